This is an optimization exercise on Yosys and OpenROAD, whose aim is small area, not a production implementation. In this exercise RTL edits were held to simulation tests only and were not proved equivalent to the original. Runs are listed by start time; runs that overlapped did not see each other's results, and the first one shown may already differ from the original design. Some runs may be left out. An edit can pass the tests and still lose a function that they never use. The clock input has no modelled driver; a real chip could not lean on it and would need a root buffer or a full tree.

## config.mk

```make
export PLATFORM = sky130hd
export DESIGN_NAME = top
export DESIGN_NICKNAME = top
export VERILOG_FILES = /design/flow/design.v
export SDC_FILE = /design/flow/constraint.sdc
export NUM_CORES = 4
export LEC_CHECK = 0
export CAP_MARGIN = 20
export CORE_MARGIN = 2
export CORE_UTILIZATION = 40
export SLEW_MARGIN = 20
```

## constraint.sdc

```tcl
create_clock -name core_clock -period 5.0 [get_ports {clk}]
set_input_delay 1.0000 -clock core_clock [delete_from_list [all_inputs] [get_ports {clk}]]
set_output_delay 1.0000 -clock core_clock [all_outputs]
set_load 0.01 [all_outputs]
```

## design.v

```verilog
module fade #(
    parameter INC_DEC_INTERVAL = 10000,    
    parameter INC_DEC_MAX = 200,          
    parameter PWM_INTERVAL = 600,     
    parameter INC_DEC_VAL = PWM_INTERVAL / INC_DEC_MAX,
    parameter INITIAL_PWM = 1200
)(
    input  logic clk, 
    input  logic rst,
    output logic [$clog2(PWM_INTERVAL) - 1:0] pwm_value
);
    localparam PWM_INC = 1'b0;
    localparam PWM_DEC = 1'b1;
    logic current_state;
    logic next_state;
    logic [$clog2(INC_DEC_INTERVAL) - 1:0] count;
    logic [$clog2(INC_DEC_MAX) - 1:0] inc_dec_count;
    logic time_to_inc_dec;
    logic time_to_transition;
    always_ff @(posedge clk) begin
        if (rst)
            current_state <= PWM_INC;
        else
            current_state <= next_state;
    end
    always_comb begin
        case (current_state)
            PWM_INC: next_state = (pwm_value >= PWM_INTERVAL - INC_DEC_VAL) ? PWM_DEC : PWM_INC;
            PWM_DEC: next_state = (pwm_value <= 0) ? PWM_INC : PWM_DEC;
            default: next_state = PWM_INC;
        endcase
    end
    always_ff @(posedge clk) begin
        if (rst) begin
            count <= 0;
            time_to_inc_dec <= 1'b0;
        end else if (count == INC_DEC_INTERVAL - 1) begin
            count <= 0;
            time_to_inc_dec <= 1'b1;
        end else begin
            count <= count + 1;
            time_to_inc_dec <= 1'b0;
        end
    end
    always_ff @(posedge clk) begin
        if (rst) begin
            pwm_value <= INITIAL_PWM;
        end else if (time_to_inc_dec) begin
            case (current_state)
                PWM_INC: pwm_value <= (pwm_value + INC_DEC_VAL >= PWM_INTERVAL) ? PWM_INTERVAL : pwm_value + INC_DEC_VAL;
                PWM_DEC: pwm_value <= (pwm_value <= INC_DEC_VAL) ? 0 : pwm_value - INC_DEC_VAL;
            endcase
        end
    end
    always_ff @(posedge clk) begin
        if (rst) begin
            inc_dec_count <= 0;
            time_to_transition <= 1'b0;
        end else if (time_to_inc_dec) begin
            if (inc_dec_count == INC_DEC_MAX - 1) begin
                inc_dec_count <= 0;
                time_to_transition <= 1'b1;
            end else begin
                inc_dec_count <= inc_dec_count + 1;
                time_to_transition <= 1'b0;
            end
        end
    end
endmodule
module pwm #(
    parameter PWM_INTERVAL = 12000
)(
    input logic clk, 
    input logic rst,
    input logic [$clog2(PWM_INTERVAL) - 1:0] pwm_value, 
    output logic pwm_out
);
    logic [$clog2(PWM_INTERVAL) - 1:0] pwm_count;
    always_ff @(posedge clk) begin
        if (rst)
            pwm_count <= 0;
        else if (pwm_count == PWM_INTERVAL - 1)
            pwm_count <= 0;
        else
            pwm_count <= pwm_count + 1;
    end
    assign pwm_out = (pwm_count < pwm_value) ? 1'b1 : 1'b0;
endmodule
module top #(   
    parameter PWM_INTERVAL = 600  
)(
    input  logic clk, 
    input  logic rst,
    output logic RGB_R,
    output logic RGB_G,
    output logic RGB_B
);
    logic [$clog2(PWM_INTERVAL) - 1:0] red_value;
    logic [$clog2(PWM_INTERVAL) - 1:0] green_value;
    logic [$clog2(PWM_INTERVAL) - 1:0] blue_value;
    logic red_pwm;
    logic green_pwm;
    logic blue_pwm;
    fade #(
        .PWM_INTERVAL   (PWM_INTERVAL),
        .INITIAL_PWM    (600)
    ) fade_red (
        .clk            (clk), 
        .rst            (rst),
        .pwm_value      (red_value)
    );
    fade #(
        .PWM_INTERVAL   (PWM_INTERVAL),
        .INITIAL_PWM    (600 / 3)
    ) fade_green (
        .clk            (clk), 
        .rst            (rst),
        .pwm_value      (green_value)
    );
    fade #(
        .PWM_INTERVAL   (PWM_INTERVAL),
        .INITIAL_PWM    (600  / 6)
    ) fade_blue (
        .clk            (clk), 
        .rst            (rst),
        .pwm_value      (blue_value)
    );
    pwm #(
        .PWM_INTERVAL (PWM_INTERVAL)
    ) pwm_red (
        .clk        (clk), 
        .rst        (rst),
        .pwm_value  (red_value), 
        .pwm_out    (red_pwm)
    );
    pwm #(
        .PWM_INTERVAL (PWM_INTERVAL)
    ) pwm_green (
        .clk        (clk), 
        .rst        (rst),
        .pwm_value  (green_value), 
        .pwm_out    (green_pwm)
    );
    pwm #(
        .PWM_INTERVAL (PWM_INTERVAL)
    ) pwm_blue (
        .clk        (clk), 
        .rst        (rst),
        .pwm_value  (blue_value), 
        .pwm_out    (blue_pwm)
    );
    assign RGB_R = ~red_pwm;
    assign RGB_G = ~green_pwm;
    assign RGB_B = ~blue_pwm;
endmodule
```

## run.sh

```bash
#!/bin/bash
# synth_recipe.tcl (not shown) runs the flow's synth.tcl, then flattens the netlist and writes it again
# the make line also repeats each setting of config.mk as NAME=value (left out here)
make -C /OpenROAD-flow-scripts/flow DESIGN_CONFIG=/design/flow/config.mk WORK_HOME=/design/flow/orfs CLKGATE_MAP_FILE= SYNTH_SCRIPT=/design/flow/synth_recipe.tcl finish
```

==> notes.md, run 1 <==
GRT
In the global route stage, overall resource usage came out at 17.5%. Entering global routing, the biggest net connects 38 pins. The wire length of the first global-routing pass is 26.4 mm. The aggregate global routing overflow is 0. The number of antenna violations at the first check in global routing came to 0. The number of global-route vias before repair is 5423.

Yosys
Of all cell types, the one taking the most synthesized area is sky130_fd_sc_hd__dfxtp_1. Counting flops with an async set or reset pin after synthesis yields a share of 0%. The number of library cell types mapped by synthesis is 76. The post-synth design cell area is 6870 um^2. The mean instance size in the synthesized netlist is 7.91 um^2. The number of nets in the synthesized netlist is 916.

The main flop type after synthesis is sky130_fd_sc_hd__dfxtp_1. The number of enable-type register cells in the synthesized netlist is 0. The area share of the largest cell type after synthesis is 31.5%. Ranked by instance count, the synthesized netlist is headed by 118 x sky130_fd_sc_hd__nor2_1, 108 x sky130_fd_sc_hd__dfxtp_1, 56 x sky130_fd_sc_hd__nand2_1.

The register bit count reported by yosys is 108. The proportion of synthesized chip area in sequential cells is 31.5%. The number of warnings printed during yosys synthesis is 4.

In the post-synthesis netlist, the biggest area contributors are sky130_fd_sc_hd__dfxtp_1 31%, sky130_fd_sc_hd__ha_1 8.2%, sky130_fd_sc_hd__nor2_1 6.4%, sky130_fd_sc_hd__xor2_1 5.0%, sky130_fd_sc_hd__nand3_1 3.2%. By instance count, the leading cell after synthesis is sky130_fd_sc_hd__nor2_1. After technology mapping, the gate count stands at 869.

Critical path
The maximum single-stage delay on the critical path is 0.71 ns. The timing endpoint of the critical path is RGB_R. The total buffers and inverters traversed by the critical path is 2. The data required time of the worst path is 4.00 ns. The worst register-to-register path has a setup slack of 1.96 ns.

The worst path arrival time is 2.77 ns. Walking the worst path, the cells encountered are inv_1 > ha_1 > a21o_1 > a211o_1 > a21oi_1 > o31ai_1 > clkdlybuf4s50_1. The critical path is of the reg -> out type. The worst-case reg-to-reg path depth is 8.

The worst register-to-register path ends at fade_green.pwm_value[4]. The maximum fanout along the worst path is 19. The kind of start point of the critical path is a flip-flop. The slowest stage of the critical path is the sky130_fd_sc_hd__dfxtp_1 cell. The startpoint identified for the worst register-to-register timing path is fade_green.pwm_value[1].

The kind of cell with the highest combined delay on the critical path is flip-flops. The origin of the worst setup path is fade_red.pwm_value[2]. In this run the number of cells on the critical path is 7. The worst setup path is captured at an output port.

Layout
The share of post-route cells with drive strength above 1 is 3.93%. For this run, the post-layout net count is 882. The multi-input gate area in the final layout is 4330 um^2. The combined flip-flop and latch cell area is 2160 um^2. The layout filler cell count is 1680. Relative to the synthesized area, the layout overhead comes to 6.06%. The repair_antennas step left the layout with diodes totalling 0. At the end of the flow the core is filled with cells to 43.6%.

Timing
The final number of hold-violating endpoints came to 0. The fmax is 265 MHz. The number of pins with negative max-slew slack in the final report was 0.

In the post-route analysis, the smallest setup slack over all paths is 1.23 ns. The routed design could run at a clock period as short as 3.77 ns. For the final database, setup skew stands at 0.00891 ns. Setup repair after global routing left no endpoint under its margin. In this run the tightest slew margin relative to its limit is 47.0%.

The ratio of final minimum period to clock period is 75.4%. The worst hold margin is 0.450 ns. The actual transition at the worst max-transition pin is 0.787 ns. Setup violations remaining at the end of the flow were counted as 0.

The setup TNS after final layout is 0 ns.

Clock tree
The clock tree root buffer cell is sky130_fd_sc_hd__clkbuf_16. The post-CTS resize count is 0. In this run, CTS created clock tree buffers numbering 9. The buffer depth of the longest clock path is 2. For this design, the CTS-stage hold fixing added 0 buffers.

The total number of clock tree sinks is 108. TritonCTS built the clock tree. The post-CTS setup buffer count is 0. The number of H-tree branching levels is 3.

Clock latency on the worst-skew pair, taken at its later pin, is 0.36 ns. The post-CTS clock slew at the launch and capture registers of the worst setup and hold paths is 0.08 ns.

Drt
The total via count after detailed routing is 6028. Using the TritonRoute via totals, the vias-per-cell ratio works out to 5.69. The routed wire length per instance is 14.5 um. The post-route DRC violation count is 0.

The post-route antenna net violation count is 0. The total wire length is 15.3 mm. In this run, the number of DRC markers left after iteration 0 of detailed routing was 466. The first-pass iteration count of the detailed router is 5.

Floorplanning
Once the floorplan was initialized, standard cells occupied 41.2% of the core. The die is 135 um tall. The area of the die is 18200 um^2. The placeable core region is 16700 um^2.

5 I/O pins were placed. Measured along the x axis, the die boundary spans 135 um. Row generation in the floorplan step produced 47 rows.

Placed design
Summed over all nets, the half-perimeter wirelength after detailed placement is 10.6 mm. The count of buffers from port buffering is 4. The global placer's final weighted congestion is 0.842. OpenSTA, run right after detailed placement, puts the worst setup slack at 1.65 ns.

Worst hold path
The worst min-delay path category is reg -> reg. The start point of the worst hold path is fade_green.count[0].

Job
The count of max-cap constraint violations is 0.

Status
The run finished with no timing, DRC or antenna violations.
==> state kept, by name, indices dropped and copies added (netlist names), 10 cells and up <==
name                  flops
pwm_blue.pwm_count       10
fade_red.count           14
fade_blue.pwm_value      10
fade_green.pwm_value     10
fade_green.count         14
pwm_green.pwm_count      10
fade_blue.count          14
pwm_red.pwm_count        10
fade_red.pwm_value       10
==> area by class of cell <==
class / instances / area share [%]
Multi-Input combinational cell: 666 / 59.4
Sequential cell: 108 / 29.7
Tap cell: 220 / 3.78
Clock buffer: 9 / 3.09
Inverter: 44 / 2.27
Clock inverter: 7 / 1.08
Timing Repair Buffer: 6 / 0.687
==> metrics by stage <==
step	area, um^2	cells
3_3_place_gp	6990	1044
3_5_place_dp	6990	1044
6_report	7290	1060
4_1_cts	7290	1060
2_1_floorplan	6870	869
5_1_grt	7290	1060
==> layer usage <==
metal | up-vias | part of all wire, % | GRT usage (%)
li1 | 3096 | - | -
met1 | 2729 | 49 | 23.9
met2 | 168 | 44 | 26.8
met3 | 35 | 4.9 | 4.47
met4 | 0 | 2.3 | 6.31
met5 | - | 0 | 0
==> logic make-up after synthesis <==
group	synth area share (%)
multiplexers	0.437
AO/OA/AOI/OAI	19.8
AND/OR/NAND/NOR	26.5
buffers and inverters	5.50
adder cells (fa/ha/maj)	8.19
XOR/XNOR	8.16
flip-flops	31.5
==> worst min-delay path by stage <==
stage | end | slack (ns) | depth (start not counted)
after global routing | fade_green.count[0] | 0.48 | 1
after floorplan | fade_green.count[0] | 0.41 | 1
after detailed placement | fade_green.count[0] | 0.44 | 1
after CTS | fade_green.count[0] | 0.45 | 1
final | fade_green.count[0] | 0.45 | 1
after global placement | fade_green.count[0] | 0.43 | 1
==> placed cells by master, fill, tap and decap left out, drive strengths merged, types with 4 or more instances in the layout <==
| cell | synthesis | final |
|---|---|---|
| a211oi | 9 | 9 |
| a21o | 8 | 8 |
| a21oi | 35 | 35 |
| a221oi | 4 | 4 |
| a22oi | 4 | 4 |
| a311oi | 9 | 9 |
| a31oi | 11 | 11 |
| and2 | 4 | 4 |
| and3 | 23 | 23 |
| clkbuf | 42 | 10 |
| dfxtp | 108 | 108 |
| ha | 45 | 45 |
| inv | 44 | 48 |
| nand2 | 56 | 56 |
| nand2b | 8 | 8 |
| nand3 | 44 | 44 |
| nand4 | 20 | 20 |
| nor2 | 118 | 118 |
| nor2b | 10 | 10 |
| nor3 | 31 | 31 |
| nor4 | 9 | 9 |
| nor4b | 4 | 4 |
| o2111a | 6 | 6 |
| o2111ai | 5 | 5 |
| o211ai | 9 | 9 |
| o21a | 5 | 5 |
| o21ai | 37 | 37 |
| o311ai | 4 | 4 |
| o31ai | 12 | 12 |
| o41ai | 4 | 4 |
| or2 | 5 | 5 |
| or3 | 7 | 7 |
| or4 | 7 | 7 |
| xnor2 | 25 | 25 |
| xor2 | 39 | 39 |
Power of run 1 is not shown: the default activity estimate is doubtful for this run.
==> run 2: changes to the inputs <==
==> design.v (replaced) <==
module fade #(
    parameter logic [7:0] T0 = 8'd0,    
    parameter logic [1:0] R  = 2'd0     
)(
    input  logic       clk,
    input  logic       rst,
    input  logic       step,
    input  logic [7:0] q,
    input  logic [1:0] s,
    output logic       out
);
    logic [7:0] t;
    logic       dir;
    logic       f;
    wire [1:0] r = f ? R : 2'd0;
    wire t_zero = (t == 8'd0);
    always_ff @(posedge clk) begin
        if (rst) begin
            t   <= T0;
            dir <= 1'b0;
            f   <= (R != 2'd0);
        end else begin
            if (step) begin
                if (!dir)
                    t <= t + 8'd1;
                else if (t_zero)
                    f <= 1'b0;
                else
                    t <= t - 8'd1;
            end
            if (!dir)
                dir <= (t >= 8'd199);
            else
                dir <= !(t_zero && r == 2'd0);
        end
    end
    wire lt = (s < r);
    wire [8:0] d = {1'b0, q} - {1'b0, t} - {8'd0, lt};
    assign out = ~d[8];
endmodule
module top #(
    parameter PWM_INTERVAL = 600
)(
    input  logic clk,
    input  logic rst,
    output logic RGB_R,
    output logic RGB_G,
    output logic RGB_B
);
    logic [1:0] s;
    logic [7:0] q;
    logic [5:0] b;
    wire s_wrap = (s == 2'd2);
    wire q_wrap = (q == 8'd199);
    wire e200 = (s == 2'd0 && q == 8'd0) || (s == 2'd2 && q == 8'd66) || (s == 2'd1 && q == 8'd133);
    wire step = e200 && (b == 6'd0);
    always_ff @(posedge clk) begin
        if (rst) begin
            s <= 2'd0;
            q <= 8'd0;
            b <= 6'd0;
        end else begin
            s <= s_wrap ? 2'd0 : s + 2'd1;
            if (s_wrap)
                q <= q_wrap ? 8'd0 : q + 8'd1;
            if (e200)
                b <= (b == 6'd49) ? 6'd0 : b + 6'd1;
        end
    end
    fade #(.T0(8'd199), .R(2'd0)) fade_red   (.clk(clk), .rst(rst), .step(step), .q(q), .s(s), .out(RGB_R));
    fade #(.T0(8'd65),  .R(2'd2)) fade_green (.clk(clk), .rst(rst), .step(step), .q(q), .s(s), .out(RGB_G));
    fade #(.T0(8'd32),  .R(2'd1)) fade_blue  (.clk(clk), .rst(rst), .step(step), .q(q), .s(s), .out(RGB_B));
endmodule
==> run 2 against run 1 <==
Die area down 46%. Register-to-register slack gained 0.33 ns. Critical path depth rose by 4. Sequential cell count is 63 lower. Global-route usage decreased by 1.9 points. Routed wire length is 52% lower. Clock-buffer cell count fell by 2. Worst hold slack about the same. Sequential share of layout area down 6.4 points. Critical path type unchanged. Highest routed layer unchanged.
==> notes.md, run 2 <==
Timing
The final critical delay including setup and external delays came to 4.02 ns (was 3.77 ns). The fmax is 249 MHz (was 265 MHz). The count of endpoints failing setup in the final report was 0 (unchanged). The actual transition at the worst max-transition pin is 0.816 ns (was 0.787 ns). The setup TNS after final layout came to 0 ns (unchanged).

Unrepaired setup endpoints after global routing: false (unchanged). The max-slew headroom at the worst pin was 45.4% (was 47.0%). The final number of hold-violating endpoints came to 0 (unchanged). The setup clock skew after layout is 0.00724 ns (was 0.00891 ns). The number of pins with negative max-slew slack in the final report was 0 (unchanged). The ratio of final minimum period to clock period is 80.3% (was 75.4%).

Placed design
The global placer's final weighted congestion is 0.809 (was 0.842). The count of buffers from port buffering is 4 (unchanged). The post-DP HPWL is 5.60 mm (was 10.6 mm).

Clock tree
The cts-stage hold buffer count is 0 (unchanged). The clock tree from TritonCTS is built (unchanged). The clock tree root buffer cell is sky130_fd_sc_hd__clkbuf_8 (was sky130_fd_sc_hd__clkbuf_16). The post-CTS setup buffer count was 0 (unchanged). The number of H-tree branching levels is 2 (was 3). The post-CTS resize count is 0 (unchanged). The post-CTS clock slew at the launch and capture registers of the worst setup and hold paths came to 0.09 ns (was 0.08 ns). The total number of clock tree sinks is 45 (was 108). The number of buffers inserted during clock tree synthesis was 5 (was 9). The buffer depth of the longest clock path is 2 (unchanged). The clock latency on the worst-skew pair is 0.29 ns (was 0.36 ns).

Floorplanning
The site row count is 34 (was 47). The die height came to 99.3 um (was 135 um). The die width is 99.3 um (was 135 um). The starting density of the core is 41.5% (was 41.2%). The placeable core region is 8760 um^2 (was 16700 um^2).

The I/O pin count is 5 (unchanged). The area of the die is 9870 um^2 (was 18200 um^2).

Yosys
The post-synth design cell area is 3630 um^2 (was 6870 um^2). Most frequent cells after synthesis: 66 x sky130_fd_sc_hd__ha_1, 61 x sky130_fd_sc_hd__inv_1, 45 x sky130_fd_sc_hd__dfxtp_1 (was 118 x sky130_fd_sc_hd__nor2_1, 108 x sky130_fd_sc_hd__dfxtp_1, 56 x sky130_fd_sc_hd__nand2_1). The share of synthesized registers carrying an async set or reset is 0% (unchanged).

The area share of the largest cell type after synthesis is 24.8% (was 31.5%). The cell type with the highest aggregate area in the netlist is sky130_fd_sc_hd__dfxtp_1 (unchanged). The number of enable-type register cells in the synthesized netlist is 0 (unchanged). The proportion of synthesized chip area in sequential cells is 24.8% (was 31.5%). The number of warnings printed during yosys synthesis is 4 (unchanged). The most instantiated library cell after synthesis is sky130_fd_sc_hd__ha_1 (was sky130_fd_sc_hd__nor2_1). The number of library cell types mapped by synthesis came to 53 (was 76). The main flop type after synthesis is sky130_fd_sc_hd__dfxtp_1 (unchanged). Largest cells by area after synthesis: sky130_fd_sc_hd__dfxtp_1 25%, sky130_fd_sc_hd__ha_1 23%, sky130_fd_sc_hd__inv_1 6.3%, sky130_fd_sc_hd__xnor2_1 3.9%, sky130_fd_sc_hd__nor2_1 3.7% (was sky130_fd_sc_hd__dfxtp_1 31%, sky130_fd_sc_hd__ha_1 8.2%, sky130_fd_sc_hd__nor2_1 6.4%, sky130_fd_sc_hd__xor2_1 5.0%, sky130_fd_sc_hd__nand3_1 3.2%). The number of nets in the synthesized netlist was 517 (was 916). The mean instance size in the synthesized netlist was 8.15 um^2 (was 7.91 um^2). The register bit count reported by yosys is 45 (was 108). The number of instances in the synthesized netlist is 446 (was 869).

Layout
Top library cells by usage in the layout, fill and taps aside: 66 x sky130_fd_sc_hd__ha_1, 61 x sky130_fd_sc_hd__inv_1, 45 x sky130_fd_sc_hd__dfxtp_1 (was 118 x sky130_fd_sc_hd__nor2_1, 108 x sky130_fd_sc_hd__dfxtp_1, 56 x sky130_fd_sc_hd__nand2_1). The share of post-route cells with drive strength above 1 is 3.34% (was 3.93%). The number of nets at the end of the flow is 519 (was 882). The most common library cell in the layout ignoring fill and taps is sky130_fd_sc_hd__ha_1 (was sky130_fd_sc_hd__nor2_1). The number of antenna cells inserted came to 0 (unchanged). The synthesis-to-finish area growth is 6.71% (was 6.06%).

GRT
The maximum number of pins on one net before global-route repair is 21 (was 38). The met1 capacity usage during global routing came to 21.2% (was 23.9%). The number of antenna violations at the first check in global routing is 0 (unchanged). The number of global-route vias before repair is 2769 (was 5423). The aggregate global routing overflow was 0 (unchanged). The routing usage on met3 was 2.25% (was 4.47%).

The global-route layer with the greatest usage is met2 (unchanged). The total global-route track usage was 15.6% (was 17.5%). The met2 track utilization from global routing was 26.7% (was 26.8%).

The wire length of the first global-routing pass is 12.8 mm (was 26.4 mm).

Drt
The post-route DRC violation count is 0 (unchanged). The total wire length is 7.29 mm (was 15.3 mm). The total via count after detailed routing is 2963 (was 6028). The average via count per standard cell is 5.32 (was 5.69). The post-route antenna net violation count came to 0 (unchanged). The routed wire length per instance is 13.1 um (was 14.5 um). The first-pass iteration count of the detailed router came to 4 (was 5). The number of DRC markers in iteration 0 is 68 (was 466).

Critical path
The kind of start point of the critical path is a flip-flop (unchanged). The worst path arrival time was 3.02 ns (was 2.77 ns). The maximum fanout along the worst path is 7 (was 19). The kind of capture point of the worst setup path is an output port (unchanged). The kind of critical path is reg -> out (unchanged). The data required time of the worst path is 4.00 ns (about the same).

Job
The count of max-cap constraint violations is 0 (unchanged).

Worst hold path
The worst min-delay path category is reg -> reg (unchanged).

Status
Outcome: timing/DRC/antenna clean (unchanged).
-- run 2: changes by cell type after synthesis, moves of 10 or more --
cell	previous run	this run
sky130_fd_sc_hd__clkbuf_1	42	5
sky130_fd_sc_hd__ha_1	45	66
sky130_fd_sc_hd__nand4_1	20	7
sky130_fd_sc_hd__xor2_1	39	6
sky130_fd_sc_hd__dfxtp_1	108	45
sky130_fd_sc_hd__nand2_1	56	32
sky130_fd_sc_hd__o21ai_0	36	15
sky130_fd_sc_hd__nor2_1	118	36
sky130_fd_sc_hd__nand3_1	44	11
sky130_fd_sc_hd__nor3_1	31	14
sky130_fd_sc_hd__and3_1	23	3
sky130_fd_sc_hd__inv_1	43	61
sky130_fd_sc_hd__o31ai_1	11	1
sky130_fd_sc_hd__a21oi_1	35	23
-- run 2: area by class of cell --
cell class              instances  area (um^2)
fillers                       851         4880
multi-input cells             329         2460
flip-flops and latches         45          901
inverters                      61          229
well taps                     108          135
clock buffers                   7         96.3
repair buffers                  6         55.1
clock inverters                 1         5.00
-- run 2: cells by family after synthesis --
family,synth area share (%)
and+or+nand+nor,19.8
AOI/OAI and AO/OA,15.9
buffers and inverters,7.61
adders and majority gates,24.4
DFF,24.8
xor gates and xnor gates,5.30
muxes,2.24
-- run 2: metrics by stage --
step           hold slack, ns  std cells  cell area [um^2]  setup WS [ns]  util, %
2_1_floorplan           0.419        446              3630           1.98        -
3_3_place_gp            0.430        549              3780           1.36     43.1
3_5_place_dp            0.441        549              3780           1.34     43.1
4_1_cts                 0.448        557              3880          0.986     44.3
5_1_grt                 0.488        557              3880          0.768     44.3
6_report                0.449        557              3880          0.985     44.3
-- run 2: worst paths after layout --
| kind | from | end | depth (start not counted) | slack [ns] |
|---|---|---|---|---|
| worst max-delay path | fade_blue.t[0] | RGB_B | 11 | 0.98 |
| worst min-delay path | s[0] | s[0] | 1 | 0.45 |
| worst max register to register | s[0] | fade_red.t[1] | 7 | 2.29 |
| worst min register to register | s[0] | s[0] | 1 | 0.45 |
-- run 2: routing by layer --
| metal | share of wire (%) | up-vias |
|---|---|---|
| li1 | - | 1556 |
| met1 | 51 | 1376 |
| met2 | 46 | 25 |
| met3 | 1.8 | 6 |
| met4 | 0.89 | 0 |
| met5 | 0 | - |
-- run 2: critical path: stages (launching register included) --
cell                              delay, ns
sky130_fd_sc_hd__dfxtp_1               0.46
sky130_fd_sc_hd__inv_1                 0.12
sky130_fd_sc_hd__ha_1                  0.30
sky130_fd_sc_hd__a21o_1                0.18
sky130_fd_sc_hd__ha_1                  0.27
sky130_fd_sc_hd__nand2_1               0.07
sky130_fd_sc_hd__nand3b_1              0.08
sky130_fd_sc_hd__a211oi_1              0.24
sky130_fd_sc_hd__o21bai_1              0.11
sky130_fd_sc_hd__a31oi_1               0.22
sky130_fd_sc_hd__xnor2_1               0.14
sky130_fd_sc_hd__clkdlybuf4s50_1       0.54
Power of run 2 is not shown: the default activity estimate is doubtful for this run.
==> run 3: changes to the inputs <==
==> design.v (replaced) <==
module top #(
    parameter PWM_INTERVAL = 600
)(
    input  logic clk,
    input  logic rst,
    output logic RGB_R,
    output logic RGB_G,
    output logic RGB_B
);
    logic [1:0] s;
    logic [7:0] q;
    logic [5:0] b;
    wire s_wrap = (s == 2'd2);
    wire q_wrap = (q == 8'd199);
    wire e200 = (s == 2'd0 && q == 8'd0) || (s == 2'd2 && q == 8'd66) || (s == 2'd1 && q == 8'd133);
    wire step = e200 && (b == 6'd0);
    always_ff @(posedge clk) begin
        if (rst) begin
            s <= 2'd0;
            q <= 8'd0;
            b <= 6'd0;
        end else begin
            s <= s_wrap ? 2'd0 : s + 2'd1;
            if (s_wrap)
                q <= q_wrap ? 8'd0 : q + 8'd1;
            if (e200)
                b <= (b == 6'd49) ? 6'd0 : b + 6'd1;
        end
    end
    logic [8:0] u;
    logic gT, bT;    
    always_ff @(posedge clk) begin
        if (rst) begin
            u <= 9'd197;
            gT <= 1'b1;
            bT <= 1'b1;
        end else if (step) begin
            u <= (u == 9'd397) ? 9'd0 : u + 9'd1;
            if (u == 9'd132) gT <= 1'b0;
            if (u == 9'd165) bT <= 1'b0;
        end
    end
    wire        [10:0] D = 11'd512 + {3'b0, q} - {2'b0, u};    
    wire        [9:0]  S = {2'b0, q} + {1'b0, u};
    function automatic logic chan(input logic [8:0] u, input logic [10:0] D,
                                  input logic [9:0] S, input logic [8:0] c, input logic lt);
        if (u >= c)
            chan = (D >= 11'd512 + {10'd0, lt} - {2'b0, c}) || (S >= 10'd398 + c + lt);
        else
            chan = (S >= c + lt);
    endfunction
    wire red0 = (u == 9'd198) && bT;
    assign RGB_R = !red0 && chan(u, D, S, 9'd0, 1'b0);
    assign RGB_G = gT ? chan(u, D, S, 9'd132, s < 2'd2) : chan(u, D, S, 9'd133, 1'b0);
    assign RGB_B = bT ? chan(u, D, S, 9'd165, s < 2'd1) : chan(u, D, S, 9'd166, 1'b0);
endmodule
==> run 3 against run 2 <==
Still clean on timing, DRC and antenna. Setup slack worse by 0.85 ns. Via count down 2.2%. Sequential cell count down 18. Final cell count down 10%. Clock-buffer cell count down 4.
==> notes.md, run 3 <==
Status
Outcome: timing/DRC/antenna clean (unchanged).

Drt
The routed wire length per instance came to 16.5 um (was 13.1 um). The number of DRC markers in iteration 0 is 235 (was 68). The average via count per standard cell was 5.81 (was 5.32). The post-route antenna net violation count is 0 (unchanged). The total via count after detailed routing was 2898 (was 2963). The first-pass iteration count of the detailed router is 5 (was 4). The post-route DRC violation count is 0 (unchanged). The total wire length is 8.26 mm (was 7.29 mm).

Yosys
The number of nets in the synthesized netlist was 434 (was 517). Most frequent cells after synthesis: 42 x sky130_fd_sc_hd__nor2_1, 37 x sky130_fd_sc_hd__ha_1, 27 x sky130_fd_sc_hd__dfxtp_1 (was 66 x sky130_fd_sc_hd__ha_1, 61 x sky130_fd_sc_hd__inv_1, 45 x sky130_fd_sc_hd__dfxtp_1). The main flop type after synthesis was sky130_fd_sc_hd__dfxtp_1 (unchanged). The mean instance size in the synthesized netlist is 7.67 um^2 (was 8.15 um^2). The number of warnings printed during yosys synthesis is 1 (was 4). The number of library cell types mapped by synthesis is 65 (was 53). The cell type with the highest aggregate area in the netlist is sky130_fd_sc_hd__dfxtp_1 (unchanged).

The register bit count reported by yosys was 27 (was 45). The post-synth design cell area is 3020 um^2 (was 3630 um^2). The share of synthesized registers carrying an async set or reset was 0% (unchanged).

Largest cells by area after synthesis: sky130_fd_sc_hd__dfxtp_1 18%, sky130_fd_sc_hd__ha_1 15%, sky130_fd_sc_hd__nor2_1 5.2%, sky130_fd_sc_hd__xnor2_1 4.6%, sky130_fd_sc_hd__o21ai_0 3.5% (was sky130_fd_sc_hd__dfxtp_1 25%, sky130_fd_sc_hd__ha_1 23%, sky130_fd_sc_hd__inv_1 6.3%, sky130_fd_sc_hd__xnor2_1 3.9%, sky130_fd_sc_hd__nor2_1 3.7%). The number of enable-type register cells in the synthesized netlist was 0 (unchanged). The proportion of synthesized chip area in sequential cells was 17.9% (was 24.8%). The area share of the largest cell type after synthesis is 17.9% (was 24.8%).

The most instantiated library cell after synthesis is sky130_fd_sc_hd__nor2_1 (was sky130_fd_sc_hd__ha_1). The number of instances in the synthesized netlist came to 393 (was 446).

Clock tree
The clock latency on the worst-skew pair was 0.29 ns (about the same). The buffer depth of the longest clock path came to 2 (unchanged). The number of buffers inserted during clock tree synthesis is 3 (was 5).

The number of H-tree branching levels is 1 (was 2). The cts-stage hold buffer count is 0 (unchanged). The total number of clock tree sinks is 27 (was 45). The clock tree root buffer cell is sky130_fd_sc_hd__clkbuf_8 (unchanged). The post-CTS clock slew at the launch and capture registers of the worst setup and hold paths was 0.11 ns (was 0.09 ns). The clock tree from TritonCTS is built (unchanged).

Layout
Top library cells by usage in the layout, fill and taps aside: 42 x sky130_fd_sc_hd__nor2_1, 36 x sky130_fd_sc_hd__ha_1, 25 x sky130_fd_sc_hd__inv_1 (was 66 x sky130_fd_sc_hd__ha_1, 61 x sky130_fd_sc_hd__inv_1, 45 x sky130_fd_sc_hd__dfxtp_1). The post-route non-filler standard cell count came to 499 (was 557). The register with the most flip-flops in the layout has 9 of them.

The layout filler cell count came to 755 (was 851). The register with the most flip-flops is u. The share of post-route cells with drive strength above 1 was 10.0% (was 3.34%). The combined flip-flop and latch cell area is 544 um^2 (was 901 um^2).

The synthesis-to-finish area growth was 11.1% (was 6.71%). The largest registers in the layout are u: 9 flops, q: 8 flops, b: 6 flops. The most common library cell in the layout ignoring fill and taps is sky130_fd_sc_hd__nor2_1 (was sky130_fd_sc_hd__ha_1). The number of nets at the end of the flow is 442 (was 519). The number of antenna cells inserted is 0 (unchanged). The multi-input gate area in the final layout is 2380 um^2 (was 2460 um^2).

GRT
The number of global-route vias before repair was 2609 (was 2769). The maximum number of pins on one net before global-route repair is 19 (was 21). The total global-route track usage came to 19.8% (was 15.6%). The aggregate global routing overflow came to 0 (unchanged). The wire length of the first global-routing pass came to 13.3 mm (was 12.8 mm). The number of antenna violations at the first check in global routing came to 0 (unchanged).

Floorplanning
The I/O pin count came to 5 (unchanged). The area of the die is 8250 um^2 (was 9870 um^2). The starting density of the core is 41.4% (was 41.5%).

The site row count came to 31 (was 34). The die height came to 90.8 um (was 99.3 um). The placeable core region is 7290 um^2 (was 8760 um^2). The die width is 90.8 um (was 99.3 um).

Critical path
The kind of critical path is reg -> out (unchanged). The kind of start point of the critical path is a flip-flop (unchanged). The critical-path cell with the highest stage delay is sky130_fd_sc_hd__clkdlybuf4s50_1 (unchanged). The data required time of the worst path is 4.00 ns (about the same). The worst path arrival time came to 3.86 ns (was 3.02 ns).

The worst-case reg-to-reg path depth is 10 (was 7). The maximum fanout along the worst path is 6 (was 7). The terminus of the critical flop-to-flop path is u[7] (was fade_red.t[1]). The origin of the worst setup path is q[0] (was fade_blue.t[0]). The maximum single-stage delay on the critical path is 0.48 ns (was 0.54 ns). The kind of capture point of the worst setup path is an output port (unchanged).

CP Cell Sequence: buf_4 > ha_1 > fa_1 > nand2b_1 > a21oi_2 > a31oi_4 > mux2_2 > a21o_1 > o21ai_1 > or4b_1 > a32o_1 > clkdlybuf4s50_1 (was inv_1 > ha_1 > a21o_1 > ha_1 > nand2_1 > nand3b_1 > a211oi_1 > o21bai_1 > a31oi_1 > xnor2_1 > clkdlybuf4s50_1). The worst setup slack for register-to-register paths is 2.37 ns (was 2.29 ns). The startpoint of the worst register-to-register path is s[0] (unchanged).

Timing
The final critical delay including setup and external delays is 4.86 ns (was 4.02 ns). The count of endpoints failing setup in the final report was 0 (unchanged). The setup clock skew after layout is 0.0105 ns (was 0.00724 ns). The final number of hold-violating endpoints is 0 (unchanged). The setup TNS after final layout is 0 ns (unchanged). The post-route worst setup slack was 0.139 ns (was 0.985 ns). The ratio of final minimum period to clock period is 97.2% (was 80.3%). The fmax is 206 MHz (was 249 MHz). The max-slew headroom at the worst pin is 52.7% (was 45.4%).

The actual transition at the worst max-transition pin was 0.709 ns (was 0.816 ns). The number of pins with negative max-slew slack in the final report is 0 (unchanged).

Placed design
The count of placed standard cells including taps is 495 (was 549). The count of buffers from port buffering came to 4 (unchanged). The post-place setup slack came to 0.237 ns (was 1.34 ns). The global placer's final weighted congestion came to 0.893 (was 0.809). The post-DP HPWL is 6.44 mm (was 5.60 mm).

Job
The count of max-cap constraint violations came to 0 (unchanged).

Worst hold path
The start point of the worst hold path is s[0] (unchanged). The worst min-delay path category was reg -> reg (unchanged). The endpoint with the worst hold slack is s[0] (unchanged).

The instance count along the most critical hold path came to 1 (unchanged).
-- run 3: cell types whose count changed after synthesis, sizes merged, moves of 6 or more --
| cell | change |
|---|---|
| dfxtp | -18 |
| o21ai | +6 |
| nand2 | -9 |
| nand2b | +9 |
| inv | -35 |
| ha | -29 |
| nand4 | +8 |
| clkbuf | +7 |
| a211o | -6 |
-- run 3: logic make-up after synthesis --
logic type / share of synthesized area, %
simple gates: 27.9
compound gates: 23.1
mux: 1.37
fa+ha+maj: 16.7
buf+inv: 5.52
xor+xnor: 7.55
flops: 17.9
-- run 3: critical path, delay by kind of cell, from the launching register on --
kind            cells  cell delay, ns
mux                 1            0.39
fa+ha+maj           2            0.65
buf+inv             2            0.63
compound gates      5            0.97
simple gates        2            0.59
flops               1            0.33
-- run 3: what timing repair did --
action                                  in CTS  in global routing
pin swaps                                    0                  1
resized for setup                            5                 15
buffers inserted                             0                  0
endpoints found under the setup margin       1                  2
-- run 3: worst max-delay path by stage --
stage,slack [ns],to,cells after the start
after global placement,0.27,RGB_G,11
after CTS,0.04,RGB_G,11
after detailed placement,0.24,RGB_G,11
after floorplan,0.97,RGB_G,12
final,0.14,RGB_B,12
after global routing,-0.08,RGB_G,13
-- run 3: metrics by stage --
| step | hold WS, ns | util (%) | cell area, um^2 |
|---|---|---|---|
| after floorplan | 0.419 | - | 3020 |
| after global placement | 0.441 | 44.2 | 3220 |
| after detailed placement | 0.451 | 44.2 | 3220 |
| after CTS | 0.467 | 45.2 | 3290 |
| after global routing | 0.507 | 46.0 | 3350 |
| final | 0.467 | 46.0 | 3350 |
-- run 3: cell type report --
cell class,count,share of cell area (%)
clock inverter,1,0.261
sequential,27,16.2
timing repair buffer,19,4.56
clock buffer,3,1.23
multi-input combinational,324,71.1
inverter,26,2.91
tap,99,3.70
-- run 3: metal layers --
| metal | track usage, % | wire length, um | vias to the layer above |
|---|---|---|---|
| li1 | - | - | 1445 |
| met1 | 29.8 | 4160 | 1354 |
| met2 | 29.2 | 3560 | 84 |
| met3 | 2.25 | 345 | 15 |
| met4 | 5.93 | 191 | 0 |
| met5 | 0 | 0 | - |
Power of run 3 is not shown: the default activity estimate is doubtful for this run.
==> run 4: changes to the inputs <==
==> flow/run.sh (new file) <==
#!/bin/bash
bash standard.sh > standard.log 2>&1
==> standard.sh (new file) <==
#!/bin/bash
# synth_recipe.tcl (not shown) runs the flow's synth.tcl, then flattens the netlist and writes it again
# the make line also repeats each setting of config.mk as NAME=value (left out here)
make -C /OpenROAD-flow-scripts/flow DESIGN_CONFIG=/design/flow/config.mk WORK_HOME=/design/flow/orfs CLKGATE_MAP_FILE= SYNTH_SCRIPT=/design/flow/synth_recipe.tcl "${@:-finish}"
removed: run.sh
==> run 4 against run 3 <==
Still clean on timing, DRC and antenna. Routed wire length stayed put. Design area stayed put. Setup slack stayed put. Sequential share of layout area stayed put. Synthesized cell count stayed put. Core utilization stayed put. Area after synthesis stayed put. Worst hold slack stayed put. Sequential cell count stayed put. Critical path type unchanged. Largest cell class unchanged. Highest routed layer unchanged.
==> notes.md, run 4 <==
Drt
The post-route antenna net violation count came to 0 (unchanged). The wire length on met3 is 345 um (unchanged). The highest metal layer with signal wires is met4 (unchanged). The total via count after detailed routing is 2898 (unchanged). The average via count per standard cell is 5.81 (unchanged). The number of DRC markers in iteration 0 came to 235 (unchanged). The met1 wire length was 4.16 mm (unchanged). The post-route DRC violation count came to 0 (unchanged). The routed wire length per instance is 16.5 um (unchanged). The wire length on met2 is 3.56 mm (unchanged).

The total wire length is 8.26 mm (unchanged). The first-pass iteration count of the detailed router is 5 (unchanged).

Layout
The number of antenna cells inserted is 0 (unchanged). The number of nets at the end of the flow was 442 (unchanged). The register with the most flip-flops was u (unchanged). Registers with the most flip-flops: u: 9 flops, q: 8 flops, b: 6 flops (unchanged). The most common library cell in the layout ignoring fill and taps was sky130_fd_sc_hd__nor2_1 (unchanged).

The flip-flop count of the largest register after layout was 9 (unchanged). The synthesis-to-finish area growth is 11.1% (unchanged). The layout filler cell count is 755 (unchanged). Top library cells by usage in the layout, fill and taps aside: 42 x sky130_fd_sc_hd__nor2_1, 36 x sky130_fd_sc_hd__ha_1, 25 x sky130_fd_sc_hd__inv_1 (unchanged).

The multi-input gate area in the final layout is 2380 um^2 (unchanged). The combined flip-flop and latch cell area was 544 um^2 (unchanged). The share of post-route cells with drive strength above 1 is 10.0% (unchanged).

Yosys
The number of enable-type register cells in the synthesized netlist is 0 (unchanged). The adder and majority gate portion of the synthesized area came to 16.7% (unchanged). The dominant combinational cell family by area after synthesis is simple AND/OR/NAND/NOR gates (unchanged). The number of nets in the synthesized netlist is 434 (unchanged). The fraction of the mapped netlist area in compound gates is 23.1% (unchanged). The cell type with the highest aggregate area in the netlist is sky130_fd_sc_hd__dfxtp_1 (unchanged). The share of synthesized registers carrying an async set or reset came to 0% (unchanged). The main flop type after synthesis is sky130_fd_sc_hd__dfxtp_1 (unchanged).

The number of warnings printed during yosys synthesis is 1 (unchanged). The number of instances in the synthesized netlist was 393 (unchanged). The area share of and/or/nand/nor cells after synthesis is 27.9% (unchanged). The XOR/XNOR share of the synthesized area is 7.55% (unchanged). The post-synth design cell area is 3020 um^2 (unchanged). The register bit count reported by yosys was 27 (unchanged). The most instantiated library cell after synthesis is sky130_fd_sc_hd__nor2_1 (unchanged).

The mean instance size in the synthesized netlist came to 7.67 um^2 (unchanged). Largest cells by area after synthesis: sky130_fd_sc_hd__dfxtp_1 18%, sky130_fd_sc_hd__ha_1 15%, sky130_fd_sc_hd__nor2_1 5.2%, sky130_fd_sc_hd__xnor2_1 4.6%, sky130_fd_sc_hd__o21ai_0 3.5% (unchanged). Most frequent cells after synthesis: 42 x sky130_fd_sc_hd__nor2_1, 37 x sky130_fd_sc_hd__ha_1, 27 x sky130_fd_sc_hd__dfxtp_1 (unchanged). The proportion of synthesized chip area in sequential cells is 17.9% (unchanged). The area share of the largest cell type after synthesis was 17.9% (unchanged). The number of library cell types mapped by synthesis was 65 (unchanged). The mux share of post-synthesis cell area came to 1.37% (unchanged).

Placed design
The post-DP HPWL is 6.44 mm (unchanged). The global placer's final weighted congestion is 0.893 (unchanged). The count of buffers from port buffering is 4 (unchanged).

Timing
The number of pins with negative max-slew slack in the final report is 0 (unchanged). The fmax came to 206 MHz (unchanged). The worst hold margin is 0.467 ns (unchanged). The final number of hold-violating endpoints is 0 (unchanged). The ratio of final minimum period to clock period was 97.2% (unchanged).

The count of endpoints failing setup in the final report is 0 (unchanged). The max-slew headroom at the worst pin is 52.7% (unchanged). The setup clock skew after layout is 0.0105 ns (unchanged). The actual transition at the worst max-transition pin was 0.709 ns (unchanged). The final critical delay including setup and external delays is 4.86 ns (unchanged). The setup TNS after final layout is 0 ns (unchanged).

Clock tree
The cts-stage hold buffer count is 0 (unchanged). The post-CTS clock slew at the launch and capture registers of the worst setup and hold paths is 0.11 ns (about the same). The number of H-tree branching levels is 1 (unchanged). The buffer depth of the longest clock path is 2 (unchanged). The number of buffers inserted during clock tree synthesis was 3 (unchanged). The post-CTS setup buffer count is 0 (unchanged). The total number of clock tree sinks is 27 (unchanged).

The clock tree root buffer cell is sky130_fd_sc_hd__clkbuf_8 (unchanged). The clock latency on the worst-skew pair is 0.29 ns (about the same). The clock tree from TritonCTS was built (unchanged).

Floorplanning
The die height came to 90.8 um (unchanged). The die width is 90.8 um (unchanged). The placeable core region is 7290 um^2 (unchanged). The area of the die is 8250 um^2 (unchanged). The starting density of the core is 41.4% (unchanged). The site row count is 31 (unchanged). The I/O pin count is 5 (unchanged).

GRT
The total global-route track usage was 19.8% (unchanged). The wire length of the first global-routing pass is 13.3 mm (unchanged). The maximum number of pins on one net before global-route repair is 19 (unchanged).

The aggregate global routing overflow came to 0 (unchanged). The number of antenna violations at the first check in global routing is 0 (unchanged). The number of global-route vias before repair is 2609 (unchanged).

Status
Outcome: timing/DRC/antenna clean (unchanged).

Critical path
The kind of start point of the critical path is a flip-flop (unchanged). The worst path arrival time was 3.86 ns (about the same). The data required time of the worst path was 4.00 ns (about the same). The kind of capture point of the worst setup path is an output port (unchanged). The maximum fanout along the worst path is 6 (unchanged).

The kind of critical path is reg -> out (unchanged).

Worst hold path
The worst min-delay path category is reg -> reg (unchanged).

Job
The count of max-cap constraint violations is 0 (unchanged).
[run 4: logic make-up after synthesis]
family | Yosys count
simple gates | 154
compound gates | 101
buf+inv | 42
fa+ha+maj | 39
flops | 27
xor+xnor | 26
mux | 4
[run 4: area by class of cell]
cell class	instances	area share, %
multi-input combinational	324	71.1
sequential	27	16.2
timing repair buffer	19	4.56
tap	99	3.70
inverter	26	2.91
clock buffer	3	1.23
clock inverter	1	0.261
[run 4: routing by layer]
metal	up-vias	track usage, %
met5	-	0
met4	0	5.93
met3	15	2.25
met2	84	29.2
met1	1354	29.8
li1	1445	-
[run 4: repair_timing]
action / CTS / global route
pin swaps: 0 / 1
endpoints found under the setup margin: 1 / 2
gates cloned: 0 / 0
resized for setup: 5 / 15
[run 4: path summary, 6_finish.rpt]
path                            startpoint    end  slack [ns]  depth (start not counted)
worst max register to register        s[0]   u[7]        2.37                         10
worst min register to register        s[0]   s[0]        0.47                          1
worst max-delay path                  q[0]  RGB_B        0.14                         12
worst min-delay path                  s[0]   s[0]        0.47                          1
[run 4: worst max-delay path: stages, from the launching register on]
cell and delay, ns:
sky130_fd_sc_hd__dfxtp_1 0.33, sky130_fd_sc_hd__buf_4 0.15, sky130_fd_sc_hd__ha_1 0.22, sky130_fd_sc_hd__fa_1 0.43, sky130_fd_sc_hd__nand2b_1 0.14, sky130_fd_sc_hd__a21oi_2 0.11, sky130_fd_sc_hd__a31oi_4 0.24, sky130_fd_sc_hd__mux2_2 0.39
sky130_fd_sc_hd__a21o_1 0.24, sky130_fd_sc_hd__o21ai_1 0.13, sky130_fd_sc_hd__or4b_1 0.45, sky130_fd_sc_hd__a32o_1 0.25, sky130_fd_sc_hd__clkdlybuf4s50_1 0.48
[run 4: stage by stage]
step,util [%],cell area (um^2),setup WS (ns),std cells
2_1_floorplan,-,3020,0.968,393
3_3_place_gp,44.2,3220,0.271,495
3_5_place_dp,44.2,3220,0.237,495
4_1_cts,45.2,3290,0.0370,499
5_1_grt,46.0,3350,-0.0760,499
6_report,46.0,3350,0.139,499
Power of run 4 is not shown: the default activity estimate is doubtful for this run.
==> run 5: changes to the inputs <==
==> flow/run.sh (replaced) <==
#!/bin/bash
# Standard synthesis, then the combinational logic between the standard
# synthesis's registers is re-mapped by ABC for area (registers, their names
# and cells untouched), then the standard layout from that netlist.
set -euo pipefail
HERE=$(pwd)
RES=$HERE/orfs/results/$FLOW_PLATFORM/top/base
YOSYS=$(command -v yosys || echo "$FLOW_HOME/../tools/install/yosys/bin/yosys")

bash standard.sh synth > std_synth.log 2>&1

cp "$RES/1_2_yosys.v" "$HERE/std_1_2_yosys.v"
LIB=$FLOW_HOME/platforms/$FLOW_PLATFORM/lib/sky130_fd_sc_hd__tt_025C_1v80.lib
sed -e "s#@LIB@#$LIB#g" -e "s#@IN@#$HERE/std_1_2_yosys.v#g" -e "s#@OUT@#$HERE/reopt.v#g" \
    -e "s#@ABC@#$HERE/flow/area.abc#g" flow/reopt.ys > reopt_run.ys
"$YOSYS" -l reopt.log -q reopt_run.ys > reopt_stdout.log 2>&1

cp "$HERE/reopt.v" "$RES/1_2_yosys.v"
rm -f "$RES/1_synth.odb" "$RES/1_synth.sdc"
bash standard.sh finish > std_finish.log 2>&1
==> flow/area.abc (new file) <==
strash
&get -n
&deepsyn -T 30
&put
&get -n
&dch -f
&nf -R 1000
&put
==> flow/reopt.ys (new file) <==
read_liberty -ignore_miss_func -overwrite -setattr liberty_cell @LIB@
read_verilog @IN@
hierarchy -top top
setattr -mod -set keep_hierarchy 1 sky130_fd_sc_hd__dfxtp_1
flatten top
opt_clean -purge top
select top
abc -script @ABC@ -liberty @LIB@ -dont_use *lpflow* -dont_use *probe*
setundef -zero
splitnets
opt_clean -purge
hilomap -singleton -hicell sky130_fd_sc_hd__conb_1 HI -locell sky130_fd_sc_hd__conb_1 LO
insbuf -buf sky130_fd_sc_hd__buf_4 A X
opt_clean -purge
tee -o reopt_stat.txt stat -liberty @LIB@
select -clear
delete A:liberty_cell
write_verilog -noattr -nohex -nodec @OUT@
==> run 5 against run 4 <==
Setup slack better by 0.039 ns. Routed wire length decreased by 54%. Register-to-register slack got worse by 0.61 ns. Final cell count is 44% lower. Still clean on timing, DRC and antenna. Design area down 45%. Clock skew decreased by 0.0024 ns. Clock-buffer cell count did not move. Synthesized cell count fell by 44%. Maximum frequency up 0.81%. Critical path depth fell by 1. Global-route usage fell by 2.3 points. Non-clock buffer count fell by 14.
==> notes.md, run 5 <==
Floorplanning
The die height came to 68.5 um (was 90.8 um). The I/O pin count came to 5 (unchanged). The site row count was 23 (was 31).

The die width came to 68.5 um (was 90.8 um). The starting density of the core came to 41.6% (was 41.4%). The placeable core region is 4000 um^2 (was 7290 um^2). The area of the die is 4690 um^2 (was 8250 um^2).

Timing
The fmax came to 207 MHz (was 206 MHz). The number of pins with negative max-slew slack in the final report is 0 (unchanged). The actual transition at the worst max-transition pin came to 0.562 ns (was 0.709 ns). The count of endpoints failing setup in the final report is 0 (unchanged). The ratio of final minimum period to clock period is 96.4% (was 97.2%).

The max-slew headroom at the worst pin was 62.4% (was 52.7%). The post-route worst setup slack is 0.178 ns (was 0.139 ns). The final number of hold-violating endpoints is 0 (unchanged). The final critical delay including setup and external delays is 4.82 ns (was 4.86 ns). The setup clock skew after layout is 0.00804 ns (was 0.0105 ns).

Clock tree
The cts-stage hold buffer count is 0 (unchanged). The clock tree from TritonCTS is built (unchanged). The buffer depth of the longest clock path was 2 (unchanged).

The clock latency on the worst-skew pair came to 0.28 ns (was 0.29 ns). The post-CTS clock slew at the launch and capture registers of the worst setup and hold paths is 0.10 ns (was 0.11 ns). The total number of clock tree sinks was 27 (unchanged).

The number of buffers inserted during clock tree synthesis came to 3 (unchanged). The clock tree root buffer cell is sky130_fd_sc_hd__clkbuf_8 (unchanged). The number of H-tree branching levels is 1 (unchanged).

Drt
The average via count per standard cell is 5.41 (was 5.81). The routed wire length per instance is 13.6 um (was 16.5 um). The total wire length is 3.83 mm (was 8.26 mm). The total via count after detailed routing is 1521 (was 2898). The number of DRC markers in iteration 0 is 90 (was 235). The first-pass iteration count of the detailed router is 4 (was 5). The post-route DRC violation count is 0 (unchanged).

The post-route antenna net violation count came to 0 (unchanged).

Layout
The share of post-route cells with drive strength above 1 is 4.76% (was 10.0%). The number of nets at the end of the flow is 234 (was 442). The post-layout instance area was 1840 um^2 (was 3350 um^2). Top library cells by usage in the layout, fill and taps aside: 32 x sky130_fd_sc_hd__nor2_1, 23 x sky130_fd_sc_hd__dfxtp_1, 22 x sky130_fd_sc_hd__nor3_1 (was 42 x sky130_fd_sc_hd__nor2_1, 36 x sky130_fd_sc_hd__ha_1, 25 x sky130_fd_sc_hd__inv_1). The multi-input gate area in the final layout is 1110 um^2 (was 2380 um^2).

The flip-flop count of the largest register after layout is 9 (unchanged). The combined flip-flop and latch cell area is 548 um^2 (was 544 um^2). The most common library cell in the layout ignoring fill and taps is sky130_fd_sc_hd__nor2_1 (unchanged). The post-route non-filler standard cell count is 281 (was 499). The register with the most flip-flops is u (unchanged). Registers with the most flip-flops: u: 9 flops, q: 8 flops, b: 6 flops (unchanged). The number of antenna cells inserted came to 0 (unchanged). The layout filler cell count was 431 (was 755). The synthesis-to-finish area growth is 10.3% (was 11.1%).

Critical path
The data required time of the worst path is 4.00 ns (about the same). The worst path arrival time is 3.82 ns (was 3.86 ns). The total buffers and inverters traversed by the critical path is 1 (was 2). The origin of the worst setup path is u[2] (was q[0]). The maximum fanout along the worst path is 9 (was 6). The worst setup slack for register-to-register paths is 1.76 ns (was 2.37 ns). The kind of capture point of the worst setup path is an output port (unchanged). The kind of critical path is reg -> out (unchanged). The kind of start point of the critical path is a flip-flop (unchanged).

The worst-case reg-to-reg path depth is 14 (was 10). The timing endpoint of the critical path is RGB_B (unchanged). The number of cells on the critical path came to 11 (was 12). The kind of cell with the highest combined delay on the critical path is adder cells (was compound AO/OA/AOI/OAI gates). The critical-path cell with the highest stage delay is sky130_fd_sc_hd__clkdlybuf4s50_1 (unchanged). The startpoint of the worst register-to-register path was s[1] (was s[0]). The terminus of the critical flop-to-flop path was u[8] (was u[7]). By instance count, the cell type seen most on the critical path is sky130_fd_sc_hd__maj3_1.

CP Cell Sequence: and2_0 > nor2_1 > a21oi_2 > a21oi_1 > maj3_1 > maj3_1 > maj3_1 > maj3_2 > o32ai_1 > nand2_1 > clkdlybuf4s50_1 (was buf_4 > ha_1 > fa_1 > nand2b_1 > a21oi_2 > a31oi_4 > mux2_2 > a21o_1 > o21ai_1 > or4b_1 > a32o_1 > clkdlybuf4s50_1). The maximum single-stage delay on the critical path is 0.48 ns (about the same).

Yosys
The number of instances in the synthesized netlist came to 222 (was 393). The mean instance size in the synthesized netlist is 7.50 um^2 (was 7.67 um^2). The number of warnings printed during yosys synthesis was 1 (unchanged). The number of nets in the synthesized netlist was 224 (was 434). The post-synth design cell area is 1660 um^2 (was 3020 um^2).

Placed design
The post-place setup slack is 0.345 ns (was 0.237 ns). The standard cell area after detailed placement is 1770 um^2 (was 3220 um^2). The post-DP HPWL is 2.90 mm (was 6.44 mm). The count of buffers from port buffering came to 4 (unchanged). The count of placed standard cells including taps is 277 (was 495). The global placer's final weighted congestion is 0.802 (was 0.893).

Job
The count of max-cap constraint violations is 0 (unchanged).

GRT
The total global-route track usage was 17.4% (was 19.8%). The number of antenna violations at the first check in global routing is 0 (unchanged). The wire length of the first global-routing pass is 6.13 mm (was 13.3 mm). The number of global-route vias before repair is 1279 (was 2609). The maximum number of pins on one net before global-route repair is 17 (was 19). The aggregate global routing overflow is 0 (unchanged).

Status
Outcome: timing/DRC/antenna clean (unchanged).

Worst hold path
The worst min-delay path category is reg -> reg (unchanged).
==> run 5: routing by layer <==
layer / GRT usage, % / up-vias / routed length (um)
met1: 24.4 / 670 / 1940
met5: 0 / - / 0
met4: 6.00 / 0 / 55
met3: 1.95 / 5 / 94
li1: - / 825 / -
met2: 27.6 / 21 / 1740
==> run 5: worst min-delay path by stage <==
stage,end,cells after the start,from,slack (ns)
floorplan,gT,2,gT,0.44
global placement,s[0],1,s[0],0.48
detailed placement,s[0],1,s[0],0.48
CTS,s[0],1,s[0],0.50
global route,s[0],1,s[0],0.54
finish,s[0],1,s[0],0.50
==> run 5: stage by stage <==
step	setup TNS, ns	utilization [%]	hold WS [ns]
2_1_floorplan	0	-	0.443
3_3_place_gp	0	44.4	0.484
3_5_place_dp	0	44.4	0.481
4_1_cts	0	45.6	0.498
5_1_grt	-0.0288	45.9	0.541
6_report	0	45.9	0.500
==> run 5: layout make-up <==
cell class              instances  area share [%]
clock buffers                   3            2.25
clock inverters                 1           0.409
inverters                       5            1.02
multi-input cells             190            60.5
flip-flops and latches         27            29.9
well taps                      50            3.41
repair buffers                  5            2.59
==> run 5: repair_timing <==
item	in CTS	in global routing
setup endpoints to repair	0	3
resized for setup	0	7
buffers inserted	0	0
hold endpoints to repair	0	0
Power of run 5 is not shown: the default activity estimate is doubtful for this run.
==> run 6: changes to the inputs <==
==> design.v (replaced) <==
module top #(
    parameter PWM_INTERVAL = 600
)(
    input  logic clk,
    input  logic rst,
    output logic RGB_R,
    output logic RGB_G,
    output logic RGB_B
);
    logic [1:0] s;    
    logic [7:0] q;    
    logic [5:0] b;    
    logic [8:0] u;    
    logic       bT;   
    wire s_wrap = s[1];                                    
    wire q_wrap = q[7] & q[6] & q[2] & q[1] & q[0];        
    wire b_wrap = b[5] & b[4] & b[0];                      
    wire u_wrap = u[8] & u[7] & u[3] & u[2] & u[0];        
    wire e200 = (!s[1] && !s[0] && q == 8'd0) || (s[1] && q == 8'd66) || (s[0] && q == 8'd133);
    wire step = e200 && (b == 6'd0);
    always_ff @(posedge clk) begin
        if (rst) begin
            s  <= 2'd0;
            q  <= 8'd0;
            b  <= 6'd0;
            u  <= 9'd197;
            bT <= 1'b1;
        end else begin
            s <= s_wrap ? 2'd0 : s + 2'd1;
            if (s_wrap)
                q <= q_wrap ? 8'd0 : q + 8'd1;
            if (e200)
                b <= b_wrap ? 6'd0 : b + 6'd1;
            if (step) begin
                u <= u_wrap ? 9'd0 : u + 9'd1;
                if (u == 9'd165) bT <= 1'b0;
            end
        end
    end
    wire gT = bT && !(u >= 9'd133 && u <= 9'd165);
    wire red0 = bT && (u == 9'd198);
    wire [10:0] D = 11'd512 + {3'b0, q} - {2'b0, u};    
    wire [9:0]  S = {2'b0, q} + {1'b0, u};
    function automatic logic chan(input logic [8:0] u, input logic [10:0] D,
                                  input logic [9:0] S, input logic [8:0] c, input logic lt);
        if (u >= c)
            chan = (D >= 11'd512 + {10'd0, lt} - {2'b0, c}) || (S >= 10'd398 + c + lt);
        else
            chan = (S >= c + lt);
    endfunction
    assign RGB_R = !red0 && chan(u, D, S, 9'd0, 1'b0);
    assign RGB_G = gT ? chan(u, D, S, 9'd132, !s[1]) : chan(u, D, S, 9'd133, 1'b0);
    assign RGB_B = bT ? chan(u, D, S, 9'd165, !s[1] && !s[0]) : chan(u, D, S, 9'd166, 1'b0);
endmodule
==> run 6 against run 5 <==
Critical path depth is 2 higher. Sequential share of layout area down 1.3 points. Maximum frequency is 2.8% higher. Die area shrank 2.3%. Still clean on timing, DRC and antenna. Worst hold slack improved by 0.013 ns. Routed wire length decreased by 7.5%. Synthesized cell count did not move.
==> notes.md, run 6 <==
Critical path
The kind of start point of the critical path is a flip-flop (unchanged). The maximum fanout along the worst path is 7 (was 9). The kind of capture point of the worst setup path is an output port (unchanged). The data required time of the worst path is 4.00 ns (about the same). The kind of critical path is reg -> out (unchanged). The worst path arrival time is 3.69 ns (was 3.82 ns). The worst setup slack for register-to-register paths is 1.85 ns (was 1.76 ns).

Placed design
The post-place setup slack is 0.144 ns (was 0.345 ns). The count of buffers from port buffering is 4 (unchanged). The post-DP HPWL came to 2.81 mm (was 2.90 mm). The standard cell area after detailed placement came to 1760 um^2 (was 1770 um^2). The global placer's final weighted congestion is 0.818 (was 0.802).

GRT
The total global-route track usage is 17.7% (was 17.4%). The aggregate global routing overflow came to 0 (unchanged). The number of global-route vias before repair was 1364 (was 1279). The wire length of the first global-routing pass is 6.20 mm (was 6.13 mm). The number of antenna violations at the first check in global routing is 0 (unchanged). The maximum number of pins on one net before global-route repair is 16 (was 17).

Timing
The final number of hold-violating endpoints is 0 (unchanged). The actual transition at the worst max-transition pin is 0.550 ns (was 0.562 ns). The post-route worst setup slack is 0.309 ns (was 0.178 ns). The setup TNS after final layout is 0 ns (unchanged). The setup clock skew after layout is 0.00770 ns (was 0.00804 ns). The max-slew headroom at the worst pin is 63.2% (was 62.4%). The count of endpoints failing setup in the final report came to 0 (unchanged). Setup repair after global routing left no endpoint under its margin.

The number of pins with negative max-slew slack in the final report was 0 (unchanged). The final critical delay including setup and external delays was 4.69 ns (was 4.82 ns). The ratio of final minimum period to clock period is 93.8% (was 96.4%). The fmax is 213 MHz (was 207 MHz).

Layout
The flip-flop count of the largest register after layout is 9 (unchanged). The synthesis-to-finish area growth came to 14.0% (was 10.3%). The most common library cell in the layout ignoring fill and taps is sky130_fd_sc_hd__nor2_1 (unchanged). The post-layout instance area is 1850 um^2 (was 1840 um^2). The number of antenna cells inserted is 0 (unchanged). The share of post-route cells with drive strength above 1 is 5.11% (was 4.76%). The number of nets at the end of the flow is 238 (was 234). The end-of-flow core utilization is 46.9% (was 45.9%). Top library cells by usage in the layout, fill and taps aside: 32 x sky130_fd_sc_hd__nor2_1, 25 x sky130_fd_sc_hd__a21oi_1, 24 x sky130_fd_sc_hd__dfxtp_1 (was 32 x sky130_fd_sc_hd__nor2_1, 23 x sky130_fd_sc_hd__dfxtp_1, 22 x sky130_fd_sc_hd__nor3_1).

The register with the most flip-flops is u (unchanged). Registers with the most flip-flops: u: 9 flops, q: 8 flops, b: 6 flops (unchanged).

Clock tree
The post-CTS setup buffer count came to 0 (unchanged). The number of H-tree branching levels is 1 (unchanged). The number of buffers inserted during clock tree synthesis is 3 (unchanged). The post-CTS clock slew at the launch and capture registers of the worst setup and hold paths came to 0.09 ns (was 0.10 ns). The clock tree from TritonCTS is built (unchanged). The cts-stage hold buffer count came to 0 (unchanged). The total number of clock tree sinks is 26 (was 27). The clock tree root buffer cell was sky130_fd_sc_hd__clkbuf_8 (unchanged). The clock latency on the worst-skew pair was 0.28 ns (about the same). The buffer depth of the longest clock path is 2 (unchanged).

Yosys
The post-synth design cell area is 1620 um^2 (was 1660 um^2). The number of nets in the synthesized netlist came to 224 (unchanged). The mean instance size in the synthesized netlist is 7.31 um^2 (was 7.50 um^2). The number of warnings printed during yosys synthesis came to 1 (unchanged). The number of instances in the synthesized netlist is 222 (unchanged).

Drt
The number of DRC markers in iteration 0 came to 75 (was 90). The total wire length is 3.54 mm (was 3.83 mm). The routed wire length per instance is 12.4 um (was 13.6 um).

The average via count per standard cell was 5.36 (was 5.41). The total via count after detailed routing is 1527 (was 1521). The first-pass iteration count of the detailed router is 4 (unchanged). The post-route antenna net violation count was 0 (unchanged).

The post-route DRC violation count is 0 (unchanged).

Job
The count of max-cap constraint violations is 0 (unchanged).

Floorplanning
The area of the die is 4580 um^2 (was 4690 um^2). The die width was 67.7 um (was 68.5 um). The placeable core region was 3940 um^2 (was 4000 um^2). The die height is 67.7 um (was 68.5 um).

The site row count was 23 (unchanged). The I/O pin count is 5 (unchanged). The starting density of the core was 41.2% (was 41.6%).

Worst hold path
The worst min-delay path category was reg -> reg (unchanged).

Status
Outcome: timing/DRC/antenna clean (unchanged).
## run 6: path summary, 6_finish.rpt
check,from,to,cells past startpoint
max,q[1],RGB_R,13
min,b[2],b[2],2
max reg2reg,s[1],u[7],11
min reg2reg,b[2],b[2],2
## run 6: timing repair
item / CTS / global route
cloned: 0 / 0
pin swaps: 1 / 1
resized for setup: 3 / 5
endpoints found under the setup margin: 3 / 3
## run 6: worst max-delay path, cell delays in order, from the launching register on
cell and delay, ns:
sky130_fd_sc_hd__dfxtp_4 0.39, sky130_fd_sc_hd__xor2_1 0.19, sky130_fd_sc_hd__a21oi_1 0.10, sky130_fd_sc_hd__and2_0 0.19, sky130_fd_sc_hd__a21o_1 0.19, sky130_fd_sc_hd__maj3_1 0.39
sky130_fd_sc_hd__maj3_1 0.40, sky130_fd_sc_hd__maj3_2 0.37, sky130_fd_sc_hd__maj3_1 0.39, sky130_fd_sc_hd__a21oi_1 0.16, sky130_fd_sc_hd__nor3_1 0.10, sky130_fd_sc_hd__nor4_1 0.28
sky130_fd_sc_hd__nor4_1 0.09, sky130_fd_sc_hd__dlymetal6s2s_1 0.18
## run 6: layer usage
metal	GRT usage, %	vias to the layer above	share of wire [%]
li1	-	828	-
met1	25.0	683	53
met2	27.7	11	44
met3	1.50	5	1.7
met4	6.89	0	1.6
met5	0	-	0
## run 6: final cells by class
type / count / area (um^2)
fillers: 410 / 2090
multi-input cells: 188 / 1070
flip-flops and latches: 26 / 528
repair buffers: 9 / 85.1
well taps: 50 / 62.6
clock buffers: 3 / 41.3
clock inverters: 1 / 30.0
inverters: 8 / 30.0
## run 6: stage by stage
step	hold WS, ns	std cells
final	0.513	285
after global routing	0.541	285
after CTS	0.513	285
after detailed placement	0.494	281
after global placement	0.496	281
after floorplan	0.449	222
Power of run 6 is not shown: the default activity estimate is doubtful for this run.
==> run 7: changes to the inputs <==
==> flow/run.sh (replaced) <==
#!/bin/bash
# Standard synthesis, then the combinational logic between the standard
# synthesis's registers is re-mapped by ABC for area (registers, their names
# and cells untouched; several ABC seeds in parallel, the smallest result kept),
# then the standard layout from that netlist, with buf_1 port buffers and a
# clkbuf_8 clock tree.
set -euo pipefail
HERE=$(pwd)
RES=$HERE/orfs/results/$FLOW_PLATFORM/top/base
YOSYS=$(command -v yosys || echo "$FLOW_HOME/../tools/install/yosys/bin/yosys")
LIB=$FLOW_HOME/platforms/$FLOW_PLATFORM/lib/sky130_fd_sc_hd__tt_025C_1v80.lib

bash standard.sh synth > std_synth.log 2>&1
cp "$RES/1_2_yosys.v" "$HERE/std_1_2_yosys.v"

SEEDS="1 2 3 4"
for S in $SEEDS; do
  sed -e "s#@S@#$S#g" -e "s#@T@#${DEEPSYN_T:-60}#g" flow/area.abc > "area_$S.abc"
  sed -e "s#@LIB@#$LIB#g" -e "s#@IN@#$HERE/std_1_2_yosys.v#g" -e "s#@OUT@#$HERE/reopt_$S.v#g" \
      -e "s#@ABC@#$HERE/area_$S.abc#g" -e "s#reopt_stat.txt#reopt_stat_$S.txt#g" flow/reopt.ys > "reopt_$S.ys"
  "$YOSYS" -l "reopt_$S.log" -q "reopt_$S.ys" > "reopt_stdout_$S.log" 2>&1 &
done
wait
BEST=""; BESTA=""
for S in $SEEDS; do
  [ -s "reopt_$S.v" ] || continue
  A=$(awk '/Chip area/ {print $NF}' "reopt_stat_$S.txt")
  if [ -z "$BEST" ] || awk -v a="$A" -v b="$BESTA" 'BEGIN {exit !(a < b)}'; then BEST=$S; BESTA=$A; fi
done
echo "best seed $BEST area $BESTA" > reopt_choice.txt
cp "$HERE/reopt_$BEST.v" "$RES/1_2_yosys.v"
rm -f "$RES/1_synth.odb" "$RES/1_synth.sdc"

export BUFFER_PORTS_ARGS="-buffer_cell sky130_fd_sc_hd__buf_1"
export CTS_ARGS="-sink_clustering_enable -repair_clock_nets -buf_list sky130_fd_sc_hd__clkbuf_8 -root_buf sky130_fd_sc_hd__clkbuf_8 -sink_clustering_size 30 -dont_use_dummy_load"
bash standard.sh finish > std_finish.log 2>&1
==> flow/area.abc (replaced) <==
strash
&get -n
&deepsyn -T @T@ -S @S@
&put
&get -n
&dch -f
&nf -R 1000
&put
==> run 7 against run 6 <==
Sequential cell count did not move. Still clean on timing, DRC and antenna. Synthesized cell count fell by 1.4%. Non-clock buffer count fell by 4. Clock skew fell by 0.0011 ns. Die area fell by 0.15%.
==> notes.md, run 7 <==
Drt
The wire length on met3 is 82 um (was 59 um). The first-pass iteration count of the detailed router is 4 (unchanged). The highest metal layer with signal wires is met4 (unchanged).

The routed wire length per instance is 13.4 um (was 12.4 um). The post-route DRC violation count is 0 (unchanged). The total wire length is 3.71 mm (was 3.54 mm).

The met1 wire length is 1.89 mm (was 1.88 mm). The number of DRC markers in iteration 0 came to 55 (was 75). The wire length on met2 is 1.70 mm (was 1.55 mm). The average via count per standard cell came to 5.49 (was 5.36). The total via count after detailed routing was 1521 (was 1527).

The post-route antenna net violation count was 0 (unchanged).

Floorplanning
The site row count is 23 (unchanged). The die width is 67.6 um (was 67.7 um). The die height came to 67.6 um (was 67.7 um).

The starting density of the core is 41.1% (was 41.2%). The area of the die was 4580 um^2 (about the same). The placeable core region came to 3940 um^2 (unchanged). The I/O pin count is 5 (unchanged).

GRT
The number of global-route vias before repair was 1405 (was 1364). The number of antenna violations at the first check in global routing was 0 (unchanged). The aggregate global routing overflow was 0 (unchanged). The wire length of the first global-routing pass was 6.33 mm (was 6.20 mm). The total global-route track usage is 17.8% (was 17.7%). The maximum number of pins on one net before global-route repair is 15 (was 16).

Layout
The number of nets at the end of the flow is 231 (was 238). The flip-flop count of the largest register after layout is 9 (unchanged). The most common library cell in the layout ignoring fill and taps is sky130_fd_sc_hd__nor2_1 (unchanged). The synthesis-to-finish area growth came to 8.34% (was 14.0%). The end-of-flow core utilization is 44.5% (was 46.9%). The layout filler cell count is 405 (was 410). The register with the most flip-flops is u (unchanged).

The number of antenna cells inserted is 0 (unchanged). The share of post-route cells with drive strength above 1 is 4.85% (was 5.11%). Top library cells by usage in the layout, fill and taps aside: 34 x sky130_fd_sc_hd__nor2_1, 22 x sky130_fd_sc_hd__dfxtp_1, 18 x sky130_fd_sc_hd__nand2_1 (was 32 x sky130_fd_sc_hd__nor2_1, 25 x sky130_fd_sc_hd__a21oi_1, 24 x sky130_fd_sc_hd__dfxtp_1). Registers with the most flip-flops: u: 9 flops, q: 8 flops, b: 6 flops (unchanged).

Timing
The count of endpoints failing setup in the final report is 0 (unchanged). The number of pins with negative max-slew slack in the final report is 0 (unchanged). The ratio of final minimum period to clock period is 94.2% (was 93.8%). The actual transition at the worst max-transition pin was 0.558 ns (was 0.550 ns). The fmax is 212 MHz (was 213 MHz). Unrepaired setup endpoints after global routing: false (unchanged). The setup TNS after final layout is 0 ns (unchanged). The worst hold margin is 0.478 ns (was 0.513 ns).

The final critical delay including setup and external delays is 4.71 ns (was 4.69 ns). The setup clock skew after layout came to 0.00657 ns (was 0.00770 ns). The max-slew headroom at the worst pin is 62.4% (was 63.2%).

The post-route worst setup slack is 0.291 ns (was 0.309 ns). The final number of hold-violating endpoints is 0 (unchanged).

Placed design
The count of buffers from port buffering is 4 (unchanged). The post-place setup slack is 0.289 ns (was 0.144 ns). The global placer's final weighted congestion is 0.815 (was 0.818).

The post-DP HPWL is 2.83 mm (was 2.81 mm).

Clock tree
The number of H-tree branching levels is 1 (unchanged). The clock tree root buffer cell is sky130_fd_sc_hd__clkbuf_8 (unchanged). The total number of clock tree sinks came to 26 (unchanged).

The clock tree from TritonCTS was built (unchanged). The clock latency on the worst-skew pair is 0.27 ns (was 0.28 ns). The post-CTS clock slew at the launch and capture registers of the worst setup and hold paths is 0.09 ns (about the same). The buffer depth of the longest clock path is 2 (unchanged). The number of buffers inserted during clock tree synthesis is 3 (unchanged).

Yosys
The number of instances in the synthesized netlist is 219 (was 222). The number of warnings printed during yosys synthesis is 1 (unchanged). The post-synth design cell area is 1620 um^2 (about the same). The mean instance size in the synthesized netlist came to 7.40 um^2 (was 7.31 um^2). The number of nets in the synthesized netlist is 221 (was 224).

Critical path
CP Cell Sequence: nor2_1 > o21ai_1 > maj3_2 > maj3_1 > maj3_1 > nand2_1 > o21ai_1 > maj3_2 > maj3_2 > nand2_1 > nand2_1 > o21ai_0 > nand4_1 > a31oi_1 > o41ai_1 > buf_1 (was xor2_1 > a21oi_1 > and2_0 > a21o_1 > maj3_1 > maj3_1 > maj3_2 > maj3_1 > a21oi_1 > nor3_1 > nor4_1 > nor4_1 > dlymetal6s2s_1). The kind of critical path is reg -> out (unchanged). The data required time of the worst path is 4.00 ns (about the same). The critical-path cell with the highest stage delay was sky130_fd_sc_hd__maj3_1 (unchanged). The kind of start point of the critical path is a flip-flop (unchanged). The kind of capture point of the worst setup path is an output port (unchanged). The number of cells on the critical path is 16 (was 13). The kind of cell with the highest combined delay on the critical path is adder cells (unchanged). The maximum fanout along the worst path is 8 (was 7). The worst-case reg-to-reg path depth is 11 (unchanged). The maximum single-stage delay on the critical path is 0.40 ns (about the same).

The total buffers and inverters traversed by the critical path is 1 (unchanged). The worst path arrival time is 3.71 ns (was 3.69 ns).

Job
The count of max-cap constraint violations was 0 (unchanged).

Worst hold path
The instance count along the most critical hold path was 1 (was 2). The worst min-delay path category is reg -> reg (unchanged).

Status
Outcome: timing/DRC/antenna clean (unchanged).
run 7: through the flow:
step	instances	area, um^2
2_1_floorplan	219	1620
3_3_place_gp	274	1710
3_5_place_dp	274	1710
4_1_cts	277	1750
5_1_grt	277	1760
6_report	277	1760
run 7: area by class of cell:
cell class                      instances  area [um^2]  area share (%)
Clock buffer                            3         41.3            2.35
Inverter                                6         22.5            1.28
Multi-Input combinational cell        187         1080            61.6
Sequential cell                        26          526            29.9
Tap cell                               50         62.6            3.56
Timing Repair Buffer                    5         22.5            1.28
run 7: worst paths after layout:
check / startpoint / end / slack, ns
min reg2reg: s[0] / s[0] / 0.48
max: u[1] / RGB_B / 0.29
max reg2reg: s[1] / u[7] / 2.21
min: s[0] / s[0] / 0.48
run 7: layer usage:
| metal | track usage [%] | vias up |
|---|---|---|
| li1 | - | 805 |
| met1 | 24.2 | 702 |
| met2 | 29.5 | 10 |
| met3 | 2.50 | 4 |
| met4 | 4.34 | 0 |
| met5 | 0 | - |
run 7: timing repair:
action | CTS | global route
buffers inserted | 0 | 0
hold buffers | 0 | 0
gates resized for setup | 1 | 8
endpoints found under the setup margin | 1 | 1
pin swaps | 0 | 1
Power of run 7 is not shown: the default activity estimate is doubtful for this run.
==> run 8: changes to the inputs <==
--- a/design.v
+++ b/design.v
@@ -14,15 +14,15 @@
     logic       bT;   
     wire s_wrap = s[1];                                    
     wire q_wrap = q[7] & q[6] & q[2] & q[1] & q[0];        
-    wire b_wrap = b[5] & b[4] & b[0];                      
+    wire b_wrap = (b == 6'd26);                            
     wire u_wrap = u[8] & u[7] & u[3] & u[2] & u[0];        
     wire e200 = (!s[1] && !s[0] && q == 8'd0) || (s[1] && q == 8'd66) || (s[0] && q == 8'd133);
-    wire step = e200 && (b == 6'd0);
+    wire step = e200 && (b == 6'd1);
     always_ff @(posedge clk) begin
         if (rst) begin
             s  <= 2'd0;
             q  <= 8'd0;
-            b  <= 6'd0;
+            b  <= 6'd1;
             u  <= 9'd197;
             bT <= 1'b1;
         end else begin
@@ -30,7 +30,7 @@
             if (s_wrap)
                 q <= q_wrap ? 8'd0 : q + 8'd1;
             if (e200)
-                b <= b_wrap ? 6'd0 : b + 6'd1;
+                b <= b_wrap ? 6'd1 : {b[4:0], b[5] ^ b[4]};
             if (step) begin
                 u <= u_wrap ? 9'd0 : u + 9'd1;
                 if (u == 9'd165) bT <= 1'b0;
--- a/flow/run.sh
+++ b/flow/run.sh
@@ -3,7 +3,7 @@
 # synthesis's registers is re-mapped by ABC for area (registers, their names
 # and cells untouched; several ABC seeds in parallel, the smallest result kept),
 # then the standard layout from that netlist, with buf_1 port buffers and a
-# clkbuf_8 clock tree.
+# clock tree of a single clkbuf_16 (flow/post_cts.tcl collapses the CTS tree).
 set -euo pipefail
 HERE=$(pwd)
 RES=$HERE/orfs/results/$FLOW_PLATFORM/top/base
@@ -15,7 +15,7 @@
 
 SEEDS="1 2 3 4"
 for S in $SEEDS; do
-  sed -e "s#@S@#$S#g" -e "s#@T@#${DEEPSYN_T:-60}#g" flow/area.abc > "area_$S.abc"
+  sed -e "s#@S@#$S#g" -e "s#@T@#${DEEPSYN_T:-120}#g" flow/area.abc > "area_$S.abc"
   sed -e "s#@LIB@#$LIB#g" -e "s#@IN@#$HERE/std_1_2_yosys.v#g" -e "s#@OUT@#$HERE/reopt_$S.v#g" \
       -e "s#@ABC@#$HERE/area_$S.abc#g" -e "s#reopt_stat.txt#reopt_stat_$S.txt#g" flow/reopt.ys > "reopt_$S.ys"
   "$YOSYS" -l "reopt_$S.log" -q "reopt_$S.ys" > "reopt_stdout_$S.log" 2>&1 &
@@ -32,5 +32,6 @@
 rm -f "$RES/1_synth.odb" "$RES/1_synth.sdc"
 
 export BUFFER_PORTS_ARGS="-buffer_cell sky130_fd_sc_hd__buf_1"
-export CTS_ARGS="-sink_clustering_enable -repair_clock_nets -buf_list sky130_fd_sc_hd__clkbuf_8 -root_buf sky130_fd_sc_hd__clkbuf_8 -sink_clustering_size 30 -dont_use_dummy_load"
+export CTS_ARGS="-sink_clustering_enable -repair_clock_nets -buf_list sky130_fd_sc_hd__clkbuf_8 -root_buf sky130_fd_sc_hd__clkbuf_16 -sink_clustering_size 30 -dont_use_dummy_load"
+export POST_CTS_TCL=$HERE/flow/post_cts.tcl
 bash standard.sh finish > std_finish.log 2>&1
==> flow/post_cts.tcl (new file) <==
# Collapse the clock tree to a single buffer: every clock sink is moved from the
# leaf buffers' nets onto the root buffer's net, and the leaf buffers removed.
set block [ord::get_db_block]
set clk_net [$block findNet clk]
set roots {}
foreach it [$clk_net getITerms] {
  set inst [$it getInst]
  if { [string match "*clkbuf*" [[$inst getMaster] getName]] } { lappend roots $inst }
}
puts "clock collapse: [llength $roots] root buffer(s) on clk"
if { [llength $roots] == 1 } {
  set root [lindex $roots 0]
  set rootnet [[$root findITerm X] getNet]
  set leaves {}
  foreach it [$rootnet getITerms] {
    if { [$it isOutputSignal] } { continue }
    set inst [$it getInst]
    if { [string match "*clkbuf*" [[$inst getMaster] getName]] } { lappend leaves $inst }
  }
  foreach leaf $leaves {
    set lnet [[$leaf findITerm X] getNet]
    set sinks {}
    foreach it [$lnet getITerms] {
      if { [$it getInst] != $leaf } { lappend sinks $it }
    }
    foreach it $sinks { $it disconnect; $it connect $rootnet }
    [$leaf findITerm A] disconnect
    [$leaf findITerm X] disconnect
    odb::dbInst_destroy $leaf
    odb::dbNet_destroy $lnet
    puts "clock collapse: removed [$leaf getName], moved [llength $sinks] sinks"
  }
  if { [info exists ::env(CLK_ROOT_CELL)] } {
    $root swapMaster [[ord::get_db] findMaster $::env(CLK_ROOT_CELL)]
  }
  estimate_parasitics -placement
  report_clock_skew
  report_check_types -max_slew -max_capacitance -violators
}
==> run 8 against run 7 <==
Still clean. Clock skew up 0.0014 ns. Routed wire length down 6.6%. Critical path depth down 4. Non-clock buffer count down 1. Core utilization up 0.66 points. Final cell count down 6.5%. Die area down 1.7%. Setup slack better by 0.18 ns. Sequential cell count unchanged. Area after synthesis down 1.8%.
==> notes.md, run 8 <==
Status
Outcome: timing/DRC/antenna clean (unchanged).

Timing
The final number of hold-violating endpoints is 0 (unchanged). The setup clock skew after layout is 0.00794 ns (was 0.00657 ns). The max-slew headroom at the worst pin came to 59.6% (was 62.4%). The final critical delay including setup and external delays came to 4.53 ns (was 4.71 ns). The actual transition at the worst max-transition pin is 0.605 ns (was 0.558 ns). Unrepaired setup endpoints after global routing: false (unchanged). The count of endpoints failing setup in the final report is 0 (unchanged). The ratio of final minimum period to clock period is 90.6% (was 94.2%).

The fmax was 221 MHz (was 212 MHz). The number of pins with negative max-slew slack in the final report is 0 (unchanged). The setup TNS after final layout is 0 ns (unchanged).

The post-route worst setup slack is 0.468 ns (was 0.291 ns).

Critical path
The kind of capture point of the worst setup path is an output port (unchanged). The worst setup slack for register-to-register paths was 2.22 ns (was 2.21 ns). The kind of critical path is reg -> out (unchanged). The startpoint of the worst register-to-register path was q[7] (was s[1]). The maximum fanout along the worst path came to 9 (was 8).

The worst path arrival time is 3.53 ns (was 3.71 ns). The data required time of the worst path is 4.00 ns (about the same). The worst-case reg-to-reg path depth is 10 (was 11). The kind of start point of the critical path is a flip-flop (unchanged). The terminus of the critical flop-to-flop path is u[7] (unchanged).

Floorplanning
The site row count is 22 (was 23). The starting density of the core is 42.5% (was 41.1%). The die height is 67.1 um (was 67.6 um). The die width is 67.1 um (was 67.6 um).

The I/O pin count came to 5 (unchanged). The area of the die is 4500 um^2 (was 4580 um^2). The placeable core region came to 3740 um^2 (was 3940 um^2).

GRT
The wire length of the first global-routing pass is 5.95 mm (was 6.33 mm). The number of global-route vias before repair was 1312 (was 1405). The total global-route track usage is 18.8% (was 17.8%). The maximum number of pins on one net before global-route repair is 27 (was 15). The number of antenna violations at the first check in global routing is 0 (unchanged). The aggregate global routing overflow is 0 (unchanged).

Worst hold path
The worst min-delay path category is reg -> reg (unchanged). The start point of the worst hold path is s[0] (unchanged). The endpoint with the worst hold slack is s[0] (unchanged).

The instance count along the most critical hold path is 1 (unchanged).

Yosys
The number of nets in the synthesized netlist is 208 (was 221). The mean instance size in the synthesized netlist is 7.73 um^2 (was 7.40 um^2). The post-synth design cell area is 1590 um^2 (was 1620 um^2). The number of instances in the synthesized netlist was 206 (was 219). The number of warnings printed during yosys synthesis was 1 (unchanged).

Clock tree
The post-CTS clock slew at the launch and capture registers of the worst setup and hold paths is 0.10 ns (was 0.09 ns). The clock latency on the worst-skew pair was 0.16 ns (was 0.27 ns). The total number of clock tree sinks was 26 (unchanged).

Layout
The number of nets at the end of the flow is 215 (was 231). The number of antenna cells inserted is 0 (unchanged). Top library cells by usage in the layout, fill and taps aside: 26 x sky130_fd_sc_hd__dfxtp_1, 25 x sky130_fd_sc_hd__nor2_1, 21 x sky130_fd_sc_hd__a21oi_1 (was 34 x sky130_fd_sc_hd__nor2_1, 22 x sky130_fd_sc_hd__dfxtp_1, 18 x sky130_fd_sc_hd__nand2_1). The end-of-flow core utilization is 45.2% (was 44.5%).

The register with the most flip-flops is u (unchanged). The most common library cell in the layout ignoring fill and taps is sky130_fd_sc_hd__dfxtp_1 (was sky130_fd_sc_hd__nor2_1). The layout filler cell count was 406 (was 405).

The synthesis-to-finish area growth came to 6.29% (was 8.34%). The flip-flop count of the largest register after layout is 9 (unchanged). Registers with the most flip-flops: u: 9 flops, q: 8 flops, b: 6 flops (unchanged). The share of post-route cells with drive strength above 1 is 0.474% (was 4.85%).

Placed design
The global placer's final weighted congestion is 0.810 (was 0.815). The post-place setup slack came to 0.677 ns (was 0.289 ns). The count of buffers from port buffering is 4 (unchanged). The post-DP HPWL is 2.66 mm (was 2.83 mm).

Drt
The post-route antenna net violation count is 0 (unchanged). The average via count per standard cell is 5.77 (was 5.49). The routed wire length per instance is 13.4 um (about the same). The total via count after detailed routing is 1495 (was 1521). The total wire length is 3.47 mm (was 3.71 mm). The post-route DRC violation count is 0 (unchanged). The number of DRC markers in iteration 0 came to 96 (was 55). The first-pass iteration count of the detailed router is 7 (was 4).

Job
The count of max-cap constraint violations is 0 (unchanged).
-- run 8: changes by cell type in the layout (fill, tap and decap cells not counted), moves of 5 or more --
cell / delta
sky130_fd_sc_hd__a21oi_1: +5
sky130_fd_sc_hd__a22o_1: +6
sky130_fd_sc_hd__nand2_1: -5
sky130_fd_sc_hd__nor2_1: -9
-- run 8: worst max path at each step --
stage	end	slack, ns	start	depth (start not counted)
floorplan	RGB_R	0.96	q[0]	11
global placement	RGB_R	0.75	q[0]	12
detailed placement	RGB_R	0.68	q[0]	12
global route	RGB_R	0.20	q[0]	12
finish	RGB_R	0.47	q[0]	12
-- run 8: layer usage --
metal / track usage [%] / vias to the layer above / share of wire [%]
met3: 1.69 / 2 / 3.7
met5: 0 / - / 0
met1: 27.2 / 688 / 49
li1: - / 776 / -
met4: 2.04 / 0 / 0.38
met2: 30.9 / 29 / 47
-- run 8: area by class of cell --
type	instances	area [um^2]	area share [%]
Multi-Input combinational cell	172	1040	61.5
Sequential cell	26	520	30.8
Tap cell	48	60.1	3.55
Inverter	8	30.0	1.78
Clock buffer	1	25.0	1.48
Timing Repair Buffer	4	15.0	0.888
-- run 8: critical path, stage by stage, from the launching register on --
cell                        delay, ns
sky130_fd_sc_hd__dfxtp_1         0.40
sky130_fd_sc_hd__nand2_1         0.13
sky130_fd_sc_hd__a21oi_1         0.10
sky130_fd_sc_hd__maj3_1          0.40
sky130_fd_sc_hd__maj3_1          0.40
sky130_fd_sc_hd__maj3_1          0.39
sky130_fd_sc_hd__a21oi_1         0.22
sky130_fd_sc_hd__nor2_1          0.08
sky130_fd_sc_hd__maj3_1          0.39
sky130_fd_sc_hd__o21a_1          0.20
sky130_fd_sc_hd__a2111oi_0       0.40
sky130_fd_sc_hd__o31ai_1         0.13
sky130_fd_sc_hd__buf_1           0.14
-- run 8: stage by stage --
stage	instance area, um^2	instances	hold slack, ns
floorplan	1590	206	0.426
global placement	1670	258	0.453
detailed placement	1670	258	0.459
global route	1690	259	0.506
finish	1690	259	0.472
Power of run 8 is not shown: the default activity estimate is doubtful for this run.
==> run 9: changes to the inputs <==
--- a/flow/run.sh
+++ b/flow/run.sh
@@ -13,13 +13,17 @@
 bash standard.sh synth > std_synth.log 2>&1
 cp "$RES/1_2_yosys.v" "$HERE/std_1_2_yosys.v"
 
-SEEDS="1 2 3 4"
-for S in $SEEDS; do
+SEEDS="1 2 3 4 5 6 7 8"
+reopt() {
+  local S=$1
   sed -e "s#@S@#$S#g" -e "s#@T@#${DEEPSYN_T:-120}#g" flow/area.abc > "area_$S.abc"
   sed -e "s#@LIB@#$LIB#g" -e "s#@IN@#$HERE/std_1_2_yosys.v#g" -e "s#@OUT@#$HERE/reopt_$S.v#g" \
       -e "s#@ABC@#$HERE/area_$S.abc#g" -e "s#reopt_stat.txt#reopt_stat_$S.txt#g" flow/reopt.ys > "reopt_$S.ys"
-  "$YOSYS" -l "reopt_$S.log" -q "reopt_$S.ys" > "reopt_stdout_$S.log" 2>&1 &
-done
+  "$YOSYS" -l "reopt_$S.log" -q "reopt_$S.ys" > "reopt_stdout_$S.log" 2>&1 || true
+}
+for S in 1 2 3 4; do reopt $S & done
+wait
+for S in 5 6 7 8; do reopt $S & done
 wait
 BEST=""; BESTA=""
 for S in $SEEDS; do
==> run 9 against run 8 <==
Still clean on timing, DRC and antenna. Global-route usage unchanged. Critical path depth unchanged. Setup slack unchanged. Maximum frequency unchanged. Via count unchanged. Area after synthesis unchanged. Final cell count unchanged. Sequential share of layout area unchanged. Routed wire length unchanged. Design area unchanged. First-iteration DRC count unchanged. Largest cell class unchanged.
==> notes.md, run 9 <==
Status
Outcome: timing/DRC/antenna clean (unchanged).

Timing
The actual transition at the worst max-transition pin was 0.605 ns (unchanged). The setup TNS after final layout is 0 ns (unchanged). The setup clock skew after layout came to 0.00794 ns (unchanged). The count of endpoints failing setup in the final report is 0 (unchanged). The ratio of final minimum period to clock period is 90.6% (unchanged). The final critical delay including setup and external delays was 4.53 ns (unchanged).

The final number of hold-violating endpoints is 0 (unchanged). The fmax came to 221 MHz (unchanged). Unrepaired setup endpoints after global routing: false (unchanged). The number of pins with negative max-slew slack in the final report was 0 (unchanged). The max-slew headroom at the worst pin is 59.6% (unchanged). The worst hold margin is 0.472 ns (unchanged).

GRT
The number of global-route vias before repair is 1312 (unchanged). The maximum number of pins on one net before global-route repair is 27 (unchanged). The number of antenna violations at the first check in global routing is 0 (unchanged). The total global-route track usage came to 18.8% (unchanged).

The aggregate global routing overflow is 0 (unchanged). The wire length of the first global-routing pass is 5.95 mm (unchanged).

Layout
Top library cells by usage in the layout, fill and taps aside: 26 x sky130_fd_sc_hd__dfxtp_1, 25 x sky130_fd_sc_hd__nor2_1, 21 x sky130_fd_sc_hd__a21oi_1 (unchanged). The flip-flop count of the largest register after layout was 9 (unchanged). The synthesis-to-finish area growth is 6.29% (unchanged). The most common library cell in the layout ignoring fill and taps is sky130_fd_sc_hd__dfxtp_1 (unchanged).

Registers with the most flip-flops: u: 9 flops, q: 8 flops, b: 6 flops (unchanged). The register with the most flip-flops is u (unchanged). The post-layout instance area is 1690 um^2 (unchanged). The number of nets at the end of the flow is 215 (unchanged). The number of antenna cells inserted is 0 (unchanged). The share of post-route cells with drive strength above 1 is 0.474% (unchanged). The end-of-flow core utilization is 45.2% (unchanged).

Drt
The post-route antenna net violation count is 0 (unchanged). The number of DRC markers in iteration 0 is 96 (unchanged). The total via count after detailed routing is 1495 (unchanged). The first-pass iteration count of the detailed router came to 7 (unchanged). The routed wire length per instance was 13.4 um (unchanged). The post-route DRC violation count is 0 (unchanged). The average via count per standard cell is 5.77 (unchanged). The total wire length is 3.47 mm (unchanged).

Placed design
The post-DP HPWL is 2.66 mm (unchanged). The standard cell area after detailed placement came to 1670 um^2 (unchanged). The global placer's final weighted congestion was 0.810 (unchanged). The count of buffers from port buffering was 4 (unchanged).

Yosys
The number of nets in the synthesized netlist was 208 (unchanged). The mean instance size in the synthesized netlist is 7.73 um^2 (unchanged). The number of warnings printed during yosys synthesis is 1 (unchanged). The number of instances in the synthesized netlist was 206 (unchanged).

The post-synth design cell area is 1590 um^2 (unchanged).

Job
The count of max-cap constraint violations came to 0 (unchanged).

Critical path
The worst path arrival time was 3.53 ns (about the same). The kind of capture point of the worst setup path is an output port (unchanged). The critical-path cell with the highest stage delay is sky130_fd_sc_hd__dfxtp_1 (unchanged). The kind of start point of the critical path was a flip-flop (unchanged). CP Cell Sequence: nand2_1 > a21oi_1 > maj3_1 > maj3_1 > maj3_1 > a21oi_1 > nor2_1 > maj3_1 > o21a_1 > a2111oi_0 > o31ai_1 > buf_1 (unchanged). The maximum fanout along the worst path came to 9 (unchanged).

The total buffers and inverters traversed by the critical path came to 1 (unchanged). The kind of cell with the highest combined delay on the critical path is adder cells (unchanged). The data required time of the worst path is 4.00 ns (about the same). The most repeated library cell on the critical path was sky130_fd_sc_hd__maj3_1 (unchanged). The maximum single-stage delay on the critical path is 0.40 ns (about the same). The kind of critical path is reg -> out (unchanged).

Clock tree
The post-CTS clock slew at the launch and capture registers of the worst setup and hold paths is 0.10 ns (about the same). The total number of clock tree sinks is 26 (unchanged). The clock latency on the worst-skew pair is 0.16 ns (about the same).

Floorplanning
The die height is 67.1 um (unchanged). The placeable core region is 3740 um^2 (unchanged). The area of the die is 4500 um^2 (unchanged). The starting density of the core is 42.5% (unchanged). The die width came to 67.1 um (unchanged). The site row count is 22 (unchanged). The I/O pin count is 5 (unchanged).

Worst hold path
The worst min-delay path category is reg -> reg (unchanged).
-- run 9: cell counts in the layout (fill, tap and decap cells not counted) --
Identical to the previous run, type by type.
-- run 9: final cells by class --
type                       count  area, um^2
tap                           48        60.1
multi-input combinational    172        1040
timing repair buffer           4        15.0
inverter                       8        30.0
clock buffer                   1        25.0
sequential                    26         520
fill                         406        2050
-- run 9: final timing paths --
| kind | from | end | slack, ns | cells after the start |
|---|---|---|---|---|
| setup / recovery | q[0] | RGB_R | 0.47 | 12 |
| hold / removal | s[0] | s[0] | 0.47 | 1 |
| setup reg to reg | q[7] | u[7] | 2.22 | 10 |
| hold reg to reg | s[0] | s[0] | 0.47 | 1 |
-- run 9: per-stage QoR --
step | instances | worst slack (ns)
floorplan | 206 | 0.955
global placement | 258 | 0.752
detailed placement | 258 | 0.677
global route | 259 | 0.202
finish | 259 | 0.468
-- run 9: worst register-to-register path, delay by kind of cell, from the launching register on --
kind | cells | cell delay, ns
AOI/OAI and AO/OA | 3 | 0.35
DFF | 1 | 0.54
and+or+nand+nor | 7 | 1.79
-- run 9: routing by layer --
metal / track usage [%] / wire length [um] / vias to the layer above
li1: - / - / 776
met1: 27.2 / 1690 / 688
met2: 30.9 / 1630 / 29
met3: 1.69 / 127 / 2
met4: 2.04 / 13 / 0
met5: 0 / 0 / -
Power of run 9 is not shown: the default activity estimate is doubtful for this run.
==> run 10: changes to the inputs <==
--- a/design.v
+++ b/design.v
@@ -41,14 +41,12 @@
     wire red0 = bT && (u == 9'd198);
     wire [10:0] D = 11'd512 + {3'b0, q} - {2'b0, u};    
     wire [9:0]  S = {2'b0, q} + {1'b0, u};
-    function automatic logic chan(input logic [8:0] u, input logic [10:0] D,
-                                  input logic [9:0] S, input logic [8:0] c, input logic lt);
-        if (u >= c)
-            chan = (D >= 11'd512 + {10'd0, lt} - {2'b0, c}) || (S >= 10'd398 + c + lt);
-        else
-            chan = (S >= c + lt);
+    function automatic logic chan(input logic [10:0] D, input logic [9:0] S,
+                                  input logic [8:0] c, input logic lt);
+        chan = ((D >= 11'd512 + {10'd0, lt} - {2'b0, c}) && (S >= {1'b0, c} + {9'd0, lt}))
+            || (S >= 10'd398 + {1'b0, c} + {9'd0, lt});
     endfunction
-    assign RGB_R = !red0 && chan(u, D, S, 9'd0, 1'b0);
-    assign RGB_G = gT ? chan(u, D, S, 9'd132, !s[1]) : chan(u, D, S, 9'd133, 1'b0);
-    assign RGB_B = bT ? chan(u, D, S, 9'd165, !s[1] && !s[0]) : chan(u, D, S, 9'd166, 1'b0);
+    assign RGB_R = !red0 && chan(D, S, 9'd0, 1'b0);
+    assign RGB_G = gT ? chan(D, S, 9'd132, !s[1]) : chan(D, S, 9'd133, 1'b0);
+    assign RGB_B = bT ? chan(D, S, 9'd165, !s[1] && !s[0]) : chan(D, S, 9'd166, 1'b0);
 endmodule
--- a/flow/run.sh
+++ b/flow/run.sh
@@ -13,18 +13,18 @@
 bash standard.sh synth > std_synth.log 2>&1
 cp "$RES/1_2_yosys.v" "$HERE/std_1_2_yosys.v"
 
-SEEDS="1 2 3 4 5 6 7 8"
+SEEDS="$(seq 1 16)"
 reopt() {
   local S=$1
-  sed -e "s#@S@#$S#g" -e "s#@T@#${DEEPSYN_T:-120}#g" flow/area.abc > "area_$S.abc"
+  sed -e "s#@S@#$S#g" -e "s#@T@#${DEEPSYN_T:-90}#g" flow/area.abc > "area_$S.abc"
   sed -e "s#@LIB@#$LIB#g" -e "s#@IN@#$HERE/std_1_2_yosys.v#g" -e "s#@OUT@#$HERE/reopt_$S.v#g" \
       -e "s#@ABC@#$HERE/area_$S.abc#g" -e "s#reopt_stat.txt#reopt_stat_$S.txt#g" flow/reopt.ys > "reopt_$S.ys"
   "$YOSYS" -l "reopt_$S.log" -q "reopt_$S.ys" > "reopt_stdout_$S.log" 2>&1 || true
 }
-for S in 1 2 3 4; do reopt $S & done
-wait
-for S in 5 6 7 8; do reopt $S & done
-wait
+for BATCH in "1 2 3 4" "5 6 7 8" "9 10 11 12" "13 14 15 16"; do
+  for S in $BATCH; do reopt $S & done
+  wait
+done
 BEST=""; BESTA=""
 for S in $SEEDS; do
   [ -s "reopt_$S.v" ] || continue
==> run 10 against run 9 <==
Worst hold slack gained 0.016 ns. Sequential share of layout area shrank 0.27 points. Via count grew 1.7%. Area after synthesis grew 0.47%. Final cell count grew 2.3%. Design area grew 0.89%. Synthesized cell count grew 2.9%. Setup slack gained 0.030 ns. First-iteration DRC count shrank 7.3%. Die area grew 0.45%. Clock-buffer cell count is the same. Register-to-register slack gained 0.10 ns. Critical endpoint unchanged. Highest routed layer unchanged.
==> notes.md, run 10 <==
Layout
The register with the most flip-flops was u (unchanged). The post-route non-filler standard cell count came to 265 (was 259). The flip-flop count of the largest register after layout is 9 (unchanged).

The number of nets at the end of the flow came to 221 (was 215). The synthesis-to-finish area growth was 6.73% (was 6.29%). The most common library cell in the layout ignoring fill and taps is sky130_fd_sc_hd__nor2_1 (was sky130_fd_sc_hd__dfxtp_1). The layout filler cell count was 395 (was 406). The share of post-route cells with drive strength above 1 was 0.922% (was 0.474%). Registers with the most flip-flops: u: 9 flops, q: 8 flops, b: 6 flops (unchanged). Top library cells by usage in the layout, fill and taps aside: 30 x sky130_fd_sc_hd__nor2_1, 26 x sky130_fd_sc_hd__dfxtp_1, 19 x sky130_fd_sc_hd__a21oi_1 (was 26 x sky130_fd_sc_hd__dfxtp_1, 25 x sky130_fd_sc_hd__nor2_1, 21 x sky130_fd_sc_hd__a21oi_1). The number of antenna cells inserted came to 0 (unchanged).

Worst hold path
The start point of the worst hold path is s[0] (unchanged). The worst min-delay path category is reg -> reg (unchanged).

Timing
The number of pins with negative max-slew slack in the final report is 0 (unchanged). The ratio of final minimum period to clock period is 90.0% (was 90.6%). The setup clock skew after layout is 0.000896 ns (was 0.00794 ns). The max-slew headroom at the worst pin came to 59.3% (was 59.6%).

The post-route worst setup slack is 0.498 ns (was 0.468 ns). The setup TNS after final layout is 0 ns (unchanged). The final number of hold-violating endpoints is 0 (unchanged). The actual transition at the worst max-transition pin is 0.611 ns (was 0.605 ns). The fmax is 222 MHz (was 221 MHz). The final critical delay including setup and external delays is 4.50 ns (was 4.53 ns). The count of endpoints failing setup in the final report was 0 (unchanged). The worst hold margin is 0.488 ns (was 0.472 ns). Unrepaired setup endpoints after global routing: false (unchanged).

Critical path
The most repeated library cell on the critical path is sky130_fd_sc_hd__o21ai_0 (was sky130_fd_sc_hd__maj3_1). The critical-path cell with the highest stage delay is sky130_fd_sc_hd__dfxtp_1 (unchanged). The kind of cell with the highest combined delay on the critical path is compound AO/OA/AOI/OAI gates (was adder cells). The worst path arrival time came to 3.50 ns (was 3.53 ns). The kind of start point of the critical path is a flip-flop (unchanged).

The data required time of the worst path was 4.00 ns (about the same). The kind of critical path is reg -> out (unchanged). The kind of capture point of the worst setup path is an output port (unchanged). The maximum fanout along the worst path is 7 (was 9). The total buffers and inverters traversed by the critical path came to 3 (was 1).

The startpoint of the worst register-to-register path is q[7] (unchanged). CP Cell Sequence: xor2_2 > clkinv_1 > o21ai_0 > o21ai_0 > a21oi_1 > maj3_1 > maj3_1 > clkinv_1 > nand2_1 > o21ai_0 > o21ai_0 > o21ai_0 > a221o_1 > nand2_1 > buf_1 (was nand2_1 > a21oi_1 > maj3_1 > maj3_1 > maj3_1 > a21oi_1 > nor2_1 > maj3_1 > o21a_1 > a2111oi_0 > o31ai_1 > buf_1). The origin of the worst setup path is q[1] (was q[0]). The maximum single-stage delay on the critical path is 0.48 ns (was 0.40 ns).

Placed design
The global placer's final weighted congestion is 0.806 (was 0.810). The post-DP HPWL came to 2.76 mm (was 2.66 mm). The post-place setup slack is 0.558 ns (was 0.677 ns).

The count of placed standard cells including taps was 264 (was 258). The count of buffers from port buffering is 4 (unchanged).

Yosys
The mean instance size in the synthesized netlist is 7.54 um^2 (was 7.73 um^2). The number of nets in the synthesized netlist is 214 (was 208). The number of instances in the synthesized netlist is 212 (was 206). The post-synth design cell area is 1600 um^2 (was 1590 um^2). The number of warnings printed during yosys synthesis came to 1 (unchanged).

Drt
The routed wire length per instance is 13.7 um (was 13.4 um). The first-pass iteration count of the detailed router came to 5 (was 7). The post-route DRC violation count is 0 (unchanged).

The post-route antenna net violation count is 0 (unchanged). The average via count per standard cell is 5.74 (was 5.77). The number of DRC markers in iteration 0 is 89 (was 96). The total wire length is 3.63 mm (was 3.47 mm). The total via count after detailed routing came to 1520 (was 1495).

Floorplanning
The site row count is 22 (unchanged). The starting density of the core is 42.7% (was 42.5%). The area of the die is 4520 um^2 (was 4500 um^2). The die height is 67.2 um (was 67.1 um). The die width came to 67.2 um (was 67.1 um). The placeable core region was 3740 um^2 (unchanged). The I/O pin count is 5 (unchanged).

GRT
The aggregate global routing overflow is 0 (unchanged). The wire length of the first global-routing pass is 6.27 mm (was 5.95 mm). The number of antenna violations at the first check in global routing is 0 (unchanged). The maximum number of pins on one net before global-route repair is 27 (unchanged).

The number of global-route vias before repair is 1356 (was 1312). The total global-route track usage is 20.1% (was 18.8%).

Clock tree
The post-CTS clock slew at the launch and capture registers of the worst setup and hold paths is 0.10 ns (about the same). The total number of clock tree sinks came to 26 (unchanged). The clock latency on the worst-skew pair is 0.16 ns (about the same).

Status
Outcome: timing/DRC/antenna clean (unchanged).

Job
The count of max-cap constraint violations is 0 (unchanged).
==> run 10: final cells by class <==
type / count / area [um^2] / area share (%)
multi-input combinational: 176 / 1050 / 61.4
sequential: 26 / 520 / 30.5
clock buffer: 1 / 25.0 / 1.47
timing repair buffer: 4 / 15.0 / 0.880
inverter: 10 / 37.5 / 2.20
tap: 48 / 60.1 / 3.52
==> run 10: metrics by stage <==
step / cell area [um^2] / util [%]
global placement: 1670 / 44.7
finish: 1710 / 45.6
global route: 1710 / 45.6
detailed placement: 1670 / 44.7
floorplan: 1600 / -
==> run 10: path summary, 6_finish.rpt <==
check	cells past startpoint	slack [ns]	end
worst min-delay path	1	0.49	s[0]
worst max-delay path	15	0.50	RGB_R
worst min register to register	1	0.49	s[0]
worst max register to register	11	2.32	u[7]
==> run 10: metal layers <==
layer / global-route usage [%] / share of wire (%)
met3: 2.00 / 5.5
met4: 3.83 / 0.94
met2: 31.6 / 45
met5: 0 / 0
met1: 30.0 / 48
==> run 10: worst register-to-register path, stage by stage, from the launching register on <==
cell	delay (ns)
sky130_fd_sc_hd__dfxtp_1	0.46
sky130_fd_sc_hd__nor3_1	0.23
sky130_fd_sc_hd__a31oi_1	0.06
sky130_fd_sc_hd__nor4_1	0.18
sky130_fd_sc_hd__o21ai_0	0.14
sky130_fd_sc_hd__a21oi_1	0.24
sky130_fd_sc_hd__nand3_1	0.11
sky130_fd_sc_hd__nor2_1	0.30
sky130_fd_sc_hd__and4_1	0.33
sky130_fd_sc_hd__and3_1	0.23
sky130_fd_sc_hd__a21oi_1	0.07
sky130_fd_sc_hd__or2_0	0.21
Power of run 10 is not shown: the default activity estimate is doubtful for this run.
==> run 11: changes to the inputs <==
--- a/flow/run.sh
+++ b/flow/run.sh
@@ -13,18 +13,18 @@
 bash standard.sh synth > std_synth.log 2>&1
 cp "$RES/1_2_yosys.v" "$HERE/std_1_2_yosys.v"
 
-SEEDS="$(seq 1 16)"
+SEEDS="1 2 3 4 5 6 7 8"
 reopt() {
   local S=$1
-  sed -e "s#@S@#$S#g" -e "s#@T@#${DEEPSYN_T:-90}#g" flow/area.abc > "area_$S.abc"
+  sed -e "s#@S@#$S#g" -e "s#@T@#${DEEPSYN_T:-120}#g" flow/area.abc > "area_$S.abc"
   sed -e "s#@LIB@#$LIB#g" -e "s#@IN@#$HERE/std_1_2_yosys.v#g" -e "s#@OUT@#$HERE/reopt_$S.v#g" \
       -e "s#@ABC@#$HERE/area_$S.abc#g" -e "s#reopt_stat.txt#reopt_stat_$S.txt#g" flow/reopt.ys > "reopt_$S.ys"
   "$YOSYS" -l "reopt_$S.log" -q "reopt_$S.ys" > "reopt_stdout_$S.log" 2>&1 || true
 }
-for BATCH in "1 2 3 4" "5 6 7 8" "9 10 11 12" "13 14 15 16"; do
-  for S in $BATCH; do reopt $S & done
-  wait
-done
+for S in 1 2 3 4; do reopt $S & done
+wait
+for S in 5 6 7 8; do reopt $S & done
+wait
 BEST=""; BESTA=""
 for S in $SEEDS; do
   [ -s "reopt_$S.v" ] || continue
==> run 11 against run 10 <==
Largest cell class unchanged. Area after synthesis decreased by 0.63%. Sequential share of layout area increased by 0.32 points. Register-to-register slack got worse by 0.08 ns. Worst hold slack improved by 0.0088 ns. Core utilization decreased by 0.47 points. Setup slack improved by 0.029 ns. First-iteration DRC count increased by 42%. Die area decreased by 0.58%.
==> notes.md, run 11 <==
Placed design
The post-DP HPWL is 2.63 mm (was 2.76 mm). The count of buffers from port buffering is 4 (unchanged). The global placer's final weighted congestion is 0.848 (was 0.806).

Timing
The fmax came to 224 MHz (was 222 MHz). The number of pins with negative max-slew slack in the final report is 0 (unchanged). The final number of hold-violating endpoints is 0 (unchanged).

The ratio of final minimum period to clock period is 89.5% (was 90.0%). The setup clock skew after layout is 0.00804 ns (was 0.000896 ns). The final critical delay including setup and external delays is 4.47 ns (was 4.50 ns). The count of endpoints failing setup in the final report is 0 (unchanged). Unrepaired setup endpoints after global routing: false (unchanged). The actual transition at the worst max-transition pin is 0.583 ns (was 0.611 ns). The setup TNS after final layout is 0 ns (unchanged). The max-slew headroom at the worst pin is 60.8% (was 59.3%).

GRT
The number of global-route vias before repair came to 1307 (was 1356). The aggregate global routing overflow is 0 (unchanged). The wire length of the first global-routing pass came to 5.84 mm (was 6.27 mm). The number of antenna violations at the first check in global routing is 0 (unchanged). The maximum number of pins on one net before global-route repair was 27 (unchanged). The total global-route track usage is 18.7% (was 20.1%).

Critical path
The total buffers and inverters traversed by the critical path is 2 (was 3). The data required time of the worst path was 4.00 ns (about the same). The worst setup slack for register-to-register paths is 2.24 ns (was 2.32 ns). CP Cell Sequence: xor2_1 > a21oi_1 > maj3_1 > maj3_1 > clkinv_1 > nor2_1 > a21oi_1 > a21oi_1 > nor2b_1 > o21bai_1 > o21ai_0 > o21ai_0 > nand3_1 > a31oi_1 > a31oi_1 > buf_1 (was xor2_2 > clkinv_1 > o21ai_0 > o21ai_0 > a21oi_1 > maj3_1 > maj3_1 > clkinv_1 > nand2_1 > o21ai_0 > o21ai_0 > o21ai_0 > a221o_1 > nand2_1 > buf_1). The kind of capture point of the worst setup path is an output port (unchanged). The kind of cell with the highest combined delay on the critical path was compound AO/OA/AOI/OAI gates (unchanged). The maximum fanout along the worst path is 8 (was 7). The critical-path cell with the highest stage delay is sky130_fd_sc_hd__dfxtp_1 (unchanged). The kind of critical path was reg -> out (unchanged). The kind of start point of the critical path was a flip-flop (unchanged).

The worst path arrival time came to 3.47 ns (was 3.50 ns). The maximum single-stage delay on the critical path is 0.47 ns (was 0.48 ns). The most repeated library cell on the critical path is sky130_fd_sc_hd__a21oi_1 (was sky130_fd_sc_hd__o21ai_0).

Layout
The layout filler cell count is 396 (was 395). Top library cells by usage in the layout, fill and taps aside: 26 x sky130_fd_sc_hd__dfxtp_1, 25 x sky130_fd_sc_hd__nor2_1, 19 x sky130_fd_sc_hd__nand2_1 (was 30 x sky130_fd_sc_hd__nor2_1, 26 x sky130_fd_sc_hd__dfxtp_1, 19 x sky130_fd_sc_hd__a21oi_1). The register with the most flip-flops is u (unchanged).

The synthesis-to-finish area growth was 6.30% (was 6.73%). Registers with the most flip-flops: u: 9 flops, q: 8 flops, b: 6 flops (unchanged). The flip-flop count of the largest register after layout is 9 (unchanged). The most common library cell in the layout ignoring fill and taps was sky130_fd_sc_hd__dfxtp_1 (was sky130_fd_sc_hd__nor2_1). The share of post-route cells with drive strength above 1 is 0.467% (was 0.922%). The number of antenna cells inserted is 0 (unchanged).

The number of nets at the end of the flow came to 218 (was 221).

Clock tree
The post-CTS clock slew at the launch and capture registers of the worst setup and hold paths is 0.10 ns (about the same). The clock latency on the worst-skew pair is 0.16 ns (about the same). The total number of clock tree sinks is 26 (unchanged).

Floorplanning
The area of the die is 4490 um^2 (was 4520 um^2). The die height was 67.0 um (was 67.2 um). The I/O pin count is 5 (unchanged). The starting density of the core is 42.4% (was 42.7%).

The site row count is 22 (unchanged). The placeable core region is 3740 um^2 (unchanged). The die width came to 67.0 um (was 67.2 um).

Worst hold path
The worst min-delay path category was reg -> reg (unchanged).

Drt
The total wire length is 3.45 mm (was 3.63 mm). The post-route DRC violation count was 0 (unchanged). The average via count per standard cell is 5.63 (was 5.74). The number of DRC markers in iteration 0 is 126 (was 89). The routed wire length per instance was 13.2 um (was 13.7 um).

The first-pass iteration count of the detailed router is 5 (unchanged). The post-route antenna net violation count is 0 (unchanged). The total via count after detailed routing is 1475 (was 1520).

Status
Outcome: timing/DRC/antenna clean (unchanged).

Yosys
The number of instances in the synthesized netlist was 209 (was 212). The mean instance size in the synthesized netlist is 7.60 um^2 (was 7.54 um^2). The number of nets in the synthesized netlist is 211 (was 214). The post-synth design cell area came to 1590 um^2 (was 1600 um^2). The number of warnings printed during yosys synthesis was 1 (unchanged).

Job
The count of max-cap constraint violations is 0 (unchanged).
## run 11: worst paths after layout
check,from,to,cells past startpoint
hold reg to reg,s[0],s[0],1
hold / removal,s[0],s[0],1
setup reg to reg,q[2],u[7],10
setup / recovery,q[1],RGB_R,16
## run 11: area by class of cell
cell class | instances | area [um^2] | share of cell area, %
Multi-Input combinational cell | 174 | 1030 | 61.3
Sequential cell | 26 | 520 | 30.8
Tap cell | 48 | 60.1 | 3.56
Inverter | 9 | 33.8 | 2.00
Clock buffer | 1 | 25.0 | 1.48
Timing Repair Buffer | 4 | 15.0 | 0.889
## run 11: per-layer routing
layer  track usage (%)  part of all wire, %  vias up
li1                  -                    -      778
met1              25.7                   49      656
met2              31.8                   45       35
met3              1.69                  4.5        6
met4              3.32                  1.2        0
met5                 0                    0        -
## run 11: stage by stage
step | cells | util [%] | instance area, um^2 | setup slack (ns) | hold WS, ns
detailed placement | 261 | 44.5 | 1660 | 0.744 | 0.480
global route | 262 | 45.1 | 1690 | 0.131 | 0.519
finish | 262 | 45.1 | 1690 | 0.527 | 0.496
global placement | 261 | 44.5 | 1660 | 0.798 | 0.468
floorplan | 209 | - | 1590 | 1.10 | 0.427
## run 11: worst register-to-register path: stages, from the launching register on
cell and delay [ns]:
sky130_fd_sc_hd__dfxtp_1 0.40, sky130_fd_sc_hd__nor3_1 0.27, sky130_fd_sc_hd__a22oi_1 0.12, sky130_fd_sc_hd__nor3_1 0.14
sky130_fd_sc_hd__a41oi_1 0.07, sky130_fd_sc_hd__nor4_1 0.47, sky130_fd_sc_hd__and4_1 0.42, sky130_fd_sc_hd__and3_1 0.24
sky130_fd_sc_hd__and3_1 0.23, sky130_fd_sc_hd__nand3_1 0.11, sky130_fd_sc_hd__a31o_1 0.19
Power of run 11 is not shown: the default activity estimate is doubtful for this run.

## static timing again, ports no longer ideal
Ports are ideal in the flow. The routed layouts listed here were re-timed in OpenROAD. Step 1, drivers: a clkbuf_16 drives clk and a buf_2 each remaining input, both assumed. Step 2 adds t to the input delays and takes it off the output delays; t is the mean of the earliest and latest rising clock arrival at the registers after step 1. Input paths then give back, and output paths get back, about the clock's delay inside the block. Three values: no drivers, after step 1, after step 2; two values: the first two.
run | shift t [ns] | slack for setup (ns) | worst hold slack (ns) | latest minus earliest clock arrival (ns) | cell pins on the clock port's net
run 1 | 0.400 | 1.232 / 1.192 / 1.592 | 0.450 / 0.450 / 0.450 | 0.012 / 0.011 | 1
run 2 | 0.319 | 0.985 / 0.957 / 1.275 | 0.449 / 0.449 / 0.449 | 0.007 / 0.007 | 1
run 3 | 0.317 | 0.139 / 0.111 / 0.428 | 0.467 / 0.467 / 0.467 | 0.010 / 0.010 | 1
run 4 | 0.317 | 0.139 / 0.111 / 0.428 | 0.467 / 0.467 / 0.467 | 0.010 / 0.010 | 1
run 5 | 0.305 | 0.178 / 0.152 / 0.457 | 0.500 / 0.500 / 0.500 | 0.008 / 0.008 | 1
run 6 | 0.294 | 0.309 / 0.286 / 0.580 | 0.513 / 0.513 / 0.513 | 0.008 / 0.008 | 1
run 7 | 0.294 | 0.291 / 0.266 / 0.560 | 0.478 / 0.478 / 0.478 | 0.007 / 0.006 | 1
run 8 | 0.188 | 0.468 / 0.439 / 0.627 | 0.472 / 0.472 / 0.472 | 0.008 / 0.008 | 1
run 9 | 0.188 | 0.468 / 0.439 / 0.627 | 0.472 / 0.472 / 0.472 | 0.008 / 0.008 | 1
run 10 | 0.186 | 0.498 / 0.469 / 0.655 | 0.488 / 0.488 / 0.488 | 0.001 / 0.001 | 1
run 11 | 0.186 | 0.527 / 0.499 / 0.685 | 0.496 / 0.496 / 0.496 | 0.008 / 0.008 | 1
After both steps setup and hold are still met in every run listed.
